Context: an optimization exercise on an open-source flow, tuned for small area, a short achievable clock period and few clock cycles. The choices shown serve that exercise and are no tape-out recipe. Only simulation tests tie the RTL to the original design; equivalence was not proved. The runs stand in the order in which they began. Some may have run side by side, so a run need not build on the results above it, and the first need not be the original design. Not every run is shown, and edits may drop behaviour that the tests do not exercise.

[design/flow/config.mk]
export PLATFORM = sky130hd
export DESIGN_NAME = RV32core
export DESIGN_NICKNAME = RV32core
export VERILOG_FILES = /design/flow/design.v
export SDC_FILE = /design/flow/constraint.sdc
export NUM_CORES = 4
export LEC_CHECK = 0
export CAP_MARGIN = 20
export CELL_PAD_IN_SITES_DETAIL_PLACEMENT = 1
export CELL_PAD_IN_SITES_GLOBAL_PLACEMENT = 2
export CORE_MARGIN = 2
export CORE_UTILIZATION = 35
export PLACE_DENSITY = 0.35
export SLEW_MARGIN = 20
[design/flow/constraint.sdc]
create_clock -name core_clock -period 14.0 [get_ports {clk}]
set_input_delay 2.8000 -clock core_clock [delete_from_list [all_inputs] [get_ports {clk}]]
set_output_delay 2.8000 -clock core_clock [all_outputs]
set_load 0.01 [all_outputs]
[design/flow/design.v]
`timescale 1ns / 1ps
module add_32(    input [31:0] a, 
				  input [31:0] b, 
				  output [31:0]c
    );
    assign c=a+b;
endmodule
`timescale 1ns / 1ps
module cmp_32(  input [31:0] a,
                input [31:0] b,
                input [2:0] ctrl,
                output c
    );
    localparam cmp_EQ  = 3'b001;
    localparam cmp_NE  = 3'b010;
    localparam cmp_LT  = 3'b011;
    localparam cmp_LTU = 3'b100;
    localparam cmp_GE  = 3'b101;
    localparam cmp_GEU = 3'b110;
    wire res_EQ  = a == b;
    wire res_NE  = ~res_EQ;
    wire res_LT  = (a[31] & ~b[31]) || (~(a[31] ^ b[31]) && a < b);
    wire res_LTU = a < b;
    wire res_GE  = ~res_LT;
    wire res_GEU = ~res_LTU;
    wire EQ  = ctrl == cmp_EQ ; 
    wire NE  = ctrl == cmp_NE ; 
    wire LT  = ctrl == cmp_LT ; 
    wire LTU = ctrl == cmp_LTU;
    wire GE  = ctrl == cmp_GE ; 
    wire GEU = ctrl == cmp_GEU;
    assign c = EQ  & res_EQ  |
               NE  & res_NE  |
               LT  & res_LT  |
               LTU & res_LTU |
               GE  & res_GE  |
               GEU & res_GEU ;
endmodule
`timescale 1ns / 1ps
module MUX2T1_32(input[31:0]I0,
				 input[31:0]I1,
				 input s,
				 output[31:0]o
    );
    assign o = s ? I1 : I0;
endmodule
`timescale 1ns / 1ps
module REG32(
                    input clk,
					input rst,
					input CE,
					input [31:0]D,
					output reg[31:0]Q
					);
	always @(posedge clk or posedge rst)
		if (rst)  Q <= 32'h00000000;
		else if (CE) Q <= D;
endmodule
`timescale 1ns / 1ps
module    REG_IF_IS(input clk,                                       
                    input rst,
                    input EN,                                        
                    input flush,                                     
                    input [31:0] PCOUT,                              
                    input [31:0] IR,                                 
                    output reg[31:0] IR_IS,                          
                    output reg[31:0] PCurrent_IS                     
                );
    always @(posedge clk or posedge rst) begin
        if(rst) begin
             IR_IS <= 32'h00000000;                             
             PCurrent_IS <= 32'h00000000;                      
            end
        else if(EN)begin
            if(flush)begin
                IR_IS <= 32'h00000000;               
            end
            else begin
                IR_IS <= IR;                        
                PCurrent_IS <= PCOUT;  end          
            end
    end
endmodule
`timescale 1ns / 1ps
module ImmGen(
            input  wire [2:0] ImmSel,
            input  wire [31:0] inst_field,
            output[31:0] Imm_out
    );
    parameter Imm_type_I = 3'b001;
    parameter Imm_type_B = 3'b010;
    parameter Imm_type_J = 3'b011;
    parameter Imm_type_S = 3'b100;
    parameter Imm_type_U = 3'b101;
    wire I = ImmSel == Imm_type_I;
    wire B = ImmSel == Imm_type_B;
    wire J = ImmSel == Imm_type_J;
    wire S = ImmSel == Imm_type_S;
    wire U = ImmSel == Imm_type_U;
    wire[31:0] Imm_I = {{20{inst_field[31]}}, inst_field[31:20]};
    wire[31:0] Imm_B = {{20{inst_field[31]}}, inst_field[7], inst_field[30:25], inst_field[11:8], 1'b0};
    wire[31:0] Imm_J = {{12{inst_field[31]}}, inst_field[19:12], inst_field[20], inst_field[30:21],1'b0};
    wire[31:0] Imm_S = {{20{inst_field[31]}}, inst_field[31:25], inst_field[11:7]};
    wire[31:0] Imm_U = {inst_field[31:12], 12'b0};
    assign Imm_out = {32{I}} & Imm_I |
                     {32{B}} & Imm_B |
                     {32{J}} & Imm_J |
                     {32{S}} & Imm_S |
                     {32{U}} & Imm_U ;
endmodule
`timescale 1ns / 1ps
module CtrlUnit(
    input[31:0] inst,
    output  ALU_use, MEM_use, MUL_use, DIV_use, JUMP_use,
    output [4:0] rs1_ctrl, rs2_ctrl, dst_ctrl,
    output ALU_use_PC,
    output ALU_use_imm,
    output[2:0] ImmSel,
    output [4:0] op
);
    wire[6:0] funct7 = inst[31:25];
    wire[2:0] funct3 = inst[14:12];
    wire[6:0] opcode = inst[6:0];
    wire[4:0] rd = inst[11:7];
    wire[4:0] rs1 = inst[19:15];
    wire[4:0] rs2 = inst[24:20];
    wire Rop = opcode == 7'b0110011;
    wire Iop = opcode == 7'b0010011;
    wire Bop = opcode == 7'b1100011;
    wire Lop = opcode == 7'b0000011;
    wire Sop = opcode == 7'b0100011;
    wire funct7_0  = funct7 == 7'h0;
    wire funct7_1  = funct7 == 7'h1;
    wire funct7_32 = funct7 == 7'h20;
    wire funct3_0 = funct3 == 3'h0;
    wire funct3_1 = funct3 == 3'h1;
    wire funct3_2 = funct3 == 3'h2;
    wire funct3_3 = funct3 == 3'h3;
    wire funct3_4 = funct3 == 3'h4;
    wire funct3_5 = funct3 == 3'h5;
    wire funct3_6 = funct3 == 3'h6;
    wire funct3_7 = funct3 == 3'h7;
    wire ADD  = Rop & funct3_0 & funct7_0;
    wire SUB  = Rop & funct3_0 & funct7_32;
    wire SLL  = Rop & funct3_1 & funct7_0;
    wire SLT  = Rop & funct3_2 & funct7_0;
    wire SLTU = Rop & funct3_3 & funct7_0;
    wire XOR  = Rop & funct3_4 & funct7_0;
    wire SRL  = Rop & funct3_5 & funct7_0;
    wire SRA  = Rop & funct3_5 & funct7_32;
    wire OR   = Rop & funct3_6 & funct7_0;
    wire AND  = Rop & funct3_7 & funct7_0;
    wire MUL    = Rop & funct3_0 & funct7_1;
    wire MULH   = Rop & funct3_1 & funct7_1;
    wire MULHSU = Rop & funct3_2 & funct7_1;
    wire MULHU  = Rop & funct3_3 & funct7_1;
    wire DIV    = Rop & funct3_4 & funct7_1;
    wire DIVU   = Rop & funct3_5 & funct7_1;
    wire REM    = Rop & funct3_6 & funct7_1;
    wire REMU    = Rop & funct3_7 & funct7_1;
    wire ADDI  = Iop & funct3_0;	
    wire SLTI  = Iop & funct3_2;
    wire SLTIU = Iop & funct3_3;
    wire XORI  = Iop & funct3_4;
    wire ORI   = Iop & funct3_6;
    wire ANDI  = Iop & funct3_7;
    wire SLLI  = Iop & funct3_1 & funct7_0;
    wire SRLI  = Iop & funct3_5 & funct7_0;
    wire SRAI  = Iop & funct3_5 & funct7_32;
    wire BEQ = Bop & funct3_0;
    wire BNE = Bop & funct3_1;
    wire BLT = Bop & funct3_4;
    wire BGE = Bop & funct3_5;
    wire BLTU = Bop & funct3_6;
    wire BGEU = Bop & funct3_7;
    wire LB =  Lop & funct3_0;
    wire LH =  Lop & funct3_1;
    wire LW =  Lop & funct3_2;
    wire LBU = Lop & funct3_4;
    wire LHU = Lop & funct3_5;
    wire SB = Sop & funct3_0;
    wire SH = Sop & funct3_1;
    wire SW = Sop & funct3_2;
    wire LUI   = opcode == 7'b0110111;
    wire AUIPC = opcode == 7'b0010111;
    wire JAL  =  opcode == 7'b1101111;
    wire JALR = (opcode == 7'b1100111) && funct3_0;
    wire R_valid = AND | OR | ADD | XOR | SLL | SRL | SRA | SUB | SLT | SLTU 
        | MUL | MULH | MULHSU | MULHU | DIV | DIVU | REM | REMU;
    wire I_valid = ANDI | ORI | ADDI | XORI | SLLI | SRLI | SRAI | SLTI | SLTIU;
    wire B_valid = BEQ | BNE | BLT | BGE | BLTU | BGEU;
    wire L_valid = LW | LH | LB | LHU | LBU;
    wire S_valid = SW | SH | SB;
    wire use_ALU = AND | OR | ADD | XOR | SLL | SRL | SRA | SUB | SLT | SLTU
        | I_valid | LUI | AUIPC;
    wire use_MEM = L_valid | S_valid;
    wire use_MUL = MUL | MULH | MULHSU | MULHU;
    wire use_DIV = DIV | DIVU | REM | REMU;
    wire use_JUMP = B_valid | JAL | JALR;
    assign ALU_use = use_ALU;
    assign MEM_use = use_MEM;
    assign MUL_use = use_MUL;
    assign DIV_use = use_DIV;
    assign JUMP_use = use_JUMP;
    assign op = {5{ADD}}          & 5'b0_0001    |
                   {5{SUB}}          & 5'b0_0010    |
                   {5{AND}}          & 5'b0_0011    |
                   {5{OR}}           & 5'b0_0100     |
                   {5{XOR}}          & 5'b0_0101    |
                   {5{SLL}}          & 5'b0_0110    |
                   {5{SRL}}          & 5'b0_0111    |
                   {5{SLT}}          & 5'b0_1000    |
                   {5{SLTU}}         & 5'b0_1001   |
                   {5{SRA}}          & 5'b0_1010    |
                   {5{LUI}}          & 5'b1_1100    |
                   {5{AUIPC}}        & 5'b1_0001  |
                   {5{ADDI}}         & 5'b1_0001   |
                   {5{ANDI}}         & 5'b1_0011   |
                   {5{ORI}}          & 5'b1_0100    |
                   {5{XORI}}         & 5'b1_0101   |
                   {5{SLLI}}         & 5'b1_0110   |
                   {5{SRLI}}         & 5'b1_0111   |
                   {5{SLTI}}         & 5'b1_1000   |
                   {5{SLTIU}}        & 5'b1_1001  |
                   {5{SRAI}}         & 5'b1_1010   |
                   {5{LB}}           & 5'b0_000_0     |
                   {5{LH}}           & 5'b0_001_0     |
                   {5{LW}}           & 5'b0_010_0     |
                   {5{LBU}}          & 5'b0_100_0    |
                   {5{LHU}}          & 5'b0_101_0    |
                   {5{SB}}           & 5'b0_000_1     |
                   {5{SH}}           & 5'b0_001_1     |
                   {5{SW}}           & 5'b0_010_1     |
                   {5{MUL}}          & 5'b00_00_0    |
                   {5{MULH}}         & 5'b00_00_1   |
                   {5{MULHSU}}       & 5'b00_01_1 |
                   {5{MULHU}}        & 5'b00_11_1  |
                   {5{DIV}}          & 5'b000_00    |
                   {5{DIVU}}         & 5'b000_01   |
                   {5{REM}}          & 5'b000_10    |
                   {5{REMU}}         & 5'b000_11   |
                   {5{BEQ}}          & 5'b0_001_0   |
                   {5{BNE}}          & 5'b0_010_0   |
                   {5{BLT}}          & 5'b0_011_0   |
                   {5{BGE}}          & 5'b0_101_0   |
                   {5{BLTU}}         & 5'b0_100_0  |
                   {5{BGEU}}         & 5'b0_110_0  |
                   {5{JAL}}          & 5'b0_000_1   |
                   {5{JALR}}         & 5'b1_000_1  ;
    assign dst_ctrl = {5{R_valid | I_valid | L_valid | LUI | AUIPC | JAL | JALR}} & rd;
    assign rs1_ctrl = {5{R_valid | I_valid | S_valid | L_valid | B_valid | JALR}} & rs1;
    assign rs2_ctrl = {5{R_valid | S_valid | B_valid}} & rs2;
    assign ALU_use_PC = ~(R_valid | I_valid | S_valid | L_valid | B_valid | JALR);
    assign ALU_use_imm = ~(R_valid | B_valid);
    assign ImmSel = {3{JALR | L_valid | I_valid}} & 3'b001 |
                    {3{B_valid}}                  & 3'b010 |
                    {3{JAL}}                      & 3'b011 |
                    {3{S_valid}}                  & 3'b100 |
                    {3{LUI | AUIPC}}              & 3'b101 ;
endmodule
`timescale 1ns / 1ps
module Regs (
    input clk,
    input rst,
    input  [ 4:0] R_addr_A,
    input  [ 4:0] R_addr_B,
    output [31:0] rdata_A,
    output [31:0] rdata_B,
    input rs_rd_w_en,
    input [4:0] R_addr_rd,
    input [7:0] rs_num_rd,
    output [7:0] rs_num_A,
    output [7:0] rs_num_B,
    input  [ 7:0] cdb_rs_num,   
    input  [31:0] cdb_data,
    input  [ 4:0] Debug_addr,   
    output [31:0] Debug_regs    
);
  reg [31:0] register[1:31];   
  reg [7:0] rat[0:31];
  integer i;
  wire A_cdb_forward = (cdb_rs_num != 0 && rat[R_addr_A] == cdb_rs_num);
  wire B_cdb_forward = (cdb_rs_num != 0 && rat[R_addr_B] == cdb_rs_num);
  assign rdata_A  = (R_addr_A == 0) ? 0 : (A_cdb_forward ? cdb_data : register[R_addr_A]);   
  assign rdata_B  = (R_addr_B == 0) ? 0 : (B_cdb_forward ? cdb_data : register[R_addr_B]);   
  assign rs_num_A = rat[R_addr_A];   
  assign rs_num_B = rat[R_addr_B];   
  always @(posedge clk or posedge rst) begin
    if (rst) begin   
      for (i = 1; i < 32; i = i + 1) begin
        register[i] <= 0;
        rat[i] <= 0;
      end
      rat[0] <= 0;
    end else begin
      if (rs_rd_w_en && rs_num_rd != 0 && R_addr_rd != 0) begin
        rat[R_addr_rd] <= rs_num_rd;
      end
      if (cdb_rs_num != 0) begin
        for (i = 1; i < 32; i = i + 1) begin
          if (rat[i] == cdb_rs_num) begin
            if (!(rs_rd_w_en && rs_num_rd != 0 && R_addr_rd == i)) rat[i] <= 0;   
            register[i] <= cdb_data;
          end
        end
      end
    end
  end
  assign Debug_regs = (Debug_addr == 0) ? 0 : register[Debug_addr];   
endmodule
`timescale 1ns / 1ps
module RS #(
    parameter FU  = 3'd0,
    parameter num = 1
) (
    input wire clk,
    input wire rst,
    input wire selected,
    output wire [7:0] free_rs,   
    input wire [4:0] op,
    input wire [7:0] Qj,
    input wire [7:0] Qk,
    input wire [31:0] Vj,
    input wire [31:0] Vk,
    input wire [31:0] A,
    input wire [31:0] pc_IS,
    output wire en_FU,
    output wire [31:0] vj,
    output wire [31:0] vk,
    output wire [4:0] op_out,
    output wire [31:0] A_o,
    output wire [31:0] pc_FU,   
    input [7:0] cdb_rs_num,
    input [31:0] cdb_data,
    output wire [7:0] cdb_rs_rd,
    output wire [31:0] pc_debug
);
  integer i;
  reg [159:0] rs_ent[1:num];
  reg [4:0] free_ptr;
  reg [159:0] ent[1:num];
  reg [4:0] fp, rp;
  reg [4:0] ready_ptr;
  assign free_rs = ((free_ptr != 0) ? {FU, free_ptr} : 8'b0);
  assign cdb_rs_rd = ((ready_ptr != 0) ? {FU, ready_ptr} : 8'b0);
  assign en_FU = (ready_ptr != 0);
  assign vj = (ready_ptr != 0 ? rs_ent[ready_ptr][63:32] : 0);  
  assign vk = (ready_ptr != 0 ? rs_ent[ready_ptr][95:64] : 0);
  assign op_out = (ready_ptr != 0 ? rs_ent[ready_ptr][5:1] : 0);
  assign A_o = (ready_ptr != 0 ? rs_ent[ready_ptr][127:96] : 0);
  assign pc_FU = (ready_ptr != 0 ? rs_ent[ready_ptr][159:128] : 0);
  always @(posedge clk or posedge rst) begin
    if (rst) begin
      for (i = 1; i <= num; i = i + 1) begin
        rs_ent[i] <= 0;
      end
      free_ptr  <= 1;
      ready_ptr <= 0;
    end else begin
      for (i = 1; i <= num; i = i + 1) begin
        ent[i] = rs_ent[i];
      end
      fp = free_ptr;
      rp = ready_ptr;
      if (selected && fp != 0) begin
        if (cdb_rs_num != 0 && cdb_rs_num == Qj) begin
          ent[fp][15:8] = 0;
          ent[fp][63:32] = cdb_data;   
        end else begin
          if (Qj == 0) begin
            ent[fp][15:8] = 0;
            ent[fp][63:32] = Vj;
          end else begin
            ent[fp][15:8] = Qj;
            ent[fp][63:32] = 0;
          end
        end
        if (cdb_rs_num != 0 && cdb_rs_num == Qk) begin
          ent[fp][23:16] = 0;
          ent[fp][95:64] = cdb_data;   
        end else begin
          if (Qk == 0) begin
            ent[fp][23:16] = 0;
            ent[fp][95:64] = Vk;
          end else begin
            ent[fp][23:16] = Qk;
            ent[fp][95:64] = 0;
          end
        end
        ent[fp][0] = 1;
        ent[fp][5:1] = op;
        ent[fp][127:96] = A;
        ent[fp][159:128] = pc_IS;
      end
      fp = 0;
      for (i = 1; i <= num; i = i + 1) begin
        if (ent[i][0] == 0) begin
          fp = i;
        end
      end
      if (rp == 0) begin
        for (i = 1; i <= num; i = i + 1) begin
          if (ent[i][0] == 1 && ent[i][15:8] == 0 && ent[i][23:16] == 0) begin
            rp = i;
          end
        end
      end
      if (cdb_rs_num != 0) begin
        for (i = 1; i <= num; i = i + 1) begin
          if (ent[i][0] && ent[i][15:8] == cdb_rs_num) begin
            ent[i][15:8] = 0;
            ent[i][63:32] = cdb_data;
          end
          if (ent[i][0] && ent[i][23:16] == cdb_rs_num) begin
            ent[i][23:16] = 0;
            ent[i][95:64] = cdb_data;
          end
        end
        if (cdb_rs_num[7:5] == FU) begin
          ent[cdb_rs_num[4:0]] = 0;
          rp = 0;
        end
      end
      for (i = 1; i <= num; i = i + 1) begin
        rs_ent[i] <= ent[i];
      end
      free_ptr  <= fp;
      ready_ptr <= rp;
    end
  end
endmodule
`timescale 1ns / 1ps
module FU_ALU(
    input clk, rst, EN,
    input[3:0] ALUControl,
    input[31:0] ALUA, ALUB,
    output[31:0] res,
    output zero, overflow,
    output finish
);
    reg state;
    assign finish = state == 1'b1;
    reg[3:0] Control;
    reg[31:0] A, B;
    always@(posedge clk or posedge rst) begin
        if(rst) state <= 0;
        else if(EN & ~state) begin  
            A <= ALUA;
            B <= ALUB;
            Control <= ALUControl;
            state <= 1;
        end
        else state <= 0;
    end
    localparam ALU_ADD  = 4'b0001;
    localparam ALU_SUB  = 4'b0010;
    localparam ALU_AND  = 4'b0011;
    localparam ALU_OR   = 4'b0100;
    localparam ALU_XOR  = 4'b0101;
    localparam ALU_SLL  = 4'b0110;
    localparam ALU_SRL  = 4'b0111;
    localparam ALU_SLT  = 4'b1000;
    localparam ALU_SLTU = 4'b1001;
    localparam ALU_SRA  = 4'b1010;
    localparam ALU_Ap4  = 4'b1011;
    localparam ALU_Bout = 4'b1100;
    wire[4:0] shamt = B[4:0];
    wire[32:0] res_subu = {1'b0,A} - {1'b0,B};
    wire[31:0] res_ADD  = A + B;
    wire[31:0] res_SUB  = A - B;
    wire[31:0] res_AND  = A & B;
    wire[31:0] res_OR   = A | B;
    wire[31:0] res_XOR  = A ^ B;
    wire[31:0] res_SLL  = A << shamt;
    wire[31:0] res_SRL  = A >> shamt;
    wire add_of = A[31] & B[31] & ~res_ADD[31] |  
                  ~A[31] & ~B[31] & res_ADD[31];  
    wire sub_of = ~A[31] & B[31] & res_SUB[31] |  
                  A[31] & ~B[31] & ~res_SUB[31];  
    wire[31:0] res_SLT  = {31'b0, res_SUB[31] ^ sub_of};
    wire[31:0] res_SLTU = {31'b0, res_subu[32]};
    wire[31:0] res_SRA  = {{32{A[31]}}, A} >> shamt;
    wire[31:0] res_Ap4  = A + 4;
    wire[31:0] res_Bout = B;
    wire ADD  = Control == ALU_ADD ;
    wire SUB  = Control == ALU_SUB ;
    wire AND  = Control == ALU_AND ;
    wire OR   = Control == ALU_OR  ;
    wire XOR  = Control == ALU_XOR ;
    wire SLL  = Control == ALU_SLL ;
    wire SRL  = Control == ALU_SRL ;
    wire SLT  = Control == ALU_SLT ;
    wire SLTU = Control == ALU_SLTU;
    wire SRA  = Control == ALU_SRA ;
    wire Ap4  = Control == ALU_Ap4 ;
    wire Bout = Control == ALU_Bout;
    assign zero = ~|res;
    assign overflow = (Control == ALU_ADD && add_of) | 
                    (Control == ALU_SUB && sub_of);
    assign res = {32{ADD }} & res_ADD  |
                 {32{SUB }} & res_SUB  |
                 {32{AND }} & res_AND  |
                 {32{OR  }} & res_OR   |
                 {32{XOR }} & res_XOR  |
                 {32{SLL }} & res_SLL  |
                 {32{SRL }} & res_SRL  |
                 {32{SLT }} & res_SLT  |
                 {32{SLTU}} & res_SLTU |
                 {32{SRA }} & res_SRA  |
                 {32{Ap4 }} & res_Ap4  |
                 {32{Bout}} & res_Bout ;
endmodule
`timescale 1ns / 1ps
module FU_mem(
    input clk, rst, EN, mem_w,
    input[2:0] bhw,
    input[31:0] rs1_data, rs2_data, imm,
    output[31:0] mem_data,
    output finish,
    output[31:0] dmem_addr,
    output[31:0] dmem_wdata,
    output dmem_we,
    output[1:0] dmem_size,
    input[31:0] dmem_rdata
);
    reg[1:0] state;
    assign finish = state[0] == 1'b1;
    reg mem_w_reg;
    reg[2:0] bhw_reg;
    reg[31:0] rs1_data_reg, rs2_data_reg, imm_reg;
    always@(posedge clk or posedge rst) begin
        if(rst) begin
            state <= 2'b00;
            mem_w_reg <= 1'b0;
            bhw_reg <= 3'b0;
            rs1_data_reg <= 32'b0;
            rs2_data_reg <= 32'b0;
            imm_reg <= 32'b0;
        end
        else if(EN & ~|state) begin
            mem_w_reg <= mem_w;
            bhw_reg <= bhw;
            rs1_data_reg <= rs1_data;
            rs2_data_reg <= rs2_data;
            imm_reg <= imm;
            state <= 2'b10;
        end
        else state <= {1'b0, state[1]};
    end
    wire[31:0] addr;
    add_32 add(.a(rs1_data_reg),.b(imm_reg),.c(addr));
    assign dmem_addr  = addr;
    assign dmem_wdata = rs2_data_reg;
    assign dmem_we    = mem_w_reg & state[1];
    assign dmem_size  = bhw_reg[1:0];
    assign mem_data = bhw_reg[1] ? dmem_rdata :
        bhw_reg[0] ? {bhw_reg[2] ? 16'b0 : {16{dmem_rdata[15]}}, dmem_rdata[15:0]} :
        {bhw_reg[2] ? 24'b0 : {24{dmem_rdata[7]}}, dmem_rdata[7:0]};
endmodule
`timescale 1ns / 1ps
module FU_mul(
    input clk, rst, EN,
    input[4:0] op,
    input[31:0] A, B,
    output[31:0] res,
    output finish
);
    reg[6:0] state;
    assign finish = state[0] == 1'b1;
    reg[31:0] A_reg, B_reg;
    reg[2:0] op_reg;
    always@(posedge clk or posedge rst) begin
        if(rst) state <= 7'b0;
        else if(EN & ~|state) begin
            A_reg <= A;
            B_reg <= B;
            op_reg <= op[2:0];
            state <= 7'b100_0000;
        end
        else state <= {1'b0, state[6:1]};
    end
    wire signed[32:0] a_ext = {~op_reg[2] & A_reg[31], A_reg};
    wire signed[32:0] b_ext = {~op_reg[1] & B_reg[31], B_reg};
    wire signed[65:0] mulres = a_ext * b_ext;
    assign res = op_reg[0] ? mulres[63:32] : mulres[31:0];
endmodule
`timescale 1ns / 1ps
module FU_div(
    input clk, rst, EN,
    input[4:0] op,
    input[31:0] A, B,
    output[31:0] res,
    output finish
);
    reg state;
    reg res_valid;
    assign finish = res_valid & state;
    reg[5:0] cnt;
    reg[31:0] quo, dvs;
    reg[32:0] rem;
    reg neg_q, neg_r, dz, is_rem;
    wire sa = ~op[0] & A[31];
    wire sb = ~op[0] & B[31];
    wire[32:0] trial = {rem[31:0], quo[31]} - {1'b0, dvs};
    always@(posedge clk or posedge rst) begin
        if(rst) begin
            state <= 0;
            res_valid <= 0;
        end
        else if(EN & ~state) begin   
            quo <= sa ? -A : A;
            dvs <= sb ? -B : B;
            rem <= 33'b0;
            neg_q <= sa ^ sb;
            neg_r <= sa;
            dz <= B == 32'b0;
            is_rem <= op[1];
            cnt <= 6'd32;
            res_valid <= 0;
            state <= 1;
        end
        else if(res_valid) begin
            res_valid <= 0;
            state <= 0;
        end
        else if(state) begin
            if(cnt != 0) begin
                rem <= trial[32] ? {rem[31:0], quo[31]} : trial;
                quo <= {quo[30:0], ~trial[32]};
                cnt <= cnt - 6'd1;
            end
            res_valid <= cnt == 6'd1;
        end
    end
    assign res = is_rem ? (neg_r ? -rem[31:0] : rem[31:0]) :
                 dz ? 32'hFFFF_FFFF : (neg_q ? -quo : quo);
endmodule
`timescale 1ns / 1ps
module FU_jump(
	input clk, rst, EN, JALR,
	input[3:0] cmp_ctrl,
	input[31:0] rs1_data, rs2_data, imm, PC,
	output[31:0] PC_jump, PC_wb,
	output is_jump, finish
);
	wire cmp_res;
    reg state;
    assign finish = state == 1'b1;
	reg JALR_reg;
	reg[3:0] cmp_ctrl_reg;
	reg[31:0] rs1_data_reg, rs2_data_reg, imm_reg, PC_reg;
	always@(posedge clk or posedge rst) begin
        if(rst) state <= 0;
        else if(EN & ~state) begin  
			JALR_reg <= JALR;
			cmp_ctrl_reg <= cmp_ctrl;
            rs1_data_reg <= rs1_data;
            rs2_data_reg <= rs2_data;
            imm_reg <= imm;
			PC_reg <= PC;
            state <= 1;
        end
        else state <= 0;
    end
	cmp_32 cmp(.a(rs1_data_reg),.b(rs2_data_reg),.ctrl(cmp_ctrl_reg[3:1]),.c(cmp_res));
	add_32 a(.a(JALR_reg ? rs1_data_reg : PC_reg),.b(imm_reg),.c(PC_jump));
	add_32 b(.a(PC_reg),.b(32'd4),.c(PC_wb));
	assign is_jump = cmp_ctrl_reg[0] | cmp_res;
endmodule
`timescale 1ns / 1ps
module RV32core (
    input clk,   
    input rst,   
    output [31:0] imem_addr,
    input  [31:0] imem_rdata,
    output [31:0] dmem_addr,
    output [31:0] dmem_wdata,
    output        dmem_we,
    output [ 1:0] dmem_size,
    input  [31:0] dmem_rdata
);
  wire debug_clk = clk;
  wire PC_EN_IF, IS_EN, FU_ALU_EN, FU_mem_EN, FU_mul_EN, FU_div_EN, FU_jump_EN;
  wire RegWrite_ctrl, ALUSrcA_ctrl, ALUSrcB_ctrl, mem_w_ctrl;
  wire [2:0] ImmSel_ctrl, bhw_ctrl, DatatoReg_ctrl;
  wire [3:0] ALUControl_ctrl;
  wire [4:0] Jump_ctrl;
  wire [4:0] rs1_addr_ctrl, rs2_addr_ctrl, rd_ctrl;
  wire [31:0] PC_ctrl, imm_ctrl;
  wire [31:0] PC_IF, next_PC_IF, PC_4_IF, inst_IF;
  wire [31:0] inst_IS, PC_IS, Imm_out_IS;
  wire [31:0] rs1_data_RO, rs2_data_RO, ALUA_RO, ALUB_RO;
  wire FU_ALU_finish, FU_mem_finish, FU_mul_finish, FU_div_finish, FU_jump_finish, is_jump_FU;
  wire [31:0] ALUout_FU, mem_data_FU, mulres_FU, divres_FU, PC_jump_FU, PC_wb_FU;
  wire [31:0] ALUout_WB, mem_data_WB, mulres_WB, divres_WB, PC_wb_WB, wt_data_WB;
  wire ALU_use, MEM_use, MUL_use, DIV_use, JUMP_use;
  wire rs_rd_w_en, rs_rd_w_en_ALU, rs_rd_w_en_MEM, rs_rd_w_en_DIV, rs_rd_w_en_MUL, rs_rd_w_en_JUMP;
  wire [4:0] R_addr_rd;
  wire [7:0] rs_num_rd, rs_num_A, rs_num_B, rs_num_rd_ALU, rs_num_rd_MEM, rs_num_rd_DIV, rs_num_rd_MUL, rs_num_rd_JUMP;
  wire [4:0] op_IS;
  wire [31:0] ALU_src1, ALU_src2, ALU_pc, MUL_src1, MUL_src2, MUL_pc, DIV_src1, DIV_src2, DIV_pc, JUMP_src1, JUMP_src2, JUMP_pc, JUMP_pc_cal, MEM_src1, MEM_src2, MEM_pc, JUMP_A, MEM_A;
  wire [4:0] ALU_op, JUMP_op, MEM_op, MUL_op, DIV_op;
  wire [7:0] ALU_rs_rd, MUL_rs_rd, DIV_rs_rd, JUMP_rs_rd, MEM_rs_rd;
  reg [7:0] cdb_rs_num;
  reg [31:0] cdb_data;
  reg ctrl_stall;
  reg IS_flush;
  wire FU_stall;
  assign PC_EN_IF = IS_EN | IS_flush | (FU_jump_finish & is_jump_FU);
  REG32 REG_PC (
      .clk(debug_clk),
      .rst(rst),
      .CE (PC_EN_IF),
      .D  (next_PC_IF),
      .Q  (PC_IF)
  );
  add_32 add_IF (
      .a(PC_IF),
      .b(32'd4),
      .c(PC_4_IF)
  );
  MUX2T1_32 mux_IF (
      .I0(PC_4_IF),
      .I1(PC_jump_FU),
      .s (FU_jump_finish & is_jump_FU),
      .o (next_PC_IF)
  );
  assign imem_addr = PC_IF;
  assign inst_IF = imem_rdata;
  REG_IF_IS reg_IF_IS (
      .clk(debug_clk),
      .rst(rst),
      .EN(IS_EN | IS_flush),
      .flush(1'b0),
      .PCOUT(PC_IF),
      .IR(inst_IF),
      .IR_IS(inst_IS),
      .PCurrent_IS(PC_IS)
  );
  ImmGen imm_gen (
      .ImmSel(ImmSel_ctrl),
      .inst_field(inst_IS),
      .Imm_out(Imm_out_IS)
  );
  CtrlUnit ctrl (
      .inst(inst_IS),
      .ImmSel(ImmSel_ctrl),
      .rs1_ctrl(rs1_addr_ctrl),
      .rs2_ctrl(rs2_addr_ctrl),
      .dst_ctrl(rd_ctrl),
      .ALU_use_PC(ALUSrcA_ctrl),
      .ALU_use_imm(ALUSrcB_ctrl),
      .op(op_IS),
      .ALU_use(ALU_use),
      .MEM_use(MEM_use),
      .MUL_use(MUL_use),
      .DIV_use(DIV_use),
      .JUMP_use(JUMP_use)
  );
  assign rs_rd_w_en = ALU_use | MEM_use | MUL_use | DIV_use | JUMP_use;
  Regs register (
      .clk(debug_clk),
      .rst(rst),
      .rs_rd_w_en(rs_rd_w_en & ~ctrl_stall & ~IS_flush),  
      .R_addr_rd(rd_ctrl),   
      .rs_num_rd(rs_num_rd),   
      .rs_num_A(rs_num_A),   
      .rs_num_B(rs_num_B),   
      .cdb_rs_num(cdb_rs_num),
      .cdb_data  (cdb_data),
      .R_addr_A(rs1_addr_ctrl),
      .rdata_A(rs1_data_RO),
      .R_addr_B(rs2_addr_ctrl),
      .rdata_B(rs2_data_RO),
      .Debug_addr(5'd0),
      .Debug_regs()
  );
  MUX2T1_32 mux_imm_ALU_RO_A (
      .I0(rs1_data_RO),
      .I1(PC_IS),
      .s (ALUSrcA_ctrl),
      .o (ALUA_RO)
  );
  MUX2T1_32 mux_imm_ALU_RO_B (
      .I0(rs2_data_RO),
      .I1(Imm_out_IS),
      .s (ALUSrcB_ctrl),
      .o (ALUB_RO)
  );
  assign FU_stall = (ALU_use && rs_num_rd_ALU == 0)
                    | (MEM_use && rs_num_rd_MEM == 0)
                    | (MUL_use && rs_num_rd_MUL == 0)
                    | (DIV_use && rs_num_rd_DIV == 0)
                    | (JUMP_use && rs_num_rd_JUMP == 0);
  assign IS_EN = ~IS_flush & (~FU_stall & ~ctrl_stall);
  always @(posedge clk or posedge rst) begin
    if (rst) begin
      ctrl_stall <= 0;
    end else begin
      if (IS_EN & JUMP_use) begin
        ctrl_stall <= 1;
      end else if (FU_jump_finish) begin
        ctrl_stall <= 0;
      end
    end
  end
  always @(posedge clk or posedge rst) begin
    if (rst) begin
      IS_flush <= 0;
    end else if (FU_jump_finish & is_jump_FU) begin
      IS_flush <= 1;
    end else begin
      IS_flush <= 0;
    end
  end
  assign rs_num_rd = {8{ALU_use}} & rs_num_rd_ALU |
                       {8{MEM_use}} & rs_num_rd_MEM |
                       {8{MUL_use}} & rs_num_rd_MUL |
                       {8{DIV_use}} & rs_num_rd_DIV |
                       {8{JUMP_use}} & rs_num_rd_JUMP;
  RS #(
      .FU (3'd1),
      .num(3)
  ) rs_alu (
      .clk(debug_clk),
      .rst(rst),
      .selected(ALU_use & IS_EN),   
      .free_rs(rs_num_rd_ALU),   
      .op(op_IS),
      .Qj(rs_num_A),   
      .Qk(rs_num_B),   
      .Vj(ALUA_RO),   
      .Vk(ALUB_RO),   
      .A(0),
      .pc_IS(PC_IS),
      .en_FU(FU_ALU_EN),
      .vj(ALU_src1),   
      .vk(ALU_src2),   
      .op_out(ALU_op),
      .A_o(),
      .pc_FU(ALU_pc),
      .cdb_rs_rd (ALU_rs_rd),
      .cdb_rs_num(cdb_rs_num),
      .cdb_data  (cdb_data),
      .pc_debug()
  );
  assign ALUControl_ctrl = (ALU_op == 5'b1_1011 ? 4'b0001 : ALU_op[3:0]);
  FU_ALU alu (
      .clk(debug_clk),
      .rst(rst),
      .EN(FU_ALU_EN & !done_record[3'd1]),
      .finish(FU_ALU_finish),
      .ALUControl(ALUControl_ctrl),
      .ALUA(ALU_src1),
      .ALUB(ALU_src2),
      .res(ALUout_FU),
      .zero(),
      .overflow()
  );
  RS #(
      .FU (3'd2),
      .num(1)
  ) rs_mem (
      .clk(debug_clk),
      .rst(rst),
      .selected(MEM_use & IS_EN),
      .free_rs(rs_num_rd_MEM),   
      .op(op_IS),
      .Qj(rs_num_A),   
      .Qk(rs_num_B),   
      .Vj(rs1_data_RO),   
      .Vk(rs2_data_RO),   
      .A(Imm_out_IS),   
      .pc_IS(PC_IS),
      .en_FU(FU_mem_EN),
      .vj(MEM_src1),
      .vk(MEM_src2),
      .op_out(MEM_op),
      .A_o(MEM_A),
      .pc_FU(MEM_pc),
      .cdb_rs_rd (MEM_rs_rd),
      .cdb_rs_num(cdb_rs_num),
      .cdb_data  (cdb_data),
      .pc_debug()
  );
  assign mem_w_ctrl = MEM_op[0];
  assign bhw_ctrl   = MEM_op[3:1];
  FU_mem mem (
      .clk(debug_clk),
      .rst(rst),
      .EN(FU_mem_EN & !done_record[3'd2]),   
      .finish(FU_mem_finish),
      .mem_w(mem_w_ctrl),
      .bhw(bhw_ctrl),
      .rs1_data(MEM_src1),
      .rs2_data(MEM_src2),
      .imm(MEM_A),
      .mem_data(mem_data_FU),
      .dmem_addr(dmem_addr),
      .dmem_wdata(dmem_wdata),
      .dmem_we(dmem_we),
      .dmem_size(dmem_size),
      .dmem_rdata(dmem_rdata)
  );
  RS #(
      .FU (3'd3),
      .num(3)
  ) rs_mul (
      .clk(debug_clk),
      .rst(rst),
      .selected(MUL_use & IS_EN),
      .free_rs(rs_num_rd_MUL),   
      .op(op_IS),
      .Qj(rs_num_A),   
      .Qk(rs_num_B),   
      .Vj(rs1_data_RO),   
      .Vk(rs2_data_RO),   
      .A(0),
      .pc_IS(PC_IS),
      .en_FU(FU_mul_EN),
      .vj(MUL_src1),   
      .vk(MUL_src2),   
      .op_out(MUL_op),
      .A_o(),
      .pc_FU(MUL_pc),
      .cdb_rs_rd (MUL_rs_rd),
      .cdb_rs_num(cdb_rs_num),
      .cdb_data  (cdb_data),
      .pc_debug()
  );
  FU_mul mu (
      .clk(debug_clk),
      .rst(rst),
      .EN(FU_mul_EN & !done_record[3'd3]),
      .op(MUL_op),
      .finish(FU_mul_finish),
      .A(MUL_src1),
      .B(MUL_src2),
      .res(mulres_FU)
  );
  RS #(
      .FU (3'd4),
      .num(3)
  ) rs_du (
      .clk(debug_clk),
      .rst(rst),
      .selected(DIV_use & IS_EN),
      .free_rs(rs_num_rd_DIV),   
      .op(op_IS),
      .Qj(rs_num_A),   
      .Qk(rs_num_B),   
      .Vj(rs1_data_RO),   
      .Vk(rs2_data_RO),   
      .A(0),
      .pc_IS(PC_IS),
      .en_FU(FU_div_EN),
      .vj(DIV_src1),   
      .vk(DIV_src2),   
      .op_out(DIV_op),
      .A_o(),
      .pc_FU(DIV_pc),
      .cdb_rs_rd (DIV_rs_rd),
      .cdb_rs_num(cdb_rs_num),
      .cdb_data  (cdb_data),
      .pc_debug()
  );
  FU_div du (
      .clk(debug_clk),
      .rst(rst),
      .EN(FU_div_EN & !done_record[3'd4]),
      .op(DIV_op),
      .finish(FU_div_finish),
      .A(DIV_src1),
      .B(DIV_src2),
      .res(divres_FU)
  );
  RS #(
      .FU (3'd5),
      .num(1)
  ) rs_jump (
      .clk(debug_clk),
      .rst(rst),
      .selected(JUMP_use & IS_EN),
      .free_rs(rs_num_rd_JUMP),   
      .op(op_IS),
      .Qj(rs_num_A),   
      .Qk(rs_num_B),   
      .Vj(rs1_data_RO),   
      .Vk(rs2_data_RO),   
      .A(Imm_out_IS),   
      .pc_IS(PC_IS),
      .en_FU(FU_jump_EN),
      .vj(JUMP_src1),
      .vk(JUMP_src2),
      .op_out(JUMP_op),
      .A_o(JUMP_A),
      .pc_FU(JUMP_pc),
      .cdb_rs_rd (JUMP_rs_rd),
      .cdb_rs_num(cdb_rs_num),
      .cdb_data  (cdb_data),
      .pc_debug()
  );
  wire jalr = JUMP_op[4];
  wire [3:0] cmp_ctrl = JUMP_op[3:0];
  FU_jump ju (
      .clk(debug_clk),
      .rst(rst),
      .EN(FU_jump_EN & !done_record[3'd5]),
      .finish(FU_jump_finish),
      .JALR(jalr),
      .cmp_ctrl(cmp_ctrl),
      .rs1_data(JUMP_src1),
      .rs2_data(JUMP_src2),
      .imm(JUMP_A),
      .PC(JUMP_pc),
      .PC_jump(PC_jump_FU),
      .PC_wb(PC_wb_FU),
      .is_jump(is_jump_FU)
  );
  reg [5:1] done_record;  
  reg [31:0] cdb_pc;   
  always @(posedge clk or posedge rst) begin
    if (rst) begin
      done_record[5:1] <= 5'b0;
    end else begin
      done_record[3'd1]  <= done_record[3'd1] | FU_ALU_finish;
      done_record[3'd2]  <= done_record[3'd2] | FU_mem_finish;
      done_record[3'd3]  <= done_record[3'd3] | FU_mul_finish;
      done_record[3'd4]  <= done_record[3'd4] | FU_div_finish;
      done_record[3'd5] <= done_record[3'd5] | FU_jump_finish;
      if (done_record[3'd1]) begin
        done_record[3'd1] <= 0;
      end else if (done_record[3'd2]) begin
        done_record[3'd2] <= 0;
      end else if (done_record[3'd3]) begin
        done_record[3'd3] <= 0;
      end else if (done_record[3'd4]) begin
        done_record[3'd4] <= 0;
      end else if (done_record[3'd5]) begin
        done_record[3'd5] <= 0;
      end
    end
  end
  always @(*) begin
    if (done_record[3'd1]) begin
      cdb_data = ALUout_FU;
      cdb_rs_num = ALU_rs_rd;
      cdb_pc = ALU_pc;
    end else if (done_record[3'd2]) begin
      cdb_data = mem_data_FU;
      cdb_rs_num = MEM_rs_rd;
      cdb_pc = MEM_pc;
    end else if (done_record[3'd3]) begin
      cdb_data = mulres_FU;
      cdb_rs_num = MUL_rs_rd;
      cdb_pc = MUL_pc;
    end else if (done_record[3'd4]) begin
      cdb_data = divres_FU;
      cdb_rs_num = DIV_rs_rd;
      cdb_pc = DIV_pc;
    end else if (done_record[3'd5]) begin
      cdb_data = PC_wb_FU;
      cdb_rs_num = JUMP_rs_rd;
      cdb_pc = JUMP_pc;
    end else begin
      cdb_data = 0;
      cdb_rs_num = 0;
      cdb_pc = 0;
    end
  end
endmodule
[design/flow/run.sh]
#!/bin/bash
# synth_recipe.tcl (not shown) runs the flow's synth.tcl, then flattens the netlist and writes it again
# the make line also repeats each setting of config.mk as NAME=value (left out here)
make -C /OpenROAD-flow-scripts/flow DESIGN_CONFIG=/design/flow/config.mk WORK_HOME=/design/flow/orfs CLKGATE_MAP_FILE= SYNTH_SCRIPT=/design/flow/synth_recipe.tcl finish
==> notes.md, run 1 <==
Status: no timing/DRC/antenna violations
Worst hold slack: 376 ps
Routed wire length: 1300000 µm
Seq/Total Area, Yosys: 0.364
Max reg flops: 992
Setup bufs post-CTS: 0
Tmin final: 11940 ps
Clk sinks: 2894
Die Area: 0.590 mm²
Top post-synthesis cells by area: dfrtp_1 (31%), fa_1 (11%), nand2_1 (6.6%)
Commonest non-fill, non-tap cell in the layout: nand2_1
Vias in the first global route: 195831
Unrepaired setup endpoints after global routing: false
H-tree levels: 5
Root buf cell: clkbuf_16
DR DRC count: 0
CP Data Arrival Time: 12860 ps
Worst-Margin Slew: 1330 ps
Fmax: 83.8 MHz
Horiz. Die Dim: 768 µm
Initial antenna violation count: 156
Largest area contributor in the netlist: dfrtp_1
DR iter-0 viols: 22858
TritonCTS clock tree: done
Routed wire per std cell: 42.3 µm
Max Cap Violations: 0
Crit path launch type: flop
Post-Syn Area: 0.204 mm²
Core Region: 0.582 mm²
CP peak stage delay: 1130 ps
Worst Path Max Fanout: 42
Clock transition at path regs: 60 ps
Initial core utilization: 0.351
Period utilization: 0.853
Dpl hpwl: 938000 µm
Gp weighted congestion: 1.02
Post-synth EDFFs: 374
Io pins: 165
Biggest registers after layout: register.register x992, rs_alu.rs_ent x258, register.rat x253
CTS-repair resized insts: 0
Hold Buf Count CTS: 0
Die Span Y: 768 µm
Mean Syn Cell Area: 8.84 µm²
I/O Buffers: 164
Yosys cell types: 125
Prevailing post-synth register cell: dfrtp_1
Crit end category: flop
Final #Nets: 24302
Non-Filler Instances: 30830
Fraction of registers with async set/reset: 0.871
Yosys warning count: 858
Most frequent CP cell: fa_1
Area grow syn2layout: 13.2%
Slew Limit Fails: 0
Post-Place Cells: 30040
Tot GR Track Use: 0.431
Clock skew: 87.2 ps
Final Hold Vio Count: 0
Post-synth top area share: 0.308
Syn_nets: 24767
Setup Crit Path Kind: reg2reg
Slew headroom: 0.108
DR vias/cell: 6.41
Most frequent cells in the layout: nand2_1 (3584), dfrtp_1 (2499), o21ai_0 (1809)
Row count: 280
Finish-stage setup viols: 0
Post-route antenna net violation count: 0
Clock latency at the later pin of the worst-skew pair: 1100 ps
Via count: 197588
Crit-path slowest cell: a211oi_4
Global-route wire length before repair: 1760000 µm
Remaining Overflow, GRT: 0
HP Class: reg2reg
CTS max path bufs: 4
Largest net degree at the start of global routing: 149
Cts bufs inserted: 371
Register bit total from synthesis: 2894
Fraction of layout cells with a size suffix above 1: 0.100
Largest Register: register.register
First-pass DRT Iterations: 11
Worst EP required: 14930 ps
Post-Synthesis Cells: 23126
-- synth_stat cells (all sizes together), types with 110 or more instances --
cell type and instances:
nand2 3607, dfrtp 2515, o21ai 1880, nor2 1723, clkbuf 1578, inv 1281
a21oi 1223, fa 1130, a22oi 714, xnor2 502, a211oi 481, mux2i 451
ha 445, and2 432, nand3 415, edfxtp 374, buf 332, nor3 280
a221oi 275, nand4 256, a22o 240, nor2b 236, o211ai 209, nand2b 186
o22ai 174, and3 168, mux2 167, xor2 142, o21a 118, o31ai 118
nor4 117, or3 110
-- layer usage --
metal | up-vias | share of wire | global-route usage
met5 | - | 0.00044 | 0
met4 | 82 | 0.091 | 0.320
li1 | 79988 | - | -
met3 | 3237 | 0.085 | 0.101
met1 | 104074 | 0.39 | 0.533
met2 | 10207 | 0.44 | 0.655
-- layout make-up --
type	instances	area (µm²)
multi-input cells	17039	120000
clock inverters	163	1980
fillers	66275	350000
repair buffers	1072	9080
inverters	1283	4820
clock buffers	529	10800
well taps	7755	9700
flip-flops and latches	2894	74300
diodes	95	238
-- path summary, 6_finish.rpt --
| check | startpoint | endpoint | slack [ps] | depth (start not counted) |
|---|---|---|---|---|
| max | mu.A_reg[7] | rs_alu.rs_ent[1][39] | 2060 | 31 |
| min | mu.state[1] | mu.state[0] | 380 | 0 |
| max reg2reg | mu.A_reg[7] | rs_alu.rs_ent[1][39] | 2060 | 31 |
| min reg2reg | mu.state[1] | mu.state[0] | 380 | 0 |
| max in group asynchronous | rst | rs_alu.rs_ent[1][34] | 8640 | 5 |
| min in group asynchronous | rst | mem.rs2_data_reg[14] | 2380 | 2 |
-- metrics by stage --
stage          instance area (µm²)  setup TNS [ps]  worst slack [ps]  utilization
2_1_floorplan               204000               -            -23830            -
3_3_place_gp                218000           -34.2             -34.2        0.375
3_5_place_dp                218000               0              2250        0.375
4_1_cts                     231000               0              2140        0.397
5_1_grt                     231000               0              1800        0.397
6_report                    231000               0              2060        0.398
-- kinds of logic after synthesis --
family          after synthesis  synth area share
simple gates               7813             0.172
xor+xnor                    644            0.0276
fa+ha+maj                  1575             0.138
buf+inv                    3193            0.0603
mux                         645            0.0343
flops                      2894             0.364
compound gates             6362             0.204
-- critical path, delay by kind of cell (launching register included) --
kind,cells,cell delay [ps]
buf+inv,6,650
flops,1,850
simple gates,5,1470
fa+ha+maj,9,4440
xor+xnor,1,450
compound gates,9,3670
mux,1,150
Testbench counts, summed over its fixed seeds: cycles 38,168.
Power of run 1 is left out: the tool's default activity adds up to more than one toggle a clock period on the data nets, which glitch-free logic cannot reach.
--- run 2: outline of the changes from run 1 ---
design/flow/design.v: 1071 -> 2007 lines; modules unchanged: 0
  Regs: edited, 49 -> 17 lines
  FU_ALU: edited, 80 -> 40 lines
  FU_mul: edited, 26 -> 1685 lines, shown in part
  FU_div: edited, 50 -> 75 lines
  RV32core: edited, 401 -> 185 lines
  removed: add_32, cmp_32, MUX2T1_32, REG32, REG_IF_IS, ImmGen, CtrlUnit, RS, FU_mem, FU_jump
  code outside the modules changed too, not shown
==> module Regs as of run 2 <==
module Regs (
    input clk,
    input [4:0] ra1,
    input [4:0] ra2,
    output [31:0] rd1,
    output [31:0] rd2,
    input we,
    input [4:0] wa,
    input [31:0] wd
);
  reg [31:0] r[1:31];
  always @(posedge clk) begin
    if (we && wa != 5'd0) r[wa] <= wd;
  end
  assign rd1 = (ra1 == 5'd0) ? 32'd0 : r[ra1];
  assign rd2 = (ra2 == 5'd0) ? 32'd0 : r[ra2];
endmodule
==> module FU_ALU as of run 2 <==
module FU_ALU (
    input [31:0] a,
    input [31:0] b,
    input [2:0] f3,
    input sub,    
    input sra,    
    output [31:0] res
);
  wire [32:0] sum = {1'b0, a} + {1'b0, sub ? ~b : b} + {32'd0, sub};
  wire ltu = ~sum[32];
  wire lt  = (a[31] ^ b[31]) ? a[31] : sum[31];
  wire [4:0] sh = b[4:0];
  wire left = ~f3[2];
  reg [31:0] a_rev;
  integer i;
  always @(*) for (i = 0; i < 32; i = i + 1) a_rev[i] = a[31 - i];
  wire fill = sra & a[31] & ~left;
  wire [31:0] s0 = left ? a_rev : a;
  wire [31:0] s1 = sh[0] ? {fill, s0[31:1]} : s0;
  wire [31:0] s2 = sh[1] ? {{2{fill}}, s1[31:2]} : s1;
  wire [31:0] s3 = sh[2] ? {{4{fill}}, s2[31:4]} : s2;
  wire [31:0] s4 = sh[3] ? {{8{fill}}, s3[31:8]} : s3;
  wire [31:0] sr = sh[4] ? {{16{fill}}, s4[31:16]} : s4;
  reg [31:0] sl;
  always @(*) for (i = 0; i < 32; i = i + 1) sl[i] = sr[31 - i];
  reg [31:0] r;
  always @(*) begin
    case (f3)
      3'd0: r = sum[31:0];
      3'd1: r = sl;
      3'd2: r = {31'd0, lt};
      3'd3: r = {31'd0, ltu};
      3'd4: r = a ^ b;
      3'd5: r = sr;
      3'd6: r = a | b;
      default: r = a & b;
    endcase
  end
  assign res = r;
endmodule
==> module FU_mul, changes in run 2, first 51 of 1710 lines <==
@@ -1,26 +1,1685 @@
-module FU_mul(
-    input clk, rst, EN,
-    input[4:0] op,
-    input[31:0] A, B,
-    output[31:0] res,
-    output finish
+module FU_mul (
+    input clk,
+    input [31:0] a,
+    input [31:0] b,
+    input [1:0] op,   
+    output [31:0] res
 );
-    reg[6:0] state;
-    assign finish = state[0] == 1'b1;
-    reg[31:0] A_reg, B_reg;
-    reg[2:0] op_reg;
-    always@(posedge clk or posedge rst) begin
-        if(rst) state <= 7'b0;
-        else if(EN & ~|state) begin
-            A_reg <= A;
-            B_reg <= B;
-            op_reg <= op[2:0];
-            state <= 7'b100_0000;
-        end
-        else state <= {1'b0, state[6:1]};
-    end
-    wire signed[32:0] a_ext = {~op_reg[2] & A_reg[31], A_reg};
-    wire signed[32:0] b_ext = {~op_reg[1] & B_reg[31], B_reg};
-    wire signed[65:0] mulres = a_ext * b_ext;
-    assign res = op_reg[0] ? mulres[63:32] : mulres[31:0];
+  wire a_s = (op == 2'd1) | (op == 2'd2);
+  wire b_s = (op == 2'd1);
+  wire [32:0] ax = {a_s & a[31], a};
+  wire [32:0] bx = {b_s & b[31], b};
+  wire t0 = bx[0];
+  wire t1 = bx[1] & ~bx[0];
+  wire t2 = (t0 & ax[0]) ^ bx[1];
+  wire t3 = ((t0 & ax[1]) | (t1 & ax[0])) ^ bx[1];
+  wire t4 = ((t0 & ax[2]) | (t1 & ax[1])) ^ bx[1];
+  wire t5 = ((t0 & ax[3]) | (t1 & ax[2])) ^ bx[1];
+  wire t6 = ((t0 & ax[4]) | (t1 & ax[3])) ^ bx[1];
+  wire t7 = ((t0 & ax[5]) | (t1 & ax[4])) ^ bx[1];
+  wire t8 = ((t0 & ax[6]) | (t1 & ax[5])) ^ bx[1];
+  wire t9 = ((t0 & ax[7]) | (t1 & ax[6])) ^ bx[1];
+  wire t10 = ((t0 & ax[8]) | (t1 & ax[7])) ^ bx[1];
+  wire t11 = ((t0 & ax[9]) | (t1 & ax[8])) ^ bx[1];
+  wire t12 = ((t0 & ax[10]) | (t1 & ax[9])) ^ bx[1];
+  wire t13 = ((t0 & ax[11]) | (t1 & ax[10])) ^ bx[1];
+  wire t14 = ((t0 & ax[12]) | (t1 & ax[11])) ^ bx[1];
==> module FU_div as of run 2 <==
module FU_div (
    input clk,
    input rst,
    input start,        
    input [31:0] a,
    input [31:0] b,
    input [1:0] op,     
    input [4:0] rd_in,
    input wr,           
    output busy,        
    output fin,
    output reg [4:0] rd,
    output [31:0] res
);
  function [4:0] clz32(input [31:0] x);
    reg [31:0] y;
    reg [4:0] n;
    begin
      y = x;
      n[4] = (y[31:16] == 16'd0); if (n[4]) y = {y[15:0], 16'd0};
      n[3] = (y[31:24] == 8'd0);  if (n[3]) y = {y[23:0], 8'd0};
      n[2] = (y[31:28] == 4'd0);  if (n[2]) y = {y[27:0], 4'd0};
      n[1] = (y[31:30] == 2'd0);  if (n[1]) y = {y[29:0], 2'd0};
      n[0] = ~y[31];
      clz32 = n;
    end
  endfunction
  localparam IDLE = 2'd0, ITER = 2'd1, FIN = 2'd2;
  reg [1:0] state;
  reg [4:0] sh;
  reg [31:0] rem, dvs, quo;
  reg neg, is_rem, dz;
  wire sa = ~op[0] & a[31];
  wire sb = ~op[0] & b[31];
  wire [31:0] ua = (a ^ {32{sa}}) + {31'd0, sa};
  wire [31:0] ub = (b ^ {32{sb}}) + {31'd0, sb};
  wire [4:0] za = clz32(ua);
  wire [4:0] zb = clz32(ub);
  wire b_zero = (b == 32'd0);
  wire trivial = b_zero | (zb < za);
  wire [32:0] diff = {1'b0, rem} - {1'b0, dvs << sh};
  wire ge = ~diff[32];
  always @(posedge clk or posedge rst) begin
    if (rst) begin
      state <= IDLE;
    end else begin
      case (state)
        IDLE: if (start) state <= trivial ? FIN : ITER;
        ITER: if (sh == 5'd0) state <= FIN;
        default: if (wr) state <= IDLE;
      endcase
    end
  end
  always @(posedge clk) begin
    if (state == IDLE) begin
      rem <= ua;
      dvs <= ub;
      quo <= 32'd0;
      sh <= zb - za;
      is_rem <= op[1];
      dz <= b_zero;
      neg <= op[1] ? sa : (sa ^ sb);
      rd <= rd_in;
    end else if (state == ITER) begin
      if (ge) rem <= diff[31:0];
      quo <= {quo[30:0], ge};
      sh <= sh - 5'd1;
    end
  end
  wire [31:0] val = is_rem ? rem : quo;
  wire [31:0] sres = (val ^ {32{neg}}) + {31'd0, neg};
  assign busy = (state != IDLE);
  assign fin = (state == FIN);
  assign res = (dz & ~is_rem) ? 32'hFFFF_FFFF : sres;
endmodule
==> module RV32core as of run 2 <==
module RV32core (
    input clk,   
    input rst,   
    output [31:0] imem_addr,
    input  [31:0] imem_rdata,
    output [31:0] dmem_addr,
    output [31:0] dmem_wdata,
    output        dmem_we,
    output [ 1:0] dmem_size,
    input  [31:0] dmem_rdata
);
  reg        e_valid;
  reg [31:0] e_a, e_b, e_imm;
  reg [ 4:0] e_rd;
  reg        e_wr;       
  reg [ 2:0] e_f3;
  reg        e_sub, e_sra, e_load, e_store, e_jal, e_jalr;
  reg        e_lui, e_auipc, e_mul, e_div;
  reg [ 5:0] e_bsel;     
  reg [31:0] fpc;        
  reg        m2_valid;   
  reg [ 4:0] m2_rd;
  wire [31:0] alu_res;
  FU_ALU alu (
      .a(e_a),
      .b(e_b),
      .f3(e_f3),
      .sub(e_sub),
      .sra(e_sra),
      .res(alu_res)
  );
  wire [31:0] addr = e_a + e_imm;
  wire [31:0] pc_tgt = fpc + e_imm;
  wire b_eq = (e_a == e_b);
  wire b_ltu = (e_a < e_b);
  wire b_lt = ({~e_a[31], e_a[30:0]} < {~e_b[31], e_b[30:0]});
  wire br_cond = (e_bsel[0] & b_eq) | (e_bsel[1] & ~b_eq) |
                 (e_bsel[2] & b_lt) | (e_bsel[3] & ~b_lt) |
                 (e_bsel[4] & b_ltu) | (e_bsel[5] & ~b_ltu);
  wire taken_pc = e_valid & (e_jal | br_cond);    
  wire taken_reg = e_valid & e_jalr;              
  wire taken = taken_pc | taken_reg;
  wire [31:0] mul_res;
  FU_mul mul (
      .clk(clk),
      .a(e_a),
      .b(e_b),
      .op(e_f3[1:0]),
      .res(mul_res)
  );
  wire [31:0] div_res;
  wire [4:0] div_rd;
  wire div_busy, div_fin, div_wr;
  FU_div div (
      .clk(clk),
      .rst(rst),
      .start(e_valid & e_div),
      .a(e_a),
      .b(e_b),
      .op(e_f3[1:0]),
      .rd_in(e_rd),
      .wr(div_wr),
      .busy(div_busy),
      .fin(div_fin),
      .rd(div_rd),
      .res(div_res)
  );
  reg [31:0] ld;
  always @(*) begin
    case (e_f3)
      3'd0: ld = {{24{dmem_rdata[7]}}, dmem_rdata[7:0]};
      3'd1: ld = {{16{dmem_rdata[15]}}, dmem_rdata[15:0]};
      3'd4: ld = {24'd0, dmem_rdata[7:0]};
      3'd5: ld = {16'd0, dmem_rdata[15:0]};
      default: ld = dmem_rdata;
    endcase
  end
  reg [31:0] wb_data;
  always @(*) begin
    if (e_load) wb_data = ld;
    else if (e_jal | e_jalr) wb_data = fpc;
    else if (e_auipc) wb_data = pc_tgt;
    else if (e_lui) wb_data = e_b;
    else wb_data = alu_res;
  end
  wire wb_en = e_valid & e_wr & ~e_div & ~e_mul;
  assign div_wr = div_fin & ~wb_en & ~m2_valid;
  wire rf_we = wb_en | m2_valid | (div_wr & (div_rd != 5'd0));
  wire [4:0] rf_wa = wb_en ? e_rd : m2_valid ? m2_rd : div_rd;
  wire [31:0] rf_wd = wb_en ? wb_data : m2_valid ? mul_res : div_res;
  always @(posedge clk or posedge rst) begin
    if (rst) m2_valid <= 1'b0;
    else m2_valid <= e_valid & e_mul & e_wr;
  end
  always @(posedge clk) m2_rd <= e_rd;
  assign dmem_addr  = addr;
  assign dmem_wdata = e_b;
  assign dmem_we    = e_valid & e_store;
  assign dmem_size  = e_f3[1:0];
  wire [31:0] fetch_pc = taken_pc ? pc_tgt : taken_reg ? addr : fpc;
  assign imem_addr = fetch_pc;
  wire [31:0] inst = imem_rdata;
  wire [4:0] opc = inst[6:2];
  wire [2:0] f3 = inst[14:12];
  wire [4:0] rd = inst[11:7];
  wire [4:0] rs1 = inst[19:15];
  wire [4:0] rs2 = inst[24:20];
  wire d_load   = (opc == 5'b00000);
  wire d_opimm  = (opc == 5'b00100);
  wire d_auipc  = (opc == 5'b00101);
  wire d_store  = (opc == 5'b01000);
  wire d_op     = (opc == 5'b01100);
  wire d_lui    = (opc == 5'b01101);
  wire d_branch = (opc == 5'b11000);
  wire d_jalr   = (opc == 5'b11001);
  wire d_jal    = (opc == 5'b11011);
  wire d_md     = d_op & inst[25];
  wire [31:0] imm_i = {{20{inst[31]}}, inst[31:20]};
  wire [31:0] imm_s = {{20{inst[31]}}, inst[31:25], inst[11:7]};
  wire [31:0] imm_b = {{20{inst[31]}}, inst[7], inst[30:25], inst[11:8], 1'b0};
  wire [31:0] imm_u = {inst[31:12], 12'd0};
  wire [31:0] imm_j = {{12{inst[31]}}, inst[19:12], inst[20], inst[30:21], 1'b0};
  wire [31:0] imm_pcrel = d_branch ? imm_b : d_jal ? imm_j : imm_u;
  wire [31:0] imm_pcrel_m4 = {imm_pcrel[31:2] - 30'd1, 2'b00};
  wire [31:0] imm_addr = (d_branch | d_jal | d_auipc) ? imm_pcrel_m4 : d_store ? imm_s : imm_i;
  wire [31:0] rf_a, rf_b;
  Regs regs (
      .clk(clk),
      .ra1(rs1),
      .ra2(rs2),
      .rd1(rf_a),
      .rd2(rf_b),
      .we(rf_we),
      .wa(rf_wa),
      .wd(rf_wd)
  );
  wire fwd_a = rf_we & (rf_wa == rs1);
  wire fwd_b = rf_we & (rf_wa == rs2);
  wire [31:0] op_a = fwd_a ? rf_wd : rf_a;
  wire [31:0] op_b = d_opimm ? imm_i : d_lui ? imm_u : fwd_b ? rf_wd : rf_b;
  wire use_rs1 = ~(d_lui | d_auipc | d_jal);
  wire use_rs2 = d_op | d_store | d_branch;
  wire has_rd  = ~(d_store | d_branch);
  wire dpend = (e_valid & e_div) | (div_busy & ~div_wr);
  wire [4:0] dpend_rd = div_busy ? div_rd : e_rd;
  wire dhold = dpend & ((d_md & f3[2]) |
                        (use_rs1 & (rs1 == dpend_rd)) |
                        (use_rs2 & (rs2 == dpend_rd)) |
                        (has_rd & (rd == dpend_rd)));
  wire mhold = e_valid & e_mul & (has_rd |
                                  (use_rs1 & (rs1 == e_rd)) |
                                  (use_rs2 & (rs2 == e_rd)));
  wire hold = dhold | mhold;
  always @(posedge clk or posedge rst) begin
    if (rst) begin
      e_valid <= 1'b0;
      fpc <= 32'd0;
    end else begin
      e_valid <= ~hold;
      fpc <= hold ? fetch_pc : fetch_pc + 32'd4;
    end
  end
  always @(posedge clk) begin
    begin
      e_a <= op_a;
      e_b <= op_b;
      e_imm <= imm_addr;
      e_rd <= rd;
      e_wr <= (rd != 5'd0) & ~(d_store | d_branch);
      e_f3 <= f3;
      e_sub <= (d_op & ~inst[25] & inst[30] & (f3 == 3'd0)) |
               ((d_op | d_opimm) & (f3 == 3'd2 | f3 == 3'd3));
      e_sra <= inst[30];
      e_load <= d_load;
      e_store <= d_store;
      e_jal <= d_jal;
      e_jalr <= d_jalr;
      e_lui <= d_lui;
      e_auipc <= d_auipc;
      e_mul <= d_md & ~f3[2];
      e_div <= d_md & f3[2];
      e_bsel <= {6{d_branch}} & {f3 == 3'd7, f3 == 3'd6, f3 == 3'd5, f3 == 3'd4, f3 == 3'd1, f3 == 3'd0};
    end
  end
endmodule
removed: design/flow/run.sh
==> design/flow/flow/run.sh (new file) <==
#!/bin/bash
# The standard layout, with timing repair aiming at 8 ns of setup slack
# instead of 0 so that the achieved period keeps shrinking past the target.
set -euo pipefail
bash standard.sh SETUP_SLACK_MARGIN=8 finish > standard_flow.log 2>&1
==> design/flow/standard.sh (new file) <==
#!/bin/bash
# synth_recipe.tcl (not shown) runs the flow's synth.tcl, then flattens the netlist and writes it again
# the make line also repeats each setting of config.mk as NAME=value (left out here)
make -C /OpenROAD-flow-scripts/flow DESIGN_CONFIG=/design/flow/config.mk WORK_HOME=/design/flow/orfs CLKGATE_MAP_FILE= SYNTH_SCRIPT=/design/flow/synth_recipe.tcl "${@:-finish}"
==> design/flow/config.mk (replaced) <==
export PLATFORM = sky130hd
export DESIGN_NAME = RV32core
export DESIGN_NICKNAME = RV32core
export VERILOG_FILES = /design/flow/design.v
export SDC_FILE = /design/flow/constraint.sdc
export NUM_CORES = 4
export LEC_CHECK = 0
export ABC_AREA = 1
export CAP_MARGIN = 20
export CORE_MARGIN = 2
export CORE_UTILIZATION = 50
export PLACE_DENSITY = 0.6
export SLEW_MARGIN = 20
==> run 2 against run 1 <==
  * Non-clock buffer count decreased by 303
  * Flip-flop and latch count fell by 1503
  * Via count down 44%
  * Critical path type is now reg2out
  * Synthesized cell count is 40% lower
  * Final area down 46%
  * Still clean on timing, DRC and antenna
  * Largest cell class unchanged
  * Global-route usage up 2.8 points
==> notes.md, run 2 <==
Fmax: 145 MHz (+73%)
H-tree levels: 4 (-1)
Cts bufs inserted: 158 (-57%)
Post-Synthesis Cells: 13895 (-40%)
Unrepaired setup endpoints after global routing: true
First-pass DRT Iterations: 9 (-2)
Top post-synthesis cells by area: edfxtp_1 (29%), nand2_1 (8.9%), fa_1 (8.5%)
Vias in the first global route: 103643 (-47%)
Syn_nets: 14785 (-40%)
Post-Syn Area: 0.109 mm² (-46%)
Register bit total from synthesis: 1391 (-52%)
Register Area: 0.0388 mm² (-48%)
Clock latency at the later pin of the worst-skew pair: 870 ps (-230 ps)
Slew headroom: 0.236 (+0.128)
DR vias/cell: 6.56 (+2.3%)
Horiz. Die Dim: 472 µm (-39%)
Die Span Y: 472 µm (-39%)
Worst-Margin Slew: 1140 ps (-190 ps)
Most frequent cells in the layout: nand2_1 (2474), o21ai_0 (1593), inv_1 (1538)
Initial antenna violation count: 20 (-87%)
Worst EP required: 11200 ps (-3730 ps)
Crit path launch type: flop
CTS max path bufs: 3 (-1)
Routed wire per std cell: 31.3 µm (-26%)
Finish-stage setup viols: 0 (unchanged)
Mean Syn Cell Area: 7.87 µm² (-11%)
Post-synthesis simple-gate area fraction: 0.166 (-0.00621)
Row count: 171 (-39%)
Biggest registers after layout: regs.r x992, mul.rx x64, mul.ry x63
Crit-path cells: buf_12 -> clkinv_8 -> buf_16 -> ha_4 -> inv_2 -> buf_6 -> a21oi_2 -> a21oi_2 -> nor3_2 -> nand2_2 -> nand2_4 -> nand2_2 -> nand2_2 -> nand3_4 -> o21ai_4 -> buf_6 -> buf_16 -> buf_6 -> o21ai_2 -> o22ai_2 -> buf_2
Dpl hpwl: 345000 µm (-63%)
Synth Area in XOR/XNOR: 0.0619 (+0.0343)
CP peak stage delay: 340 ps (-790 ps)
Dpl ws: 5700 ps (+3450 ps)
Post-synthesis compound-gate area fraction: 0.202 (-0.00181)
Largest area contributor in the netlist: edfxtp_1
Via count: 110930 (-44%)
Clk sinks: 1391 (-52%)
Post-route antenna net violation count: 0 (unchanged)
DR DRC count: 0 (unchanged)
Global-route wire length before repair: 737000 µm (-58%)
Prevailing post-synth register cell: edfxtp_1
Yosys cell types: 58 (-54%)
Worst hold slack: 413 ps (+37.1 ps)
Routed wire length: 530000 µm (-59%)
Tot GR Track Use: 0.459 (+0.0282)
Max reg flops: 992 (unchanged)
Period utilization: 0.494 (-0.359)
Largest family of logic cells by synthesized area: compound AO/OA/AOI/OAI gates
Fraction of layout cells with a size suffix above 1: 0.109 (+0.00845)
Commonest non-fill, non-tap cell in the layout: nand2_1
Slew Limit Fails: 0 (unchanged)
Fillers: 19373 (-71%)
Max Cap Violations: 0 (unchanged)
Min-delay src: e_rd[0]
Root buf cell: clkbuf_16
Crit-path slowest cell: dfxtp_2
Synth cell count leaders: nand2_1 (2605), o21ai_0 (1622), inv_1 (1574)
Seq/Total Area, Yosys: 0.354 (-0.00941)
Multi-input gate area: 0.0637 mm² (-47%)
Clock transition at path regs: 60 ps (about the same)
Clock skew: 83.2 ps (-3.94 ps)
Die Area: 0.222 mm² (-62%)
Yosys warning count: 5 (-99%)
Setup Crit Path Kind: reg2out
Crit end category: primary output
Worst path bufs/invs: 9 (+3)
Gp weighted congestion: 1.05 (+3.4%)
Fin Setup TNS: 0 ps (unchanged)
Crit path launch: e_b[11]
Post-synth EDFFs: 1069 (+190%)
Status: no timing/DRC/antenna violations
Remaining Overflow, GRT: 0 (unchanged)
DR iter-0 viols: 17299 (-24%)
Hold Buf Count CTS: 0 (unchanged)
Final Hold Vio Count: 0 (unchanged)
CP delay by family, top: buffers and inverters
CP Data Arrival Time: 4110 ps (-8750 ps)
Most common cell in the netlist: nand2_1
HP Class: reg2reg
Io pins: 165 (unchanged)
Initial core utilization: 0.503 (+0.152)
Final #Nets: 14805 (-39%)
Post-route setup slack: 7090 ps (+5020 ps)
Reg-to-reg critical path startpoint: e_b[2]
Post-synth top area share: 0.294 (-0.0144)
Worst Path Max Fanout: 4 (-90%)
Tmin final: 6910 ps (-5020 ps)
Core Region: 0.217 mm² (-63%)
Mux contribution to synthesized area: 0.00110 (-0.0332)
I/O Buffers: 162 (-1.2%)
Largest Register: regs.r
Area grow syn2layout: 15.2%
Adder-Cell Fraction of Synth Area: 0.126 (-0.0118)
Fraction of registers with async set/reset: 0.0259 (-0.845)
TritonCTS clock tree: done
Largest net degree at the start of global routing: 213 (+43%)
## run 2: final timing paths
check                      cells after the start  slack (ps)       endpoint
min                                            0         410       m2_rd[0]
max reg2reg                                   16        8000     mul.ry[34]
min in group asynchronous                      3        2390        fpc[21]
max in group asynchronous                      3       11170       m2_valid
min reg2reg                                    0         410       m2_rd[0]
max                                           21        7090  imem_addr[31]
## run 2: metal layers
layer	vias to the layer above	routed length, µm	track usage
met5	-	219	0.00346
met4	22	51000	0.351
met3	2384	70300	0.139
met2	8751	222000	0.676
met1	52591	186000	0.563
li1	47182	-	-
## run 2: metrics by stage
stage,util,instances,instance area (µm²)
global placement,0.524,16305,114000
CTS,0.571,16792,124000
finish,0.579,16918,126000
detailed placement,0.524,16305,114000
floorplan,-,13895,109000
global route,0.579,16901,126000
## run 2: layout make-up
type	instances	area share
Timing Repair Buffer	769	0.0643
Antenna cell	19	0.000377
Inverter	1637	0.0503
Sequential cell	1391	0.308
Tap cell	2854	0.0283
Timing Repair inverter	5	0.000219
Clock buffer	219	0.0355
Clock inverter	71	0.00730
Multi-Input combinational cell	9953	0.505
## run 2: repair_timing
action,CTS,global route
gates cloned,20,9
buffers inserted,177,97
pin swaps,93,89
setup endpoints to repair,163,170
resized for setup,876,277
## run 2: cell families after synthesis
family          after synthesis
compound gates             3907
xor+xnor                    773
fa+ha+maj                   824
buf+inv                    2554
flops                      1391
mux                          12
simple gates               4434
Testbench counts for the RTL of run 2, summed over its fixed seeds: cycles 13,008.
Power of run 2 is not shown: the default activity estimate is doubtful for this run.
==> run 3, diff against run 2 <==
--- a/design/flow/design.v
+++ b/design/flow/design.v
@@ -14,6 +14,16 @@
     if (we && wa != 5'd0) r[wa] <= wd;
   end
-  assign rd1 = (ra1 == 5'd0) ? 32'd0 : r[ra1];
-  assign rd2 = (ra2 == 5'd0) ? 32'd0 : r[ra2];
+  reg [31:0] o1, o2;
+  integer i;
+  always @(*) begin
+    o1 = 32'd0;
+    o2 = 32'd0;
+    for (i = 1; i < 32; i = i + 1) begin
+      o1 = o1 | ({32{ra1 == i}} & r[i]);
+      o2 = o2 | ({32{ra2 == i}} & r[i]);
+    end
+  end
+  assign rd1 = o1;
+  assign rd2 = o2;
 endmodule
 `timescale 1ns / 1ps
@@ -24,9 +34,9 @@
     input sub,    
     input sra,    
+    input lt,     
+    input ltu,
     output [31:0] res
 );
-  wire [32:0] sum = {1'b0, a} + {1'b0, sub ? ~b : b} + {32'd0, sub};
-  wire ltu = ~sum[32];
-  wire lt  = (a[31] ^ b[31]) ? a[31] : sum[31];
+  wire [31:0] sum = a + (sub ? ~b : b) + {31'd0, sub};
   wire [4:0] sh = b[4:0];
   wire left = ~f3[2];
@@ -46,5 +56,5 @@
   always @(*) begin
     case (f3)
-      3'd0: r = sum[31:0];
+      3'd0: r = sum;
       3'd1: r = sl;
       3'd2: r = {31'd0, lt};
@@ -61,4 +71,5 @@
 module FU_mul (
     input clk,
+    input ld,
     input [31:0] a,
     input [31:0] b,
@@ -1737,7 +1748,9 @@
   reg hi;
   always @(posedge clk) begin
-    rx <= sx;
-    ry <= sy;
-    hi <= (op != 2'd0);
+    if (ld) begin
+      rx <= sx;
+      ry <= sy;
+      hi <= (op != 2'd0);
+    end
   end
   wire [63:0] prod = rx + ry;
@@ -1753,4 +1766,5 @@
     input [1:0] op,     
     input [4:0] rd_in,
+    input kill,         
     input wr,           
     output busy,        
@@ -1807,5 +1821,4 @@
       dz <= b_zero;
       neg <= op[1] ? sa : (sa ^ sb);
-      rd <= rd_in;
     end else if (state == ITER) begin
       if (ge) rem <= diff[31:0];
@@ -1814,4 +1827,8 @@
     end
   end
+  always @(posedge clk) begin
+    if (state == IDLE) rd <= kill ? 5'd0 : rd_in;
+    else if (kill) rd <= 5'd0;
+  end
   wire [31:0] val = is_rem ? rem : quo;
   wire [31:0] sres = (val ^ {32{neg}}) + {31'd0, neg};
@@ -1850,11 +1867,27 @@
       .sub(e_sub),
       .sra(e_sra),
+      .lt(b_lt),
+      .ltu(b_ltu),
       .res(alu_res)
   );
   wire [31:0] addr = e_a + e_imm;
   wire [31:0] pc_tgt = fpc + e_imm;
-  wire b_eq = (e_a == e_b);
-  wire b_ltu = (e_a < e_b);
-  wire b_lt = ({~e_a[31], e_a[30:0]} < {~e_b[31], e_b[30:0]});
+  reg [30:0] c_gt, c_eq;
+  integer ci, cw;
+  always @(*) begin
+    c_gt = e_a[30:0] & ~e_b[30:0];
+    c_eq = ~(e_a[30:0] ^ e_b[30:0]);
+    for (cw = 1; cw < 31; cw = cw * 2)
+      for (ci = 0; ci < 31; ci = ci + 2 * cw)
+        if (ci + cw < 31) begin
+          c_gt[ci] = c_gt[ci + cw] | (c_eq[ci + cw] & c_gt[ci]);
+          c_eq[ci] = c_eq[ci + cw] & c_eq[ci];
+        end
+  end
+  wire lo_lt = ~c_gt[0] & ~c_eq[0];
+  wire hi_eq = ~(e_a[31] ^ e_b[31]);
+  wire b_eq = hi_eq & c_eq[0];
+  wire b_ltu = (~e_a[31] & e_b[31]) | (hi_eq & lo_lt);
+  wire b_lt = (e_a[31] & ~e_b[31]) | (hi_eq & lo_lt);
   wire br_cond = (e_bsel[0] & b_eq) | (e_bsel[1] & ~b_eq) |
                  (e_bsel[2] & b_lt) | (e_bsel[3] & ~b_lt) |
@@ -1866,4 +1899,5 @@
   FU_mul mul (
       .clk(clk),
+      .ld(e_valid & e_mul),
       .a(e_a),
       .b(e_b),
@@ -1882,4 +1916,5 @@
       .op(e_f3[1:0]),
       .rd_in(e_rd),
+      .kill(dkill),
       .wr(div_wr),
       .busy(div_busy),
@@ -1907,13 +1942,14 @@
   end
   wire wb_en = e_valid & e_wr & ~e_div & ~e_mul;
+  wire m2_wr = m2_valid & ~wb_en;
   assign div_wr = div_fin & ~wb_en & ~m2_valid;
-  wire rf_we = wb_en | m2_valid | (div_wr & (div_rd != 5'd0));
+  wire rf_we = wb_en | m2_wr | (div_wr & (div_rd != 5'd0));
   wire [4:0] rf_wa = wb_en ? e_rd : m2_valid ? m2_rd : div_rd;
   wire [31:0] rf_wd = wb_en ? wb_data : m2_valid ? mul_res : div_res;
   always @(posedge clk or posedge rst) begin
     if (rst) m2_valid <= 1'b0;
-    else m2_valid <= e_valid & e_mul & e_wr;
+    else m2_valid <= ((e_valid & e_mul & e_wr) | (m2_valid & ~m2_wr)) & ~mkill;
   end
-  always @(posedge clk) m2_rd <= e_rd;
+  always @(posedge clk) if (e_valid & e_mul) m2_rd <= e_rd;
   assign dmem_addr  = addr;
   assign dmem_wdata = e_b;
@@ -1968,10 +2004,12 @@
   wire dhold = dpend & ((d_md & f3[2]) |
                         (use_rs1 & (rs1 == dpend_rd)) |
-                        (use_rs2 & (rs2 == dpend_rd)) |
-                        (has_rd & (rd == dpend_rd)));
-  wire mhold = e_valid & e_mul & (has_rd |
-                                  (use_rs1 & (rs1 == e_rd)) |
-                                  (use_rs2 & (rs2 == e_rd)));
+                        (use_rs2 & (rs2 == dpend_rd)));
+  wire mpend = (e_valid & e_mul & e_wr) | (m2_valid & ~m2_wr);
+  wire [4:0] mpend_rd = (e_valid & e_mul) ? e_rd : m2_rd;
+  wire mhold = mpend & ((use_rs1 & (rs1 == mpend_rd)) |
+                        (use_rs2 & (rs2 == mpend_rd)));
   wire hold = dhold | mhold;
+  wire dkill = ~hold & dpend & has_rd & (rd == dpend_rd);
+  wire mkill = ~hold & mpend & has_rd & (rd == mpend_rd);
   always @(posedge clk or posedge rst) begin
     if (rst) begin
@@ -1991,6 +2029,5 @@
       e_wr <= (rd != 5'd0) & ~(d_store | d_branch);
       e_f3 <= f3;
-      e_sub <= (d_op & ~inst[25] & inst[30] & (f3 == 3'd0)) |
-               ((d_op | d_opimm) & (f3 == 3'd2 | f3 == 3'd3));
+      e_sub <= d_op & ~inst[25] & inst[30] & (f3 == 3'd0);
       e_sra <= inst[30];
       e_load <= d_load;
--- a/design/flow/config.mk
+++ b/design/flow/config.mk
@@ -9,5 +9,5 @@
 export CAP_MARGIN = 20
 export CORE_MARGIN = 2
-export CORE_UTILIZATION = 50
-export PLACE_DENSITY = 0.6
+export CORE_UTILIZATION = 40
+export PLACE_DENSITY = 0.5
 export SLEW_MARGIN = 20
==> run 3 against run 2 <==
  * Still clean
  * Final area fell by 1.8%
  * Clock skew rose by 9.2 ps
  * Largest cell class unchanged
  * Clock-buffer cell count fell by 20
==> notes.md, run 3 <==
Prevailing post-synth register cell: edfxtp_1
I/O Buffers: 162 (unchanged)
Cts bufs inserted: 165 (+4.4%)
Post-synth top area share: 0.340 (+0.0460)
Row count: 188 (+9.9%)
CP Data Arrival Time: 4230 ps (+120 ps)
Worst-Margin Slew: 1190 ps (+47.6 ps)
Syn_nets: 13538 (-8.4%)
Crit path launch type: flop
Die Area: 0.269 mm² (+21%)
Routed wire length: 563000 µm (+6.2%)
H-tree levels: 4 (unchanged)
Commonest non-fill, non-tap cell in the layout: nand2_1
Largest area contributor in the netlist: edfxtp_1
Unrepaired setup endpoints after global routing: true
Gp weighted congestion: 1.03 (-2.3%)
Fillers: 25610 (+32%)
DR DRC count: 0 (unchanged)
Worst EP required: 11200 ps (about the same)
Vias in the first global route: 97546 (-5.9%)
Remaining Overflow, GRT: 0 (unchanged)
Register Area: 0.0401 mm² (+3.4%)
Initial core utilization: 0.403 (-0.100)
Die Span Y: 518 µm (+9.9%)
Tot GR Track Use: 0.403 (-0.0554)
Crit-path cells: buf_12 -> inv_2 -> ha_1 -> or2_2 -> nor3_2 -> nand4_1 -> buf_4 -> nor2_4 -> buf_12 -> nor2_4 -> nor2_2 -> nand2_2 -> o21ai_4 -> buf_6 -> buf_4 -> buf_6 -> buf_16 -> nand2_4 -> nand2_4 -> buf_6
Io pins: 165 (unchanged)
Global-route wire length before repair: 766000 µm (+3.9%)
Reg-to-reg slack, setup: 7940 ps (-60 ps)
Most frequent cells in the layout: nand2_1 (2532), inv_1 (1669), edfxtp_1 (1197)
Slew Limit Fails: 0 (unchanged)
Clk sinks: 1391 (unchanged)
Status: no timing/DRC/antenna violations
Final #Nets: 13800 (-6.8%)
Largest net degree at the start of global routing: 75 (-65%)
Clock latency at the later pin of the worst-skew pair: 880 ps (about the same)
CP delay by family, top: buffers and inverters
Clock skew: 92.4 ps (+9.15 ps)
Root buf cell: clkbuf_16
Tmin final: 7030 ps (+121 ps)
Max Cap Violations: 0 (unchanged)
First-pass DRT Iterations: 8 (-1)
Post-route antenna net violation count: 0 (unchanged)
Routed wire per std cell: 33.9 µm (+8.4%)
TritonCTS clock tree: done
Final Hold Vio Count: 0 (unchanged)
Yosys warning count: 5 (unchanged)
Crit path launch: e_b[7]
Yosys cell types: 68 (+17%)
Fraction of layout cells with a size suffix above 1: 0.120 (+0.0114)
Crit end category: primary output
CP peak stage delay: 440 ps (+100 ps)
Fin Setup TNS: 0 ps (unchanged)
Fraction of registers with async set/reset: 0.0259 (unchanged)
Fmax: 142 MHz (-1.7%)
DR iter-0 viols: 13995 (-19%)
Worst path bufs/invs: 9 (unchanged)
Core Region: 0.263 mm² (+21%)
Setup Crit Path Kind: reg2out
Post-synth EDFFs: 1197 (+12%)
Slew headroom: 0.202 (-0.0334)
Most common cell in the netlist: nand2_1
Via count: 102727 (-7.4%)
DR vias/cell: 6.19 (-5.5%)
Most frequent CP cell: buf_6
Biggest registers after layout: regs.r x992, mul.rx x64, mul.ry x63
Multi-input gate area: 0.0594 mm² (-6.7%)
Reg-to-reg critical path startpoint: e_f3[0]
Post-Syn Area: 0.106 mm² (-3.2%)
Reg2Reg Depth: 20 (+4)
Period utilization: 0.502 (+0.00863)
Initial antenna violation count: 36 (+80%)
Mean Syn Cell Area: 8.37 µm² (+6.3%)
Area grow syn2layout: 16.8%
CP Depth: 20 (-4.8%)
Crit-path slowest cell: dfxtp_4
Finish-stage setup viols: 0 (unchanged)
Reg-to-reg critical path endpoint: regs.r[22][18]
Dpl hpwl: 392000 µm (+14%)
Synth cell count leaders: nand2_1 (2633), inv_1 (1715), edfxtp_1 (1197)
Dpl ws: 5640 ps (-61.5 ps)
Worst Path Max Fanout: 12 (+8)
Largest Register: regs.r
CTS max path bufs: 3 (unchanged)
Max reg flops: 992 (unchanged)
HP Class: reg2reg
CP Capture Point: imem_addr[6]
Post-Synthesis Cells: 12648 (-9.0%)
Top post-synthesis cells by area: edfxtp_1 (34%), nand2_1 (9.3%), fa_1 (8.8%)
Post-route setup slack: 6970 ps (-121 ps)
Clock transition at path regs: 70 ps (about the same)
Horiz. Die Dim: 518 µm (+9.9%)
Register bit total from synthesis: 1391 (unchanged)
Seq/Total Area, Yosys: 0.378 (+0.0238)
run 3: cell count changes after synthesis, sizes merged, moves of 117 or more:
cell and change:
o21ai -878, o211ai -178, dfxtp -128, clkbuf -185, o22ai +117, a221oi +224, edfxtp +128, inv +151
nand3 -133, a21oi -449
run 3: how the worst min path moves through the flow:
stage / startpoint / to / slack (ps) / cells past startpoint
after floorplan: div.quo[0] / div.quo[0] / 450 / 2
after global placement: div.quo[0] / div.quo[0] / 460 / 2
after detailed placement: div.quo[0] / div.quo[0] / 470 / 2
after CTS: div.quo[1] / div.quo[2] / 470 / 2
after global routing: div.quo[1] / div.quo[2] / 490 / 2
final: div.quo[1] / div.quo[2] / 470 / 2
run 3: cell families after synthesis:
group,count (synthesis),share of synthesized area
xor+xnor,811,0.0682
fa+ha+maj,824,0.130
buf+inv,2466,0.0882
flops,1391,0.378
simple gates,4337,0.169
mux,12,0.00113
compound gates,2807,0.165
run 3: metrics by stage:
step,hold WS (ps),area [µm²],util,instances
CTS,474,122000,0.464,16495
global placement,460,113000,0.428,16031
finish,473,124000,0.471,16584
detailed placement,472,113000,0.429,16032
global route,495,124000,0.471,16568
floorplan,447,106000,-,12648
run 3: cell type report:
type	instances	share of cell area
flip-flops and latches	1391	0.325
clock buffers	199	0.0352
diodes	20	0.000405
well taps	3515	0.0356
repair buffers	753	0.0589
clock inverters	107	0.00879
multi-input cells	8796	0.480
repair inverters	3	0.000162
inverters	1800	0.0562
run 3: layer usage:
metal / global-route usage / vias to the layer above / routed length [µm]
met1: 0.500 / 50063 / 209000
met3: 0.122 / 1902 / 68600
met5: 0.00249 / - / 157
li1: - / 43668 / -
met4: 0.279 / 16 / 47200
met2: 0.600 / 7078 / 237000
run 3: worst register-to-register path, delay by kind of cell, from the launching register on:
family	cells	cell delay (ps)
buffers and inverters	8	2380
AND/OR/NAND/NOR	9	1690
AO/OA/AOI/OAI	2	1010
flip-flops	1	310
adder cells (fa/ha/maj)	1	240
run 3: repair_timing:
| action | 4_1_cts | 5_1_grt |
|---|---|---|
| resized for setup | 834 | 251 |
| gates cloned | 14 | 6 |
| pin swaps | 95 | 77 |
| endpoints found under the setup margin | 329 | 248 |
| setup buffers | 143 | 60 |
| hold buffers | 0 | 0 |
Testbench counts for the RTL of run 3, summed over its fixed seeds: cycles 12,318.
Power of run 3 is not shown: the default activity estimate is doubtful for this run.
==> run 4, diff against run 3 <==
--- a/design/flow/design.v
+++ b/design/flow/design.v
@@ -1857,4 +1857,5 @@
   reg        e_lui, e_auipc, e_mul, e_div;
   reg [ 5:0] e_bsel;     
+  reg [31:0] c_an, c_bn;
   reg [31:0] fpc;        
   reg        m2_valid;   
@@ -1876,6 +1877,6 @@
   integer ci, cw;
   always @(*) begin
-    c_gt = e_a[30:0] & ~e_b[30:0];
-    c_eq = ~(e_a[30:0] ^ e_b[30:0]);
+    c_gt = ~c_an[30:0] & c_bn[30:0];
+    c_eq = ~(c_an[30:0] ^ c_bn[30:0]);
     for (cw = 1; cw < 31; cw = cw * 2)
       for (ci = 0; ci < 31; ci = ci + 2 * cw)
@@ -1886,8 +1887,8 @@
   end
   wire lo_lt = ~c_gt[0] & ~c_eq[0];
-  wire hi_eq = ~(e_a[31] ^ e_b[31]);
+  wire hi_eq = ~(c_an[31] ^ c_bn[31]);
   wire b_eq = hi_eq & c_eq[0];
-  wire b_ltu = (~e_a[31] & e_b[31]) | (hi_eq & lo_lt);
-  wire b_lt = (e_a[31] & ~e_b[31]) | (hi_eq & lo_lt);
+  wire b_ltu = (c_an[31] & ~c_bn[31]) | (hi_eq & lo_lt);
+  wire b_lt = (~c_an[31] & c_bn[31]) | (hi_eq & lo_lt);
   wire br_cond = (e_bsel[0] & b_eq) | (e_bsel[1] & ~b_eq) |
                  (e_bsel[2] & b_lt) | (e_bsel[3] & ~b_lt) |
@@ -2025,4 +2026,6 @@
       e_a <= op_a;
       e_b <= op_b;
+      c_an <= ~op_a;
+      c_bn <= ~op_b;
       e_imm <= imm_addr;
       e_rd <= rd;
==> run 4 against run 3 <==
  * Still clean on timing, DRC and antenna
  * Critical path depth rose by 1
  * Synthesized cell count increased by 1.0%
  * Maximum frequency is 6.1% higher
  * Setup slack gained 400 ps
  * Register-to-register slack better by 110 ps
  * Sequential share of layout area is 0.52 points higher
  * Critical path type unchanged
  * Largest cell class unchanged
==> notes.md, run 4 <==
Status: no timing/DRC/antenna violations
Final Hold Vio Count: 0 (unchanged)
I/O Buffers: 162 (unchanged)
DR DRC count: 0 (unchanged)
Reg-to-reg critical path startpoint: e_b[17]
Max reg flops: 992 (unchanged)
Horiz. Die Dim: 522 µm (+0.77%)
Mean Syn Cell Area: 8.41 µm² (+0.52%)
Routed wire per std cell: 35.2 µm (+3.8%)
Period utilization: 0.474 (-0.0288)
Busiest grt layer: met2
Clock skew: 90.5 ps (-1.92 ps)
Remaining Overflow, GRT: 0 (unchanged)
Syn_nets: 13669 (+0.97%)
H-tree levels: 4 (unchanged)
Worst-Margin Slew: 1160 ps (-28.7 ps)
Initial antenna violation count: 32 (-11%)
Yosys cell types: 71 (+4.4%)
Gp weighted congestion: 1.03 (+0.49%)
HP Class: reg2reg
Global-route wire length before repair: 803000 µm (+4.8%)
Prevailing post-synth register cell: edfxtp_1
Cts bufs inserted: 177 (+7.3%)
Grt met3 use: 0.0989 (-0.0235)
Hold Buf Count CTS: 0 (unchanged)
Unrepaired setup endpoints after global routing: true
Tmin final: 6630 ps (-403 ps)
Most common cell in the netlist: nand2_1
Post-synth top area share: 0.334 (-0.00522)
Seq/Total Area, Yosys: 0.384 (+0.00610)
Slew headroom: 0.222 (+0.0200)
Max Cap Violations: 0 (unchanged)
Fin Setup TNS: 0 ps (unchanged)
Largest area contributor in the netlist: edfxtp_1
Utilization after layout: 0.469 (-0.00162)
Post-route antenna net violation count: 0 (unchanged)
Clock latency at the later pin of the worst-skew pair: 900 ps (+20 ps)
Root buf cell: clkbuf_16
Fraction of registers with async set/reset: 0.0247 (-0.00114)
GR Util met1: 0.506 (+0.00666)
CP Capture Point: imem_addr[28]
Largest Register: regs.r
Top post-synthesis cells by area: edfxtp_1 (33%), nand2_1 (9.2%), fa_1 (8.6%)
Yosys warning count: 5 (unchanged)
Clock transition at path regs: 60 ps (about the same)
First-pass DRT Iterations: 7 (-1)
CTS max path bufs: 4 (+1)
Worst EP required: 11200 ps (about the same)
Setup Crit Path Kind: reg2out
Crit path launch type: flop
Die Area: 0.273 mm² (+1.6%)
Reg-to-reg slack, setup: 8050 ps (+110 ps)
Synth cell count leaders: nand2_1 (2627), inv_1 (1725), edfxtp_1 (1197)
Biggest registers after layout: regs.r x992, mul.rx x64, mul.ry x63
Post-Synthesis Cells: 12779 (+1.0%)
Worst Path Max Fanout: 5 (-7)
Row count: 190 (+1.1%)
Reg2Reg Depth: 17 (-15%)
Post-synth EDFFs: 1197 (unchanged)
Post-Syn Area: 0.108 mm² (+1.6%)
Slew Limit Fails: 0 (unchanged)
Tot GR Track Use: 0.421 (+0.0179)
Initial core utilization: 0.402 (-0.00125)
DR iter-0 viols: 14350 (+2.5%)
Final #Nets: 13966 (+1.2%)
Clk sinks: 1455 (+4.6%)
CP Data Arrival Time: 3830 ps (-400 ps)
Io pins: 165 (unchanged)
Dpl ws: 5470 ps (-175 ps)
TritonCTS clock tree: done
DR vias/cell: 6.28 (+1.3%)
Core Region: 0.268 mm² (+1.9%)
Fraction of layout cells with a size suffix above 1: 0.125 (+0.00434)
Most frequent cells in the layout: nand2_1 (2510), inv_1 (1694), edfxtp_1 (1197)
Vias in the first global route: 100935 (+3.5%)
Reg-to-reg critical path endpoint: mul.ry[31]
Register bit total from synthesis: 1455 (+4.6%)
Area grow syn2layout: 16.8% (about the same)
Fmax: 151 MHz (+6.1%)
Post-route setup slack: 7370 ps (+403 ps)
M2 GR Usage: 0.646 (+0.0455)
Largest net degree at the start of global routing: 82 (+9.3%)
Crit path launch: c_an[30]
Via count: 105386 (+2.6%)
Dpl hpwl: 413000 µm (+5.1%)
Finish-stage setup viols: 0 (unchanged)
Die Span Y: 522 µm (+0.77%)
Routed wire length: 592000 µm (+5.1%)
Commonest non-fill, non-tap cell in the layout: nand2_1
Crit end category: primary output
==> run 4: final cells by class <==
cell class                      instances  area, µm²
Sequential cell                      1455      41400
Multi-Input combinational cell       8843      59900
Clock inverter                        103       1100
Fill cell                           26111     142000
Antenna cell                           24       60.1
Tap cell                             3552       4440
Clock buffer                          213       4680
Inverter                             1827       6980
Timing Repair Buffer                  769       7040
Timing Repair inverter                  3       15.0
==> run 4: kinds of logic (layout without fill, tap and decap cells) <==
group / Yosys count / count (layout) / share of synthesized area
compound gates: 2827 / 2827 / 0.164
xor+xnor: 793 / 793 / 0.0651
fa+ha+maj: 824 / 824 / 0.128
buf+inv: 2485 / 2915 / 0.0875
flops: 1455 / 1455 / 0.384
mux: 13 / 13 / 0.00121
other cells: 0 / 24 / 0
simple gates: 4382 / 4386 / 0.169
==> run 4: repair_timing <==
item / 4_1_cts / 5_1_grt
pin swaps: 89 / 95
resized for setup: 764 / 308
cloned: 8 / 5
endpoints found under the setup margin: 354 / 242
hold endpoints to repair: 0 / 0
setup buffers: 121 / 74
==> run 4: layer usage <==
layer	part of all wire	wire, µm
met1	0.36	213000
met3	0.11	62700
met4	0.10	59000
met5	0.00021	125
met2	0.43	256000
==> run 4: worst max-delay path: stages, from the launching register on <==
cell and delay [ps]:
dfxtp_2 320, inv_2 40, ha_4 290, and3_4 180, nand4_1 90, buf_6 150
nor3_4 290, nand2_1 80, nand2_1 70, nor2_1 50, nand2_2 140, buf_4 130
nand3_1 90, nand2_2 120, buf_12 140, nand2_8 100, buf_16 200, buf_12 130
buf_8 120, nand2_2 50, nand2_2 70, buf_6 130
==> run 4: how the worst min path moves through the flow <==
stage | start | to | slack, ps | depth (start not counted)
after floorplan | div.quo[0] | div.quo[0] | 450 | 2
after global placement | div.quo[31] | div.quo[31] | 470 | 2
after detailed placement | div.quo[31] | div.quo[31] | 470 | 2
after CTS | div.quo[31] | div.quo[31] | 480 | 2
after global routing | div.quo[31] | div.quo[31] | 510 | 2
final | div.quo[31] | div.quo[31] | 480 | 2
==> run 4: stage by stage <==
stage               instances  hold slack, ps  instance area, µm²
finish                  16789             478              126000
global route            16767             509              126000
CTS                     16683             478              124000
detailed placement      16238             470              115000
global placement        16236             466              115000
floorplan               12779             448              108000
Testbench counts for the RTL of run 4, summed over its fixed seeds: cycles 12,318.
Power of run 4 is not shown: the default activity estimate is doubtful for this run.
==> run 5, diff against run 4 <==
==> design/flow/flow/run.sh (replaced) <==
#!/bin/bash
# The standard layout, with timing repair aiming at 7.4 ns of setup slack
# instead of 0 so that the achieved period keeps shrinking past the target
# (to about what the design's slowest paths reach, so that the other paths
# are not upsized for nothing).
set -euo pipefail
bash standard.sh SETUP_SLACK_MARGIN=7.4 finish > standard_flow.log 2>&1
==> run 5 against run 4 <==
  * Final area is 2.4% lower
  * Critical path depth increased by 1
  * Setup slack lost 97 ps
  * First-iteration DRC count up 2.7%
  * Via count decreased by 0.99%
  * Sequential share of layout area rose by 0.75 points
  * Non-clock buffer count decreased by 105
  * Critical path type unchanged
  * Largest cell class unchanged
  * Highest routed layer unchanged
==> notes.md, run 5 <==
Yosys cell types: 71 (unchanged)
Multi-input gate area: 0.0584 mm² (-2.5%)
H-tree levels: 4 (unchanged)
Status: no timing/DRC/antenna violations
Fraction of registers with async set/reset: 0.0247 (unchanged)
DR DRC count: 0 (unchanged)
I/O Buffers: 162 (unchanged)
Largest net degree at the start of global routing: 82 (unchanged)
Cts bufs inserted: 177 (unchanged)
Reg2Reg Depth: 16 (-1)
Slew Limit Fails: 0 (unchanged)
Most frequent cells in the layout: nand2_1 (2548), inv_1 (1710), edfxtp_1 (1197)
Routed wire per std cell: 35.0 µm (-0.67%)
Tot GR Track Use: 0.416 (-0.00502)
Min-delay src: div.quo[31]
Register bit total from synthesis: 1455 (unchanged)
Post-synth top area share: 0.334 (unchanged)
Seq/Total Area, Yosys: 0.384 (unchanged)
Largest area contributor in the netlist: edfxtp_1
Initial core utilization: 0.402 (unchanged)
Hold path endpoint: div.quo[31]
Commonest non-fill, non-tap cell in the layout: nand2_1
Dpl hpwl: 413000 µm (unchanged)
Crit path launch type: flop
Reg-to-reg critical path endpoint: mul.ry[38]
Remaining Overflow, GRT: 0 (unchanged)
Clock transition at path regs: 60 ps (about the same)
Post-Synthesis Cells: 12779 (unchanged)
Final Hold Vio Count: 0 (unchanged)
Area grow syn2layout: 14.1%
Clock latency at the later pin of the worst-skew pair: 910 ps (about the same)
Slew headroom: 0.118 (-0.104)
Largest Register: regs.r
Unrepaired setup endpoints after global routing: true
Io pins: 165 (unchanged)
Reg-to-reg slack, setup: 7380 ps (-670 ps)
Clock skew: 103 ps (+12.2 ps)
Setup Crit Path Kind: reg2out
Post-synth EDFFs: 1197 (unchanged)
CP Data Arrival Time: 3930 ps (+100 ps)
Top post-synthesis cells by area: edfxtp_1 (33%), nand2_1 (9.2%), fa_1 (8.6%)
Crit end category: primary output
Min-Delay Path Depth: 2 (unchanged)
First-pass DRT Iterations: 9 (+2)
Prevailing post-synth register cell: edfxtp_1
Fillers: 26416 (+1.2%)
Routed wire length: 584000 µm (-1.3%)
Via count: 104342 (-0.99%)
TritonCTS clock tree: done
Global-route wire length before repair: 795000 µm (-1.0%)
Syn_nets: 13669 (unchanged)
Most common cell in the netlist: nand2_1
CTS max path bufs: 4 (unchanged)
Worst Path Max Fanout: 7 (+2)
DR vias/cell: 6.26 (-0.33%)
Final #Nets: 13856 (-0.79%)
Biggest registers after layout: regs.r x992, mul.rx x64, mul.ry x63
DR iter-0 viols: 14743 (+2.7%)
Yosys warning count: 5 (unchanged)
HP Class: reg2reg
Worst EP required: 11200 ps (about the same)
Worst-Margin Slew: 1290 ps (+127 ps)
Register Area: 0.0413 mm² (-0.14%)
Fraction of layout cells with a size suffix above 1: 0.0983 (-0.0263)
Gp weighted congestion: 1.03 (unchanged)
Vias in the first global route: 100093 (-0.83%)
Clk sinks: 1455 (unchanged)
Core Region: 0.268 mm² (unchanged)
Horiz. Die Dim: 522 µm (unchanged)
Period utilization: 0.481 (+0.00690)
Post-route antenna net violation count: 0 (unchanged)
Fmax: 149 MHz (-1.4%)
Initial antenna violation count: 33 (+3.1%)
Root buf cell: clkbuf_16
Reg-to-reg critical path startpoint: e_f3[0]
Row count: 190 (unchanged)
Max reg flops: 992 (unchanged)
Tmin final: 6730 ps (+96.6 ps)
Fin Setup TNS: 0 ps (unchanged)
Finish-stage setup viols: 0 (unchanged)
Die Area: 0.273 mm² (unchanged)
Hold Buf Count CTS: 0 (unchanged)
Max Cap Violations: 0 (unchanged)
Die Span Y: 522 µm (unchanged)
Synth cell count leaders: nand2_1 (2627), inv_1 (1725), edfxtp_1 (1197)
Post-Syn Area: 0.108 mm² (unchanged)
Mean Syn Cell Area: 8.41 µm² (unchanged)
[run 5: cell counts after synthesis]
Identical to the previous run, type by type.
[run 5: worst max-delay path by stage]
stage | end | startpoint
after global routing | imem_addr[31] | c_an[14]
final | imem_addr[1] | c_an[30]
after global placement | e_b[26] | imem_rdata[23]
after floorplan | imem_addr[16] | e_a[1]
after detailed placement | e_b[26] | imem_rdata[23]
after CTS | imem_addr[2] | c_an[28]
[run 5: per-stage QoR]
stage	std cells	hold WS [ps]	worst slack [ps]	area, µm²	util
global route	16657	509	7170	123000	0.458
detailed placement	16238	470	5470	115000	0.428
floorplan	12779	448	8250	108000	-
global placement	16236	466	5520	115000	0.428
finish	16678	479	7270	123000	0.458
CTS	16590	478	7230	121000	0.454
[run 5: final cells by class]
| class | instances | area share |
|---|---|---|
| clock inverters | 103 | 0.00898 |
| repair buffers | 664 | 0.0466 |
| diodes | 23 | 0.000469 |
| flip-flops and latches | 1455 | 0.337 |
| repair inverters | 2 | 0.0000816 |
| inverters | 1827 | 0.0563 |
| well taps | 3552 | 0.0362 |
| clock buffers | 213 | 0.0381 |
| multi-input cells | 8839 | 0.476 |
[run 5: repair_timing]
item / CTS / global route
gates resized for setup: 304 / 195
cloned: 4 / 3
pin swaps: 38 / 53
setup endpoints to repair: 181 / 158
setup buffers: 32 / 61
[run 5: logic make-up after synthesis]
group,after synthesis,synth area share
AND/OR/NAND/NOR,4382,0.169
AO/OA/AOI/OAI,2827,0.164
buffers and inverters,2485,0.0875
flip-flops,1455,0.384
adder cells (fa/ha/maj),824,0.128
XOR/XNOR,793,0.0651
multiplexers,13,0.00121
[run 5: critical path: stages (launching register included)]
cell and delay [ps]:
dfxtp_2 320, inv_2 40, ha_4 290, and3_4 190, nand4_1 90, buf_6 150
nor3_4 290, nand2_1 80, nand2_1 70, nor2_1 50, nand2_2 160, nand2_4 70
nand2_2 60, nand2_2 50, nor2_2 100, nand2_2 80, buf_12 150, nand2_8 100
buf_12 110, buf_16 140, o211ai_1 140, o21ai_4 180, buf_6 160
[run 5: layer usage]
layer | vias to the layer above | wire length [µm] | global-route usage
met5 | - | 122 | 0.000351
met4 | 20 | 54300 | 0.319
met3 | 2033 | 62000 | 0.0949
met2 | 7218 | 255000 | 0.644
met1 | 51040 | 212000 | 0.503
li1 | 44031 | - | -
Power of run 5 is not shown: the default activity estimate is doubtful for this run.

[afterwards: timing with drivers on the ports]
The results above use ideal ports. As a check the final layouts listed here were re-extracted and re-timed, cells and wires unchanged. Step 1, drivers: a clkbuf_16 drives clk and a buf_2 each remaining input, both assumed. Step 2 adds t to the input delays and takes it off the output delays; t is the mean of the earliest and latest rising clock arrival at the registers after step 1. Input paths then give back, and output paths get back, about the clock's delay inside the block. a / b / c = ideal / step 1 / step 2; a / b = the first two.
run | t, ns | setup slack, ns | worst hold slack (ns) | slew at the worst register clock pin (ns) | cell pins on the clock port's net
run 1 | 1.196 | 2.065 / 2.065 / 2.065 | 0.376 / 0.376 / 0.376 | 0.07 / 0.07 | 1
run 2 | 0.931 | 7.087 / 6.985 / 7.054 | 0.413 / 0.413 / 0.413 | 0.07 / 0.07 | 1
run 3 | 0.940 | 6.966 / 6.865 / 6.957 | 0.473 / 0.473 / 0.473 | 0.08 / 0.08 | 1
run 4 | 0.958 | 7.369 / 7.262 / 6.972 | 0.478 / 0.478 / 0.478 | 0.08 / 0.08 | 1
run 5 | 0.960 | 7.272 / 7.172 / 6.402 | 0.479 / 0.479 / 0.479 | 0.07 / 0.07 | 1
After both steps setup and hold are still met in every run listed. For run 5, which loses most, drivers alone change the setup slack by -0.100 ns; drivers and shift together by -0.870 ns.
